Background: an optimization exercise with open tools, aiming at small area. Do not read the settings as production practice.
The RTL was checked by simulation tests, not by an equivalence proof against the original design.
The runs stand in the order in which they began. Some may have run side by side, so a run need not build on the results above it, and the first need not be the original design.
Some runs may be left out. An edit can pass the tests and still lose a function that they never use.

[design/flow/config.mk]
export PLATFORM = sky130hd
export DESIGN_NAME = life
export DESIGN_NICKNAME = life
export VERILOG_FILES = /design/flow/design.v
export SDC_FILE = /design/flow/constraint.sdc
export NUM_CORES = 4
export LEC_CHECK = 0
export CAP_MARGIN = 20
export CORE_MARGIN = 2
export CORE_UTILIZATION = 40
export SLEW_MARGIN = 20
[design/flow/constraint.sdc]
create_clock -name core_clock -period 6.0 [get_ports {clk}]
set_input_delay 1.2000 -clock core_clock [delete_from_list [all_inputs] [get_ports {clk}]]
set_output_delay 1.2000 -clock core_clock [all_outputs]
set_load 0.01 [all_outputs]
[design/flow/design.v]
`timescale 1ns / 1ps
 module life(input logic clk,
             input logic reset,
             input logic [9:0][9:0] init,
             output logic [9:0][9:0] out);
    logic [9:0][9:0] state;
    logic [9:0][9:0] nextstate;
    always_ff @(posedge clk) 
        if(reset) state <= init;
        else state <= nextstate;
    generate
        genvar i,j;
        for (i = 0; i <= 9; i = i + 1) begin
            for (j = 0; j <= 9; j = j + 1) begin
                logic [3:0] sum;
                neighsum n(i,j, state, sum);
                calc c(sum, state[i][j],nextstate[i][j]);
            end
        end
    endgenerate
    assign out = nextstate;
 endmodule
module neighsum(input logic[3:0] i,j,
                input logic [9:0][9:0] state,
                output logic [3:0] sum);
    logic [3:0] l,r,u,d;
    assign l = i == 4'd0 ? 4'd9 : i - 1;
    assign r = i == 4'd9 ? 4'd0 : i + 1;
    assign u = j == 4'd0 ? 4'd9 : j - 1;
    assign d = j == 4'd9 ? 4'd0 : j + 1;
    assign sum = state[l][d] + 
                 state[l][j] + 
                 state[l][u] + 
                 state[i][d] + 
                 state[i][u] + 
                 state[r][d] + 
                 state[r][j] + 
                 state[r][u];    
endmodule
module calc(input logic [3:0] sum,
             input logic state,
             output logic nextstate);
    assign nextstate = ((sum == 2 & state) | sum == 3) ? 1:0;             
endmodule
module copy(input logic in,
            output logic out);
    assign out = in;
endmodule
[design/flow/run.sh]
#!/bin/bash
# synth_recipe.tcl (not shown) runs the flow's synth.tcl, then flattens the netlist and writes it again
# the make line also repeats each setting of config.mk as NAME=value (left out here)
make -C /OpenROAD-flow-scripts/flow DESIGN_CONFIG=/design/flow/config.mk WORK_HOME=/design/flow/orfs CLKGATE_MAP_FILE= SYNTH_SCRIPT=/design/flow/synth_recipe.tcl finish
==> results of run 1 <==
worst paths after layout:
check        slack (ns)       from   endpoint  depth (start not counted)
min                0.62  state[29]  state[29]                          2
max                0.27  state[14]    out[25]                         11
min reg2reg        0.62  state[29]  state[29]                          2
max reg2reg        2.35  state[77]  state[76]                         10
metal layers:
| layer | wire length, um | global-route usage (%) | up-vias |
|---|---|---|---|
| met1 | 25700 | 28.3 | 7966 |
| met2 | 29100 | 38.3 | 309 |
| met3 | 2250 | 3.12 | 85 |
| met5 | 0 | 0 | - |
| li1 | - | - | 7405 |
| met4 | 1890 | 7.38 | 0 |
worst max-delay path, stage by stage (launching register included):
cell and delay, ns:
dfxtp_1 0.51, inv_1 0.24, fa_1 0.60, fa_1 0.41, inv_1 0.07, fa_1 0.18, inv_1 0.06, fa_1 0.41
a211oi_1 0.35, mux2i_1 0.17, nor3_1 0.46, clkdlybuf4s50_1 0.66
cells in the final DEF (no fill, tap or decap), types with 9 or more instances in the layout:
master and count:
a211oi_1 33, a21oi_1 66, a31oi_1 29, buf_4 22
clkbuf_16 9, clkdlybuf4s50_1 200, dfxtp_1 100, fa_1 400
ha_1 300, inv_1 705, mux2i_1 33, nand2_1 124
nor2_1 118, nor2b_1 89, nor3_1 95, o41ai_1 40
o41ai_2 55
kinds of logic (layout without fill, tap and decap cells):
logic type,count (synthesis),count (layout)
fa+ha+maj,700,700
mux,38,38
buf+inv,827,945
simple gates,426,426
compound gates,244,244
flops,100,100
stage by stage:
stage | hold WS [ns] | worst slack (ns) | std cells | area, um^2 | util, %
final | 0.616 | 0.269 | 3149 | 24300 | 45.0
after global routing | 0.666 | 0.138 | 3149 | 24300 | 45.0
after CTS | 0.613 | 0.281 | 3149 | 24300 | 45.0
after detailed placement | 0.604 | 0.759 | 3133 | 24000 | 44.5
after global placement | 0.600 | 0.757 | 3133 | 24000 | 44.5
after floorplan | 0.544 | 1.57 | 2335 | 21800 | -
layout make-up:
type	instances	area, um^2
fillers	5162	29700
clock buffers	14	254
repair buffers	224	2200
well taps	696	871
multi-input cells	1408	16300
clock inverters	2	10.0
inverters	705	2650
flip-flops and latches	100	2000
==> impl_results.md, run 1 <==
- Width of the die: 238 um
- Synth Area in Compound Gates: 10.0%
- Clock buffer depth: 2
- Max-capacitance violation count: 0
- Share of synthesized flip-flops with an asynchronous set or reset: 0%
- Initial DRC count: 655
- Core area: 53,900 um^2
- Setup crit end kind: output pin
- Core Rows: 85
- Final setup skew: 0.0144 ns
- Hold Buf Count CTS: 0
- Min cycle time layout: 5.73 ns
- Mapped cell area: 21,800 um^2
- Worst skew pair latency: 0.41 ns
- CTS Buf Count: 9
- Synth Area in Adders: 53.9%
- Final Setup Violations: 0
- Remaining global-route overflow: 0
- Worst-margin pin slew: 0.751 ns
- Multiplexer share of the synthesized area: 1.77%
- Sequential area share after synthesis: 9.17%
- Vias in the first global route: 17,400
- Worst hold path class: register to register
- Tcrit/Tclk final: 95.5%
- Top reg by flops: state
- First-pass DRT Iterations: 5
- Initial antenna violation count: 0
- DP HPWL: 51.2 mm
- Yosys cell types: 25
- Final WL: 59.0 mm
- CP Data Required Time: 4.80 ns
- Critical path startpoint category: register
- Syn nets: 3,137
- Largest net degree at the start of global routing: 85
- Synthesized instance count: 2,335
- Gpl congestion: 0.898
- Synth top area share: 36.7%
- Share of layout cells above drive strength 1: 4.04%
- CTS tree: yes
- Post_cts resized: 0
- Post-synth top cells: inv_1 (705), fa_1 (400), ha_1 (300)
- Max-Slew Margin vs Limit: 49.9%
- Vias per inst: 5.01
- Area growth, synth to finish: 11.1%
- Simple-gate portion of the synthesized area: 8.89%
- H-Tree Depth: 3
- IO buf count: 201
- Post-synth EDFFs: 0
- # diodes: 0
- Critical Path AT: 4.53 ns
- Max Slew Vio Count: 0
- Final hold violations: 0
- First-pass GRT wire length: 94.7 mm
- Initial core utilization: 40.5%
- F_max: 174 MHz
- Die H: 238 um
- Via count: 15,800
- Most frequent cell after synthesis: inv_1
- Top_reg_cell synth: dfxtp_1
- Critical-path maximum fanout: 6
- Overall Global Routing Usage: 22.1%
- Drt wl/cell: 18.7 um
- Setup TNS: 0 ns
- YS warnings: 201
- Outcome: finished clean
- Biggest regs: state x100
- Largest family of logic cells by synthesized area: adder cells
- Yosys top cell by area: fa_1
- RSZ-0062 raised after global routing: false
- Ranking of synthesized cells by area: fa_1 (37%), ha_1 (17%), inv_1 (12%), dfxtp_1 (9.2%), o41ai_2 (4.1%)
- Root Buffer: clkbuf_16
- Largest register FFs: 100
- Clk sinks: 100
- Post-CTS setup buffer count: 0
- Setup CP Type: register to output pin
- Post-route DRC: 0
- Nets@finish: 3,250
- I/O Pins: 202
- Worst-path clk slew: 0.09 ns
- Post-Synth XOR/XNOR Area: 0%
- Antenna-violating nets left: 0
- Post-Syn Area per Cell: 9.35 um^2
- Die area: 56,500 um^2
- Post-synthesis register bit count: 100
Power of run 1 is left out: the tool's default activity adds up to more than one toggle a clock period on the data nets, which glitch-free logic cannot reach.
==> run 2: changes to the inputs <==
==> design/flow/design.v (replaced) <==
module life(input logic clk,
            input logic reset,
            input logic [9:0][9:0] init,
            output logic [9:0][9:0] out);
    logic [9:0][9:0] state;
    logic [9:0][9:0] nextstate;
    logic [9:0][9:0] d;
    always_ff @(posedge clk)
        state <= d;
    logic [1:0] v [10][10];
    logic [2:0] t [10][5];
    genvar r, c;
    generate
        for (r = 0; r < 10; r = r + 1) begin : g_row
            for (c = 0; c < 10; c = c + 1) begin : g_col
                life_fa u_col(.a(state[(r + 9) % 10][c]),
                              .b(state[r][c]),
                              .c(state[(r + 1) % 10][c]),
                              .s(v[r][c][0]),
                              .co(v[r][c][1]));
            end
            for (c = 0; c < 10; c = c + 2) begin : g_pair
                life_pair u_pair(.va(v[r][c]), .vb(v[r][c + 1]), .t(t[r][c / 2]));
            end
            for (c = 0; c < 10; c = c + 1) begin : g_cell
                life_rule u_rule(.t(t[r][c / 2]),
                                 .w(c % 2 == 0 ? v[r][(c + 9) % 10] : v[r][(c + 1) % 10]),
                                 .x(state[r][c]),
                                 .reset(reset),
                                 .init(init[r][c]),
                                 .y(nextstate[r][c]),
                                 .d(d[r][c]));
            end
        end
    endgenerate
    assign out = nextstate;
endmodule
module life_fa(input logic a, b, c,
               output logic s, co);
    assign s = a ^ b ^ c;
    assign co = (a & b) | (a & c) | (b & c);
endmodule
module life_ha(input logic a, b,
               output logic s, co);
    assign s = a ^ b;
    assign co = a & b;
endmodule
module life_pair(input logic [1:0] va, vb,
                 output logic [2:0] t);
    logic k;
    life_ha u_lo(.a(va[0]), .b(vb[0]), .s(t[0]), .co(k));
    life_fa u_hi(.a(va[1]), .b(vb[1]), .c(k), .s(t[1]), .co(t[2]));
endmodule
module life_rule(input logic [2:0] t,
                 input logic [1:0] w,
                 input logic x, reset, init,
                 output logic y, d);
    logic [3:0] s;
    assign s = {1'b0, t} + {2'b0, w};
    assign y = (s == 4'd3) | (x & (s == 4'd4));
    assign d = reset ? init : y;
endmodule
==> design/flow/flow/run.sh (new file) <==
#!/bin/bash
# Own layout flow: the standard ORFS flow, with two changes.
#  1. Synthesis is the standard script (flow/synth.tcl is synth_recipe.tcl
#     plus two wrappers): ABC maps with flow/abc.script, an area-oriented
#     script, instead of ORFS's delay-driven one, and Yosys's full-adder
#     extraction only runs on the adder modules (life_fa, life_ha).
#  2. Ports are buffered with buf_1 instead of the cell buffer_ports picks.
# Every tool's output goes to a log file in the work folder.
set -euo pipefail
W=$(pwd)
export MY_ABC_SCRIPT=$W/flow/abc.script
export MY_FA_SEL="life_fa life_ha"
bash standard.sh SYNTH_SCRIPT=$W/flow/synth.tcl synth > $W/synth.log 2>&1
bash standard.sh "BUFFER_PORTS_ARGS=-buffer_cell sky130_fd_sc_hd__buf_1" finish > $W/layout.log 2>&1
test -f out/final.def
==> design/flow/flow/abc.script (new file) <==
strash; &get -n; &deepsyn -T 10; &put; dch -f; map -a; topo
==> design/flow/flow/synth.tcl (new file) <==
proc synth {args} { yosys synth -nofsm -noshare {*}$args }
proc abc {args} {
  if {[info exists ::env(MY_ABC_SCRIPT)]} {
    set i [lsearch -exact $args -script]
    if {$i >= 0} { set args [lreplace $args [expr {$i+1}] [expr {$i+1}] $::env(MY_ABC_SCRIPT)] }
    set i [lsearch -exact $args -D]
    if {$i >= 0} { set args [lreplace $args $i [expr {$i+1}]] }
  }
  yosys abc {*}$args
}
proc extract_fa {args} {
  if {[info exists ::env(MY_FA_SEL)]} {
    yosys extract_fa {*}$args {*}$::env(MY_FA_SEL)
  } else {
    yosys extract_fa {*}$args
  }
}
source $::env(SCRIPTS_DIR)/synth.tcl
# left out here: clear keep_hierarchy, flatten, clean up, hide names made inside functions, write 1_2_yosys.v
==> design/flow/standard.sh (new file) <==
#!/bin/bash
# synth_recipe.tcl (not shown) runs the flow's synth.tcl, then flattens the netlist and writes it again
# the make line also repeats each setting of config.mk as NAME=value (left out here)
make -C /OpenROAD-flow-scripts/flow DESIGN_CONFIG=/design/flow/config.mk WORK_HOME=/design/flow/orfs CLKGATE_MAP_FILE= SYNTH_SCRIPT=/design/flow/synth_recipe.tcl "${@:-finish}"
--- a/design/flow/config.mk
+++ b/design/flow/config.mk
@@ -9,3 +9,4 @@
 export CORE_MARGIN = 2
 export CORE_UTILIZATION = 40
 export SLEW_MARGIN = 20
+export SYNTH_HIERARCHICAL = 1
removed: design/flow/run.sh
==> impl_results.md, run 2 <==
- Final WL: 33.1 mm
- FF-to-FF Start: state[60]
- Nets@finish: 1,715
- Antenna-violating nets left: 0
- Worst skew pair latency: 0.36 ns
- Root Buffer: clkbuf_16
- Final setup skew: 0.0109 ns
- Critical-path maximum fanout: 6
- Largest register FFs: 100
- Die H: 171 um
- H-Tree Depth: 3
- Most frequent cell after synthesis: nor2_1
- Final hold violations: 0
- Clk sinks: 100
- Syn nets: 1,502
- Post-synth top cells: nor2_1 (300), fa_1 (150)
- Hold Buf Count CTS: 0
- R2r setup slk: 2.77 ns
- Worst R2R Path Depth: 6
- Largest family of logic cells by synthesized area: adder cells
- Critical path startpoint category: register
- Vias per inst: 5.77
- Sequential area share after synthesis: 18.0%
- Core Rows: 61
- First-pass GRT wire length: 52.2 mm
- Die area: 29,200 um^2
- Simple-gate portion of the synthesized area: 19.1%
- RSZ-0062 raised after global routing: false
- Post-Synth XOR/XNOR Area: 0%
- Yosys top cell by area: fa_1
- CP Capture Point: out[51]
- Clock buffer depth: 2
- Drt wl/cell: 18.4 um
- Reg2Reg Capture Point: state[51]
- CTS Buf Count: 9
- Max-capacitance violation count: 0
- Largest net degree at the start of global routing: 52
- Outcome: finished clean
- Post-route DRC: 0
- # diodes: 0
- Initial DRC count: 786
- Vias in the first global route: 9,680
- Post-Syn Area per Cell: 9.28 um^2
- Most common cell after layout, fill and taps aside: nor2_1
- Setup CP Type: register to output pin
- Synth Area in Adders: 32.6%
- DP HPWL: 28.3 mm
- Ranking of synthesized cells by area: fa_1 (27%), dfxtp_1 (18%), mux2_2 (10%), nor2_1 (10%), a21o_2 (7.9%)
- Worst-margin pin slew: 0.854 ns
- Top_reg_cell synth: dfxtp_1
- Top reg by flops: state
- Synth Area in Compound Gates: 20.2%
- Share of layout cells above drive strength 1: 15.4%
- First-pass DRT Iterations: 6
- Worst-path clk slew: 0.08 ns
- Multiplexer share of the synthesized area: 10.1%
- Overall Global Routing Usage: 23.1%
- Critical Path AT: 3.39 ns
- Post-synth EDFFs: 0
- Remaining global-route overflow: 0
- Width of the die: 171 um
- I/O Pins: 202
- Max-Slew Margin vs Limit: 42.3%
- Max Slew Vio Count: 0
- Core area: 27,600 um^2
- Post_cts resized: 0
- Final Setup Violations: 0
- YS warnings: 9
- Post-CTS setup buffer count: 0
- Initial core utilization: 40.3%
- Yosys cell types: 10
- Share of synthesized flip-flops with an asynchronous set or reset: 0%
- Via count: 10,400
- CP Data Required Time: 4.80 ns
- Commonest cells after routing, fill and taps aside: nor2_1 (300), buf_1 (200), fa_1 (150)
- Min cycle time layout: 4.59 ns
- Initial antenna violation count: 0
- Area growth, synth to finish: 14.5%
- Critical path launch point: state[60]
- Worst hold path class: register to register
- Tcrit/Tclk final: 76.4%
- Synthesized instance count: 1,200
- # fillers: 2,729
- Post-synthesis register bit count: 100
- F_max: 218 MHz
- Gpl congestion: 0.875
- Mapped cell area: 11,100 um^2
- Biggest regs: state x100
- IO buf count: 201
- Setup crit end kind: output pin
- Setup TNS: 0 ns
- Synth top area share: 27.0%
- CTS tree: yes
==> run 2: changes by cell type after synthesis, moves of 182 or more <==
cell	change
ha_1	-250
inv_1	-705
nor2_1	+182
fa_1	-250
==> run 2: cells by family after synthesis <==
family                     count (synthesis)
and+or+nand+nor                          500
muxes                                    100
DFF                                      100
adders and majority gates                200
AOI/OAI and AO/OA                        300
==> run 2: critical path: stages, from the launching register on <==
cell and delay (ns):
dfxtp_1 0.57, fa_1 0.54, ha_1 0.24, fa_1 0.52, a21o_2 0.23, o41ai_1 0.71
buf_1 0.21
==> run 2: metal layers <==
layer / vias to the layer above / wire length, um / GRT usage (%)
met3: 37 / 1890 / 3.01
met2: 360 / 15300 / 37.5
met1: 5010 / 15200 / 32.7
li1: 4958 / - / -
met4: 0 / 663 / 5.75
met5: - / 0 / 0
==> run 2: how the worst min path moves through the flow <==
stage | from | to | slack [ns] | cells past startpoint
CTS | state[65] | state[65] | 0.90 | 3
detailed placement | state[65] | state[65] | 0.88 | 3
global placement | state[65] | state[65] | 0.88 | 3
finish | state[71] | state[71] | 0.89 | 3
floorplan | state[0] | state[0] | 0.84 | 3
global route | state[36] | state[36] | 0.97 | 3
==> run 2: layout make-up <==
type | count | area, um^2 | share of cell area (%)
timing repair buffer | 202 | 766 | 6.01
clock inverter | 6 | 134 | 1.05
clock buffer | 10 | 239 | 1.87
multi-input combinational | 1100 | 9130 | 71.7
tap | 378 | 473 | 3.71
sequential | 100 | 2000 | 15.7
==> run 2: metrics by stage <==
stage          cell area, um^2  util (%)  hold WS (ns)  setup slack [ns]  std cells
3_5_place_dp             12400      44.8         0.880              1.82       1780
3_3_place_gp             12400      44.8         0.880              1.85       1780
6_report                 12700      46.1         0.890              1.41       1796
2_1_floorplan            11100         -         0.840              2.41       1200
4_1_cts                  12700      46.1         0.900              1.41       1796
5_1_grt                  12700      46.1         0.965              1.28       1796
==> run 2: modules after synthesis, one instance, submodules excluded, excerpt <==
module     cells  flops+latches  times used
life         100            100           1
life_fa        1              0         150
life_ha        1              0          50
life_rule      9              0         100
Power of run 2 is left out for the same reason.
==> run 3: changes to the inputs <==
==> design/flow/design.v (replaced) <==
module life(input logic clk,
            input logic reset,
            input logic [9:0][9:0] init,
            output logic [9:0][9:0] out);
    logic [9:0][9:0] state_n;
    logic [9:0][9:0] nextstate;
    logic [9:0][9:0] d_n;
    logic reset_n;
    always_ff @(posedge clk)
        state_n <= d_n;
    assign reset_n = ~reset;
    logic [1:0] vn [10][10];
    logic [2:0] tn [10][5];
    genvar r, c;
    generate
        for (r = 0; r < 10; r = r + 1) begin : g_row
            for (c = 0; c < 10; c = c + 1) begin : g_col
                life_fa u_col(.a(state_n[(r + 9) % 10][c]),
                              .b(state_n[r][c]),
                              .c(state_n[(r + 1) % 10][c]),
                              .s(vn[r][c][0]),
                              .co(vn[r][c][1]));
            end
            for (c = 0; c < 10; c = c + 2) begin : g_pair
                life_pair u_pair(.va(vn[r][c]), .vb(vn[r][c + 1]), .t(tn[r][c / 2]));
            end
            for (c = 0; c < 10; c = c + 1) begin : g_cell
                life_rule u_rule(.tn(tn[r][c / 2]),
                                 .wn(c % 2 == 0 ? vn[r][(c + 9) % 10] : vn[r][(c + 1) % 10]),
                                 .xn(state_n[r][c]),
                                 .y(nextstate[r][c]));
                life_load u_load(.reset(reset),
                                 .reset_n(reset_n),
                                 .init(init[r][c]),
                                 .y(nextstate[r][c]),
                                 .d_n(d_n[r][c]));
            end
        end
    endgenerate
    assign out = nextstate;
endmodule
module life_fa(input logic a, b, c,
               output logic s, co);
    assign s = a ^ b ^ c;
    assign co = (a & b) | (a & c) | (b & c);
endmodule
module life_ha(input logic a, b,
               output logic s, co);
    assign s = a ^ b;
    assign co = a & b;
endmodule
module life_pair(input logic [1:0] va, vb,
                 output logic [2:0] t);
    logic k;
    life_ha u_lo(.a(va[0]), .b(vb[0]), .s(t[0]), .co(k));
    life_fa u_hi(.a(va[1]), .b(vb[1]), .c(k), .s(t[1]), .co(t[2]));
endmodule
module life_rule(input logic [2:0] tn,
                 input logic [1:0] wn,
                 input logic xn,
                 output logic y);
    logic [3:0] s;
    assign s = 4'd9 - {1'b0, tn} - {2'b0, wn};
    assign y = (s == 4'd3) | (~xn & (s == 4'd4));
endmodule
module life_load(input logic reset, reset_n, init, y,
                 output logic d_n);
    assign d_n = ~((reset & init) | (reset_n & y));
endmodule
==> design/flow/flow/abc.script (replaced) <==
strash; &get -n; &deepsyn -T 10; &put; dch -f; amap; topo
==> impl_results.md, run 3 <==
- Synth top area share: 28.9%
- Worst hold path class: register to register
- Gpl congestion: 0.885
- Final Setup Violations: 0
- Post-synth EDFFs: 0
- Util after Layout: 46.8%
- CP max stage delay: 0.55 ns
- Critical-path maximum fanout: 4
- CP Data Required Time: 4.80 ns
- Core area: 25,300 um^2
- CTS Buf Count: 9
- Core Rows: 58
- Outcome: finished clean
- Top routing layer in use: met4
- IO buf count: 201
- R2r setup slk: 3.07 ns
- Hold Crit Depth: 3
- Area growth, synth to finish: 14.2%
- Mapped cell area: 10,400 um^2
- Final WL: 32.2 mm
- Reg2Reg Capture Point: state_n[62]
- Routed wl met3: 1.95 mm
- Most frequent cell after synthesis: fa_1
- Setup TNS: 0 ns
- Tcrit/Tclk final: 73.4%
- Post-Syn Area per Cell: 9.44 um^2
- CP max-delay cell: fa_1
- Worst-path clk slew: 0.08 ns
- Remaining global-route overflow: 0
- Syn nets: 1,403
- Synthesized instance count: 1,101
- Post_cts resized: 0
- Hold Buf Count CTS: 0
- Met1 wire length: 14.6 mm
- First-pass DRT Iterations: 5
- RSZ-0062 raised after global routing: false
- Largest net degree at the start of global routing: 57
- YS warnings: 9
- Share of synthesized flip-flops with an asynchronous set or reset: 0%
- Top reg by flops: state_n
- Vias in the first global route: 9,351
- Worst-margin pin slew: 0.831 ns
- Root Buffer: clkbuf_16
- Antenna-violating nets left: 0
- Nets@finish: 1,617
- Clock buffer depth: 2
- Cell Chain, Critical Path: fa_1 -> ha_1 -> fa_1 -> and2_0 -> nor3_1 -> o22ai_1 -> a31oi_1 -> buf_1
- Cell mode on critical path: fa_1
- Final hold violations: 0
- Largest register FFs: 100
- Worst R2R Path Depth: 8
- Die area: 27,300 um^2
- FF-to-FF Start: state_n[73]
- H-Tree Depth: 3
- Final setup skew: 0.00956 ns
- Max-capacitance violation count: 0
- Die H: 165 um
- Worst Min Path Start: state_n[95]
- Top_reg_cell synth: dfxtp_1
- Commonest cells after routing, fill and taps aside: buf_1 (200), fa_1 (150)
- Post-CTS setup buffer count: 0
- Ranking of synthesized cells by area: fa_1 (29%), dfxtp_1 (19%), a22oi_1 (7.2%), o21bai_1 (7.2%), a31oi_1 (6.0%)
- Via count: 10,000
- Post-route DRC: 0
- Overall Global Routing Usage: 23.9%
- I/O Pins: 202
- Yosys top cell by area: fa_1
- Worst skew pair latency: 0.36 ns
- Initial DRC count: 635
- Initial antenna violation count: 0
- Most common cell after layout, fill and taps aside: buf_1
- Setup CP Type: register to output pin
- Max-Slew Margin vs Limit: 44.6%
- Initial core utilization: 41.0%
- CTS tree: yes
- Biggest regs: state_n x100
- F_max: 227 MHz
- Setup crit end kind: output pin
- Max Slew Vio Count: 0
- Critical path startpoint category: register
- Post-synthesis register bit count: 100
- DP HPWL: 27.1 mm
- Yosys cell types: 12
- Vias per inst: 6.07
- Min cycle time layout: 4.40 ns
- Hold Path Sink: state_n[95]
- # diodes: 0
- Sequential area share after synthesis: 19.3%
- Critical Path AT: 3.20 ns
- # fillers: 2,491
- Metal2 WL: 14.9 mm
- Clk sinks: 100
- Width of the die: 165 um
- First-pass GRT wire length: 49.5 mm
- Drt wl/cell: 19.5 um
- Share of layout cells above drive strength 1: 1.29%
[run 3: modules after synthesis, one instance, submodules excluded, a selection]
module	cells	cell area, um^2	copies in the design	flops+latches
life	101	2010	1	100
life_rule	7	40.0	100	0
life_fa	1	20.0	150	0
life_ha	1	12.5	50	0
life_load	1	7.51	100	0
[run 3: per-stage QoR]
| stage | setup slack (ns) | area [um^2] | std cells | hold WS, ns |
|---|---|---|---|---|
| after floorplan | 2.57 | 10400 | 1101 | 0.843 |
| after global placement | 2.10 | 11600 | 1634 | 0.903 |
| after detailed placement | 2.05 | 11600 | 1634 | 0.910 |
| after CTS | 1.64 | 11900 | 1650 | 0.930 |
| after global routing | 1.45 | 11900 | 1650 | 0.982 |
| final | 1.60 | 11900 | 1650 | 0.931 |
[run 3: cell type report]
type | instances | area (um^2) | share of cell area [%]
Inverter | 1 | 5.00 | 0.0422
Timing Repair Buffer | 203 | 773 | 6.52
Tap cell | 330 | 413 | 3.48
Clock buffer | 12 | 236 | 1.99
Clock inverter | 4 | 50.0 | 0.422
Sequential cell | 100 | 2000 | 16.9
Multi-Input combinational cell | 1000 | 8380 | 70.7
[run 3: cells by family after synthesis]
kind of cell               Yosys count  share of synthesized area (%)
buffers and inverters                1                         0.0361
DFF                                100                           19.3
adders and majority gates          200                           34.9
AOI/OAI and AO/OA                  500                           31.3
and+or+nand+nor                    300                           14.5
[run 3: worst max-delay path: cells and delay by family, from the launching register on]
| kind | cells | cell delay (ns) |
|---|---|---|
| AOI/OAI and AO/OA | 2 | 0.46 |
| adders and majority gates | 3 | 1.27 |
| buffers and inverters | 1 | 0.20 |
| DFF | 1 | 0.53 |
| and+or+nand+nor | 2 | 0.37 |
[run 3: worst max-delay path by stage]
stage | end | depth (start not counted) | start | slack (ns)
after floorplan | out[0] | 7 | state_n[0] | 2.57
after global placement | out[51] | 8 | state_n[50] | 2.10
after global routing | out[17] | 8 | state_n[17] | 1.45
final | out[51] | 8 | state_n[50] | 1.60
after CTS | out[51] | 8 | state_n[50] | 1.64
after detailed placement | out[51] | 8 | state_n[50] | 2.05
[run 3: per-layer routing]
layer,global-route usage (%),up-vias
met3,2.67,41
met4,7.08,0
li1,-,4773
met5,0,-
met2,39.4,359
met1,33.0,4845
Power of run 3 is left out for the same reason.
==> run 4: changes to the inputs <==
--- a/design/flow/config.mk
+++ b/design/flow/config.mk
@@ -8,5 +8,7 @@
 export CAP_MARGIN = 20
 export CORE_MARGIN = 2
 export CORE_UTILIZATION = 40
+export CTS_BUF_LIST = sky130_fd_sc_hd__clkbuf_8
+export CTS_CLUSTER_SIZE = 20
 export SLEW_MARGIN = 20
 export SYNTH_HIERARCHICAL = 1
==> impl_results.md, run 4 <==
- Outcome: finished clean
- DP HPWL: 27.1 mm
- Width of the die: 165 um
- Clock buffer depth: 2
- Max-Slew Margin vs Limit: 44.7%
- Syn nets: 1,403
- YS warnings: 9
- Critical path startpoint category: register
- First-pass DRT Iterations: 5
- Cell mode on critical path: fa_1
- Setup TNS: 0 ns
- Gpl congestion: 0.885
- Via count: 10,100
- Worst-margin pin slew: 0.829 ns
- Post-Syn Area per Cell: 9.44 um^2
- Post-synthesis register bit count: 100
- Area growth, synth to finish: 13.2%
- Final hold violations: 0
- Tcrit/Tclk final: 74.3%
- Worst skew pair latency: 0.40 ns
- Clk sinks: 100
- Largest register FFs: 100
- Core area: 25,300 um^2
- Die area: 27,300 um^2
- Antenna-violating nets left: 0
- Post-synth EDFFs: 0
- Ranking of synthesized cells by area: fa_1 (29%), dfxtp_1 (19%), a22oi_1 (7.2%), o21bai_1 (7.2%), a31oi_1 (6.0%)
- Yosys cell types: 12
- Final WL: 32.2 mm
- Biggest regs: state_n x100
- Max-capacitance violation count: 0
- Vias in the first global route: 9,303
- # diodes: 0
- Most common cell after layout, fill and taps aside: buf_1
- Most frequent cell after synthesis: fa_1
- Nets@finish: 1,617
- Yosys top cell by area: fa_1
- CTS tree: yes
- Core Rows: 58
- Cells after DPL: 1,634
- Final setup skew: 0.0103 ns
- Vias per inst: 6.10
- Root Buffer: clkbuf_8
- Largest net degree at the start of global routing: 57
- FF-to-FF Start: state_n[73]
- F_max: 224 MHz
- Cell Chain, Critical Path: fa_1 -> ha_1 -> fa_1 -> and2_0 -> nor3_1 -> o22ai_1 -> a31oi_1 -> buf_1
- Initial antenna violation count: 0
- Initial core utilization: 41.0%
- Worst Min Path Start: state_n[95]
- Top_reg_cell synth: dfxtp_1
- CP max stage delay: 0.55 ns
- Setup crit end kind: output pin
- Setup CP Type: register to output pin
- Post-CTS setup buffer count: 0
- H-Tree Depth: 3
- Worst hold path class: register to register
- Commonest cells after routing, fill and taps aside: buf_1 (200), fa_1 (150)
- CTS Buf Count: 9
- Initial DRC count: 715
- Critical Path AT: 3.26 ns
- RSZ-0062 raised after global routing: false
- CP max-delay cell: dfxtp_1
- Drt wl/cell: 19.5 um
- Worst-path clk slew: 0.11 ns
- Max Slew Vio Count: 0
- Mapped cell area: 10,400 um^2
- Post-route DRC: 0
- # fillers: 2,507
- Share of layout cells above drive strength 1: 1.29%
- Hold Crit Depth: 3
- Sequential area share after synthesis: 19.3%
- Min cycle time layout: 4.46 ns
- Post_cts resized: 0
- IO buf count: 201
- CP Data Required Time: 4.80 ns
- Die H: 165 um
- Synthesized instance count: 1,101
- Top reg by flops: state_n
- Worst R2R Path Depth: 8
- Overall Global Routing Usage: 23.8%
- I/O Pins: 202
- Share of synthesized flip-flops with an asynchronous set or reset: 0%
- First-pass GRT wire length: 49.4 mm
- Critical path launch point: state_n[45]
- Synth top area share: 28.9%
- Critical-path maximum fanout: 4
- Final Setup Violations: 0
- Non-Filler Instances: 1,650
- Remaining global-route overflow: 0
- Hold Buf Count CTS: 0
-- run 4: critical path, delay by kind of cell, from the launching register on --
family | cells | cell delay [ns]
DFF | 1 | 0.55
adders and majority gates | 3 | 1.24
buffers and inverters | 1 | 0.20
AOI/OAI and AO/OA | 2 | 0.48
and+or+nand+nor | 2 | 0.36
-- run 4: stage by stage --
| stage | area (um^2) | setup WS (ns) | hold WS (ns) | utilization (%) |
|---|---|---|---|---|
| floorplan | 10400 | 2.57 | 0.843 | - |
| global placement | 11600 | 2.10 | 0.903 | 45.7 |
| detailed placement | 11600 | 2.05 | 0.910 | 45.7 |
| CTS | 11800 | 1.59 | 0.942 | 46.4 |
| global route | 11800 | 1.39 | 0.950 | 46.4 |
| finish | 11800 | 1.54 | 0.923 | 46.4 |
-- run 4: modules after synthesis, one instance, submodules excluded, excerpt --
module	times used	flops+latches	area (um^2)	cells inside
life_ha	50	0	12.5	1
life_load	100	0	7.51	1
life_rule	100	0	40.0	7
life	1	100	2010	101
life_fa	150	0	20.0	1
-- run 4: cell families after synthesis --
family / after synthesis / share of synthesized area [%]
AOI/OAI and AO/OA: 500 / 31.3
and+or+nand+nor: 300 / 14.5
adders and majority gates: 200 / 34.9
DFF: 100 / 19.3
buffers and inverters: 1 / 0.0361
-- run 4: worst paths after layout --
path | to | slack (ns)
worst max-delay path | out[35] | 1.54
worst min-delay path | state_n[95] | 0.92
worst max register to register | state_n[62] | 3.05
worst min register to register | state_n[95] | 0.92
-- run 4: final cells by class --
| cell class | count | area [um^2] | area share, % |
|---|---|---|---|
| Multi-Input combinational cell | 1000 | 8380 | 71.3 |
| Timing Repair Buffer | 203 | 773 | 6.57 |
| Tap cell | 330 | 413 | 3.51 |
| Clock buffer | 9 | 124 | 1.05 |
| Clock inverter | 7 | 61.3 | 0.521 |
| Sequential cell | 100 | 2000 | 17.0 |
| Inverter | 1 | 5.00 | 0.0426 |
-- run 4: layer usage --
metal	vias to the layer above	routed length, um	track usage, %
met2	367	15000	39.3
met4	0	705	6.80
met3	41	1920	3.17
met1	4873	14600	32.9
met5	-	0	0
li1	4777	-	-
Power of run 4 is left out for the same reason.
==> run 5: changes to the inputs <==
--- a/design/flow/design.v
+++ b/design/flow/design.v
@@ -24,11 +24,16 @@
             for (c = 0; c < 10; c = c + 2) begin : g_pair
                 life_pair u_pair(.va(vn[r][c]), .vb(vn[r][c + 1]), .t(tn[r][c / 2]));
             end
-            for (c = 0; c < 10; c = c + 1) begin : g_cell
-                life_rule u_rule(.tn(tn[r][c / 2]),
-                                 .wn(c % 2 == 0 ? vn[r][(c + 9) % 10] : vn[r][(c + 1) % 10]),
-                                 .xn(state_n[r][c]),
-                                 .y(nextstate[r][c]));
+            for (c = 0; c < 10; c = c + 2) begin : g_cell
+                life_rule2 u_rule(.tn(tn[r][c / 2]),
+                                  .wln(vn[r][(c + 9) % 10]),
+                                  .wrn(vn[r][(c + 2) % 10]),
+                                  .xan(state_n[r][c]),
+                                  .xbn(state_n[r][c + 1]),
+                                  .ya(nextstate[r][c]),
+                                  .yb(nextstate[r][c + 1]));
+            end
+            for (c = 0; c < 10; c = c + 1) begin : g_load
                 life_load u_load(.reset(reset),
                                  .reset_n(reset_n),
                                  .init(init[r][c]),
@@ -55,15 +60,17 @@
     life_ha u_lo(.a(va[0]), .b(vb[0]), .s(t[0]), .co(k));
     life_fa u_hi(.a(va[1]), .b(vb[1]), .c(k), .s(t[1]), .co(t[2]));
 endmodule
-module life_rule(input logic [2:0] tn,
-                 input logic [1:0] wn,
-                 input logic xn,
-                 output logic y);
-    logic [3:0] s;
-    assign s = 4'd9 - {1'b0, tn} - {2'b0, wn};
-    assign y = (s == 4'd3) | (~xn & (s == 4'd4));
+module life_rule2(input logic [2:0] tn,
+                  input logic [1:0] wln, wrn,
+                  input logic xan, xbn,
+                  output logic ya, yb);
+    logic [3:0] sa, sb;
+    assign sa = 4'd9 - {1'b0, tn} - {2'b0, wln};
+    assign sb = 4'd9 - {1'b0, tn} - {2'b0, wrn};
+    assign ya = (sa == 4'd3) | (~xan & (sa == 4'd4));
+    assign yb = (sb == 4'd3) | (~xbn & (sb == 4'd4));
 endmodule
 module life_load(input logic reset, reset_n, init, y,
                  output logic d_n);
-    assign d_n = ~((reset & init) | (reset_n & y));
+    assign d_n = ~((reset | y) & (reset_n | init));
 endmodule
==> design/flow/flow/abc.script (replaced) <==
strash; &get -n; &deepsyn -T 30; &put; dch -f; amap; topo
==> impl_results.md, run 5 <==
- Outcome: finished clean
- First-pass GRT wire length: 49.4 mm
- Width of the die: 163 um
- Ranking of synthesized cells by area: fa_1 (30%), dfxtp_1 (20%), nor2_1 (9.3%), a21oi_1 (7.5%), ha_1 (6.2%)
- Critical path startpoint category: register
- H-Tree Depth: 3
- FF-to-FF Start: state_n[24]
- Worst-margin pin slew: 0.794 ns
- Root Buffer: clkbuf_8
- RSZ-0062 raised after global routing: false
- Syn nets: 1,453
- Synthesized instance count: 1,151
- Post-synth EDFFs: 0
- Area growth, synth to finish: 13.9%
- F_max: 215 MHz
- Largest register FFs: 100
- CP Capture Point: out[35]
- Yosys cell types: 13
- Min cycle time layout: 4.66 ns
- CP Data Required Time: 4.80 ns
- Critical-path maximum fanout: 6
- Hold Buf Count CTS: 0
- Largest family of logic cells by synthesized area: adder cells
- Vias per inst: 5.71
- Util after Layout: 46.0%
- Post-route cell area: 11,500 um^2
- Core Rows: 58
- Critical path launch point: state_n[24]
- Initial DRC count: 650
- Setup TNS: 0 ns
- Commonest cells after routing, fill and taps aside: nor2_1 (250), buf_1 (200), a21oi_1 (150), fa_1 (150)
- Post-CTS setup buffer count: 0
- Multiplexer share of the synthesized area: 0%
- First-pass DRT Iterations: 6
- Clk sinks: 100
- Final WL: 31.9 mm
- Final setup skew: 0.0128 ns
- Final hold violations: 0
- CTS Buf Count: 9
- Post_cts resized: 0
- Yosys top cell by area: fa_1
- Overall Global Routing Usage: 24.3%
- CTS tree: yes
- Largest net degree at the start of global routing: 55
- Drt wl/cell: 18.8 um
- Die H: 163 um
- Post-Synth XOR/XNOR Area: 0%
- Top reg by flops: state_n
- Simple-gate portion of the synthesized area: 16.1%
- Vias in the first global route: 8,869
- Post-route DRC: 0
- YS warnings: 9
- IO buf count: 201
- Post-synth top cells: nor2_1 (250), a21oi_1 (150), fa_1 (150)
- I/O Pins: 202
- Synth Area in Adders: 36.0%
- Max Slew Vio Count: 0
- Max-Slew Margin vs Limit: 46.4%
- Die area: 26,500 um^2
- Hold WS: 0.946 ns
- Top_reg_cell synth: dfxtp_1
- Worst R2R Path Depth: 6
- Setup crit end kind: output pin
- Final Setup Violations: 0
- Share of synthesized flip-flops with an asynchronous set or reset: 0%
- Post-synthesis register bit count: 100
- Synth top area share: 29.8%
- Mapped cell area: 10,100 um^2
- Placed Area: 11,300 um^2
- Worst-path clk slew: 0.11 ns
- Tcrit/Tclk final: 77.6%
- Gpl congestion: 0.894
- Core area: 25,000 um^2
- Initial antenna violation count: 1
- Reg2Reg Capture Point: state_n[35]
- R2r setup slk: 2.70 ns
- Post-Syn Area per Cell: 8.75 um^2
- Worst skew pair latency: 0.39 ns
- # fillers: 2,525
- Sequential Area: 2000 um^2
- Biggest regs: state_n x100
- Clock buffer depth: 2
- Nets@finish: 1,667
- Footprint of the multi-input gates: 8070 um^2
- Sequential area share after synthesis: 19.9%
- Antenna-violating nets left: 0
- Share of layout cells above drive strength 1: 1.32%
- Via count: 9,697
- Critical Path AT: 3.46 ns
- DP HPWL: 27.2 mm
- Initial core utilization: 40.4%
- Remaining global-route overflow: 0
- # diodes: 0
- Most frequent cell after synthesis: nor2_1
- Most common cell after layout, fill and taps aside: nor2_1
- Max-capacitance violation count: 0
- Synth Area in Compound Gates: 27.9%
- Setup CP Type: register to output pin
- Worst hold path class: register to register
==> run 5: changes by cell type in the layout (fill, tap and decap cells not counted), sizes merged, moves of 100 or more <==
cell / previous run / this run
nor3: 100 / 0
nand3: 0 / 100
a22oi: 100 / 0
nor2: 0 / 250
o21bai: 100 / 0
a21oi: 0 / 150
a31oi: 100 / 0
and2: 100 / 0
==> run 5: critical path: stages (launching register included) <==
cell	delay, ns
dfxtp_1	0.58
fa_1	0.53
ha_1	0.24
fa_1	0.59
o21ai_0	0.16
o41ai_1	0.75
buf_1	0.21
==> run 5: area by class of cell <==
class | instances | share of cell area, %
Clock buffer | 13 | 1.56
Clock inverter | 1 | 0.262
Inverter | 1 | 0.0436
Multi-Input combinational cell | 1050 | 70.3
Sequential cell | 100 | 17.5
Tap cell | 330 | 3.60
Timing Repair Buffer | 203 | 6.74
==> run 5: how the worst min path moves through the flow <==
stage | startpoint | end | slack [ns] | cells after the start
final | state_n[8] | state_n[8] | 0.95 | 4
after global routing | init[19] | state_n[19] | 0.98 | 2
after CTS | state_n[40] | state_n[40] | 0.94 | 4
after detailed placement | state_n[40] | state_n[40] | 0.91 | 4
after global placement | state_n[72] | state_n[72] | 0.92 | 4
after floorplan | state_n[0] | state_n[0] | 0.86 | 4
==> run 5: kinds of logic (layout without fill, tap and decap cells) <==
family | Yosys count | after routing
buffers and inverters | 1 | 218
DFF | 100 | 100
and+or+nand+nor | 400 | 400
adders and majority gates | 200 | 200
AOI/OAI and AO/OA | 450 | 450
==> run 5: layer usage <==
layer	track usage, %	part of all wire (%)	vias to the layer above
met5	0	0	-
met4	6.64	2.1	0
met3	2.90	5.1	36
met2	40.2	47	307
met1	33.9	46	4536
li1	-	-	4818
==> run 5: Yosys stat by module (local to each module, per instance), excerpt <==
module,area [um^2],flops+latches,copies in the design,cells
life_ha,12.5,0,50,1
life_load,6.26,0,100,1
life,2010,100,1,101
life_rule2,76.3,0,50,15
life_fa,20.0,0,150,1
==> run 5: metrics by stage <==
step                setup WS (ns)  instances
finish                       1.34       1698
global route                 1.19       1698
CTS                          1.34       1698
detailed placement           1.79       1684
global placement             1.81       1684
floorplan                    2.39       1151
Power of run 5 is left out for the same reason.
==> run 6: changes to the inputs <==
--- a/design/flow/config.mk
+++ b/design/flow/config.mk
@@ -7,7 +7,7 @@
 export LEC_CHECK = 0
 export CAP_MARGIN = 20
 export CORE_MARGIN = 2
-export CORE_UTILIZATION = 40
+export CORE_UTILIZATION = 60
 export CTS_BUF_LIST = sky130_fd_sc_hd__clkbuf_8
 export CTS_CLUSTER_SIZE = 20
 export SLEW_MARGIN = 20
==> impl_results.md, run 6 <==
- Clk sinks: 100
- Top reg by flops: state_n
- Die area: 17,800 um^2
- Top_reg_cell synth: dfxtp_1
- CP max-delay cell: o41ai_1
- Synth top area share: 29.8%
- I/O Pins: 202
- RSZ-0062 raised after global routing: false
- CP Data Required Time: 4.80 ns
- Largest register FFs: 100
- Antenna-violating nets left: 0
- Syn nets: 1,453
- Cell mode on critical path: fa_1
- Share of synthesized flip-flops with an asynchronous set or reset: 0%
- Post-Syn Area per Cell: 8.75 um^2
- Max-capacitance violation count: 0
- Final setup skew: 0.00935 ns
- Post_cts resized: 0
- Outcome: finished clean
- Yosys top cell by area: fa_1
- Post-synth EDFFs: 0
- IO buf count: 201
- Critical-path maximum fanout: 6
- Tcrit/Tclk final: 78.0%
- Hold Buf Count CTS: 0
- Final hold violations: 0
- Final Setup Violations: 0
- Post-synth top cells: nor2_1 (250), a21oi_1 (150), fa_1 (150)
- Worst-path clk slew: 0.11 ns
- Ranking of synthesized cells by area: fa_1 (30%), dfxtp_1 (20%), nor2_1 (9.3%), a21oi_1 (7.5%), ha_1 (6.2%)
- Worst-margin pin slew: 0.812 ns
- Share of layout cells above drive strength 1: 1.46%
- Initial core utilization: 61.0%
- Core Rows: 47
- Sequential area share after synthesis: 19.9%
- Overall Global Routing Usage: 34.7%
- Setup CP Type: register to output pin
- Yosys cell types: 13
- Min cycle time layout: 4.68 ns
- Most common cell after layout, fill and taps aside: nor2_1
- Width of the die: 134 um
- Initial antenna violation count: 0
- CTS tree: yes
- Biggest regs: state_n x100
- Largest net degree at the start of global routing: 61
- Setup TNS: 0 ns
- Gpl congestion: 0.937
- First-pass DRT Iterations: 5
- # diodes: 0
- Critical path startpoint category: register
- Post-route DRC: 0
- Most frequent cell after synthesis: nor2_1
- F_max: 214 MHz
- Clock buffer depth: 2
- Worst skew pair latency: 0.41 ns
- Worst hold path class: register to register
- Final WL: 29.8 mm
- Cell Chain, Critical Path: fa_1 -> ha_1 -> fa_1 -> o21ai_0 -> o41ai_1 -> buf_1
- Vias in the first global route: 9,299
- Root Buffer: clkbuf_8
- Post-synthesis register bit count: 100
- CP Buf/Inv Count: 1
- First-pass GRT wire length: 48.2 mm
- Synthesized instance count: 1,151
- Initial DRC count: 826
- CP max stage delay: 0.80 ns
- DP HPWL: 24.9 mm
- Remaining global-route overflow: 0
- YS warnings: 9
- Mapped cell area: 10,100 um^2
- Max Slew Vio Count: 0
- Vias per inst: 6.26
- Max-Slew Margin vs Limit: 45.2%
- Nets@finish: 1,667
- Critical Path AT: 3.48 ns
- CTS Buf Count: 9
- Drt wl/cell: 18.7 um
- Core area: 16,500 um^2
- Setup crit end kind: output pin
- Post-CTS setup buffer count: 0
- CP delay by family, top: adder cells
- Area growth, synth to finish: 12.4%
- Commonest cells after routing, fill and taps aside: nor2_1 (250), buf_1 (200), a21oi_1 (150), fa_1 (150)
- H-Tree Depth: 3
- Die H: 134 um
- Via count: 9,958
## run 6: cell types whose count changed in the layout (fill, tap and decap cells not counted), sizes merged
cell | previous run | this run
clkbuf | 14 | 10
clkinvlp | 0 | 1
clkinv | 1 | 3
inv | 0 | 3
## run 6: stage by stage
stage | hold slack (ns) | area (um^2) | utilization [%] | setup WS (ns) | cells
final | 0.934 | 11300 | 68.5 | 1.32 | 1590
after global routing | 0.957 | 11300 | 68.5 | 1.19 | 1590
after CTS | 0.945 | 11300 | 68.5 | 1.37 | 1590
after detailed placement | 0.912 | 11100 | 67.3 | 1.83 | 1574
after global placement | 0.899 | 11100 | 67.3 | 1.87 | 1574
after floorplan | 0.857 | 10100 | - | 2.39 | 1151
## run 6: layer usage
metal  wire [um]  vias to the layer above  GRT usage [%]
met2       13800                      448           56.8
li1            -                     4822              -
met4         807                        0           10.8
met1       13000                     4626           48.2
met5           0                        -              0
met3        2160                       62           4.76
## run 6: cell type report
class / count / area (um^2)
inverter: 1 / 5.00
timing repair buffer: 203 / 773
tap: 220 / 275
sequential: 100 / 2000
fill: 1387 / 5200
clock buffer: 9 / 124
multi-input combinational: 1050 / 8070
clock inverter: 7 / 73.8
## run 6: path summary, 6_finish.rpt
check | from | endpoint | slack, ns | cells after the start
setup reg to reg | state_n[72] | state_n[63] | 2.83 | 6
hold reg to reg | state_n[96] | state_n[96] | 0.93 | 4
hold / removal | state_n[96] | state_n[96] | 0.93 | 4
setup / recovery | state_n[72] | out[63] | 1.32 | 6
## run 6: Yosys stat by module, one instance, submodules excluded, excerpt
module	times used	flip-flops and latches	cell area [um^2]
life	1	100	2010
life_load	100	0	6.26
life_fa	150	0	20.0
life_rule2	50	0	76.3
life_ha	50	0	12.5
## run 6: tightest hold or removal path, delay by kind of cell, from the launching register on
| kind | cells | cell delay, ns |
|---|---|---|
| flip-flops | 1 | 0.50 |
| AO/OA/AOI/OAI | 3 | 0.31 |
| AND/OR/NAND/NOR | 1 | 0.08 |
## run 6: logic make-up after synthesis
group / after synthesis / synth area share (%)
buffers and inverters: 1 / 0.0372
AOI/OAI and AO/OA: 450 / 27.9
DFF: 100 / 19.9
adders and majority gates: 200 / 36.0
and+or+nand+nor: 400 / 16.1
Power of run 6 is left out for the same reason.
==> run 7: changes to the inputs <==
--- a/design/flow/design.v
+++ b/design/flow/design.v
@@ -64,11 +64,24 @@
                   input logic [1:0] wln, wrn,
                   input logic xan, xbn,
                   output logic ya, yb);
-    logic [3:0] sa, sb;
-    assign sa = 4'd9 - {1'b0, tn} - {2'b0, wln};
-    assign sb = 4'd9 - {1'b0, tn} - {2'b0, wrn};
-    assign ya = (sa == 4'd3) | (~xan & (sa == 4'd4));
-    assign yb = (sb == 4'd3) | (~xbn & (sb == 4'd4));
+    logic n_t02, n_t2t1;
+    assign n_t02 = ~(tn[0] & tn[2]);
+    assign n_t2t1 = ~(tn[2] & ~tn[1]);
+    life_rule1 u_a(.tn(tn), .wn(wln), .xn(xan), .n_t02(n_t02), .n_t2t1(n_t2t1), .y(ya));
+    life_rule1 u_b(.tn(tn), .wn(wrn), .xn(xbn), .n_t02(n_t02), .n_t2t1(n_t2t1), .y(yb));
+endmodule
+module life_rule1(input logic [2:0] tn,
+                  input logic [1:0] wn,
+                  input logic xn, n_t02, n_t2t1,
+                  output logic y);
+    logic lo_none, lo_x, lo, hi_nb, hi, big_n;
+    assign lo_none = ~(wn[0] | tn[0]);
+    assign lo_x = ~(xn | lo_none);
+    assign lo = ~((wn[0] & tn[0]) | lo_x);
+    assign hi_nb = ~(wn[1] | n_t2t1);
+    assign hi = ~((tn[1] & n_t02 & wn[1]) | hi_nb);
+    assign big_n = ~(tn[2] & lo_none & hi);
+    assign y = ~((lo | hi) & big_n);
 endmodule
 module life_load(input logic reset, reset_n, init, y,
                  output logic d_n);
--- a/design/flow/config.mk
+++ b/design/flow/config.mk
@@ -7,7 +7,7 @@
 export LEC_CHECK = 0
 export CAP_MARGIN = 20
 export CORE_MARGIN = 2
-export CORE_UTILIZATION = 60
+export CORE_UTILIZATION = 40
 export CTS_BUF_LIST = sky130_fd_sc_hd__clkbuf_8
 export CTS_CLUSTER_SIZE = 20
 export SLEW_MARGIN = 20
==> impl_results.md, run 7 <==
- Outcome: finished clean
- Synth Area in Adders: 36.2%
- IO buf count: 201
- Root Buffer: clkbuf_8
- Critical-path maximum fanout: 4
- Max-capacitance violation count: 0
- Largest family of logic cells by synthesized area: adder cells
- Biggest regs: state_n x100
- Gpl congestion: 0.936
- Ranking of synthesized cells by area: fa_1 (30%), dfxtp_1 (20%), nor2_1 (11%), a31oi_1 (6.2%), ha_1 (6.2%)
- Synth top area share: 30.0%
- Vias in the first global route: 9,493
- CP delay by family, top: adder cells
- CTS Buf Count: 9
- Simple-gate portion of the synthesized area: 21.2%
- Hold Buf Count CTS: 0
- Placed Area: 11,200 um^2
- Vias per inst: 5.70
- # fillers: 2,399
- Share of layout cells above drive strength 1: 1.20%
- Post-Synth XOR/XNOR Area: 0%
- Cell Chain, Critical Path: fa_1 -> ha_1 -> fa_1 -> nand2b_1 -> nor2_1 -> a31oi_1 -> o21ai_0 -> buf_1
- RSZ-0062 raised after global routing: false
- Initial core utilization: 40.9%
- Final Setup Violations: 0
- Synthesized instance count: 1,201
- Post-synth EDFFs: 0
- Tcrit/Tclk final: 72.4%
- Most frequent cell after synthesis: nor2_1
- Share of synthesized flip-flops with an asynchronous set or reset: 0%
- CP max-delay cell: dfxtp_1
- Multiplexer share of the synthesized area: 0%
- CP Buf/Inv Count: 1
- CP max stage delay: 0.58 ns
- Antenna-violating nets left: 0
- Post-route DRC: 0
- Setup WS post-layout: 1.66 ns
- Synth Area in Compound Gates: 22.5%
- Setup crit end kind: output pin
- Pre-CTS WS: 2.07 ns
- Final setup skew: 0.0128 ns
- Critical Path AT: 3.14 ns
- Die H: 162 um
- Nets@finish: 1,717
- Syn nets: 1,503
- CTS tree: yes
- I/O Pins: 202
- Area growth, synth to finish: 13.5%
- Width of the die: 162 um
- Worst skew pair latency: 0.38 ns
- Top reg by flops: state_n
- Remaining global-route overflow: 0
- Clk sinks: 100
- Final WL: 31.4 mm
- Setup CP Type: register to output pin
- Worst-margin pin slew: 0.737 ns
- Initial DRC count: 770
- Post-synthesis register bit count: 100
- First-pass GRT wire length: 50.1 mm
- Critical path startpoint category: register
- Post-route cell area: 11,400 um^2
- Initial antenna violation count: 0
- Max Slew Vio Count: 0
- Sequential Area: 2000 um^2
- F_max: 230 MHz
- Most common cell after layout, fill and taps aside: nor2_1
- Mapped cell area: 10,000 um^2
- Final hold violations: 0
- Util after Layout: 46.4%
- Sequential area share after synthesis: 20.0%
- DP HPWL: 26.9 mm
- Setup TNS: 0 ns
- Via count: 9,931
- Footprint of the multi-input gates: 8010 um^2
- Min cycle time layout: 4.34 ns
- Max-Slew Margin vs Limit: 50.8%
- Post-synth top cells: nor2_1 (300), fa_1 (150)
- Core area: 24,500 um^2
- Largest register FFs: 100
- H-Tree Depth: 3
- Top_reg_cell synth: dfxtp_1
- Die area: 26,300 um^2
- Commonest cells after routing, fill and taps aside: nor2_1 (300), buf_1 (200), fa_1 (150)
- Core Rows: 57
- First-pass DRT Iterations: 6
- # diodes: 0
- Worst-path clk slew: 0.10 ns
- Post_cts resized: 0
- Post-Syn Area per Cell: 8.34 um^2
- Post-CTS setup buffer count: 0
- Largest net degree at the start of global routing: 54
- Yosys top cell by area: fa_1
- Drt wl/cell: 18.0 um
- Cell mode on critical path: fa_1
- Overall Global Routing Usage: 24.5%
- Clock buffer depth: 2
- YS warnings: 9
- Yosys cell types: 12
- Worst hold path class: register to register
- CP Data Required Time: 4.80 ns
==> run 7: layer usage <==
metal	track usage [%]	wire length (um)	vias to the layer above	share of wire, %
met3	2.58	1550	31	4.9
li1	-	-	4871	-
met5	0	0	-	0
met4	5.83	541	0	1.7
met2	41.3	15000	312	48
met1	34.0	14400	4717	46
==> run 7: worst min-delay path: cells and delay by family, from the launching register on <==
kind	cells	cell delay, ns
AO/OA/AOI/OAI	3	0.34
AND/OR/NAND/NOR	1	0.13
flip-flops	1	0.41
==> run 7: cell families (layout without fill, tap and decap cells) <==
logic type                 count (synthesis)  count (layout)
and+or+nand+nor                          500             500
AOI/OAI and AO/OA                        400             400
adders and majority gates                200             200
DFF                                      100             100
buffers and inverters                      1             219
==> run 7: area by class of cell <==
cell class | count | area share (%)
Tap cell | 324 | 3.57
Multi-Input combinational cell | 1100 | 70.5
Clock buffer | 11 | 1.33
Timing Repair Buffer | 203 | 6.81
Sequential cell | 100 | 17.6
Inverter | 1 | 0.0440
Clock inverter | 4 | 0.154
==> run 7: modules after synthesis (local to each module, per instance), excerpt <==
module | cells inside | cell area, um^2 | flops+latches | copies in the design
life_rule2 | 2 | 10.0 | 0 | 50
life_load | 1 | 6.26 | 0 | 100
life_fa | 1 | 20.0 | 0 | 150
life_rule1 | 7 | 32.5 | 0 | 100
life_ha | 1 | 12.5 | 0 | 50
life | 101 | 2010 | 100 | 1
==> run 7: stage by stage <==
stage / cells / hold slack (ns)
2_1_floorplan: 1201 / 0.921
3_3_place_gp: 1728 / 0.920
3_5_place_dp: 1728 / 0.928
4_1_cts: 1743 / 0.952
5_1_grt: 1743 / 0.989
6_report: 1743 / 0.926
==> run 7: final timing paths <==
check / start / end / slack (ns) / cells past startpoint
setup / recovery: state_n[38] / out[39] / 1.66 / 8
hold / removal: state_n[50] / state_n[50] / 0.93 / 4
hold reg to reg: state_n[50] / state_n[50] / 0.93 / 4
setup reg to reg: state_n[83] / state_n[82] / 3.09 / 8
Power of run 7 is left out for the same reason.
==> run 8: changes to the inputs <==
--- a/design/flow/config.mk
+++ b/design/flow/config.mk
@@ -9,6 +9,7 @@
 export CORE_MARGIN = 2
 export CORE_UTILIZATION = 40
 export CTS_BUF_LIST = sky130_fd_sc_hd__clkbuf_8
-export CTS_CLUSTER_SIZE = 20
+export CTS_CLUSTER_DIAMETER = 100
+export CTS_CLUSTER_SIZE = 30
 export SLEW_MARGIN = 20
 export SYNTH_HIERARCHICAL = 1
==> impl_results.md, run 8 <==
- Clock buffer depth: 2
- Post-CTS setup buffer count: 0
- Cell Chain, Critical Path: fa_1 -> ha_1 -> fa_1 -> nand2b_1 -> nor2_1 -> a31oi_1 -> o21ai_0 -> buf_1
- Synthesized instance count: 1,201
- Post_cts resized: 0
- Max-Slew Margin vs Limit: 50.8%
- Post-route cell area: 11,400 um^2
- First-pass DRT Iterations: 6
- Max Slew Vio Count: 0
- Via count: 9,931
- Placed Area: 11,200 um^2
- Syn nets: 1,503
- Final WL: 31.4 mm
- Worst-path clk slew: 0.10 ns
- Sequential area share after synthesis: 20.0%
- Gpl congestion: 0.936
- Sequential Area: 2000 um^2
- Hold Buf Count CTS: 0
- F_max: 230 MHz
- CTS Buf Count: 9
- Root Buffer: clkbuf_8
- Largest net degree at the start of global routing: 54
- Setup TNS: 0 ns
- Commonest cells after routing, fill and taps aside: nor2_1 (300), buf_1 (200), fa_1 (150)
- Remaining global-route overflow: 0
- Tcrit/Tclk final: 72.4%
- First-pass GRT wire length: 50.1 mm
- Core area: 24,500 um^2
- RSZ-0062 raised after global routing: false
- Worst-margin pin slew: 0.737 ns
- Cells after DPL: 1,728
- Top reg by flops: state_n
- Setup CP Type: register to output pin
- Yosys cell types: 12
- Critical path startpoint category: register
- Initial antenna violation count: 0
- Non-Filler Instances: 1,743
- Area growth, synth to finish: 13.5%
- Post-Syn Area per Cell: 8.34 um^2
- Critical Path AT: 3.14 ns
- Drt wl/cell: 18.0 um
- Die area: 26,300 um^2
- I/O Pins: 202
- Final hold violations: 0
- Post-synth top cells: nor2_1 (300), fa_1 (150)
- Initial DRC count: 770
- Nets@finish: 1,717
- Yosys top cell by area: fa_1
- H-Tree Depth: 3
- Share of synthesized flip-flops with an asynchronous set or reset: 0%
- CP Data Required Time: 4.80 ns
- CTS tree: yes
- Worst skew pair latency: 0.38 ns
- Biggest regs: state_n x100
- Synth top area share: 30.0%
- Most frequent cell after synthesis: nor2_1
- # fillers: 2,399
- Mapped cell area: 10,000 um^2
- IO buf count: 201
- Cell mode on critical path: fa_1
- DP HPWL: 26.9 mm
- Post-route DRC: 0
- Setup crit end kind: output pin
- Clk sinks: 100
- Min cycle time layout: 4.34 ns
- Most common cell after layout, fill and taps aside: nor2_1
- Vias in the first global route: 9,493
- Final setup skew: 0.0128 ns
- Overall Global Routing Usage: 24.5%
- Core Rows: 57
- Width of the die: 162 um
- YS warnings: 9
- Footprint of the multi-input gates: 8010 um^2
- Antenna-violating nets left: 0
- Largest register FFs: 100
- Pre-CTS WS: 2.07 ns
- Critical-path maximum fanout: 4
- Worst hold path class: register to register
- CP max stage delay: 0.58 ns
- Die H: 162 um
- Ranking of synthesized cells by area: fa_1 (30%), dfxtp_1 (20%), nor2_1 (11%), a31oi_1 (6.2%), ha_1 (6.2%)
- CP max-delay cell: dfxtp_1
- Post-synthesis register bit count: 100
- Top_reg_cell synth: dfxtp_1
- Post-synth EDFFs: 0
- R2r setup slk: 3.09 ns
- Vias per inst: 5.70
- Final Setup Violations: 0
- Setup WS post-layout: 1.66 ns
- Outcome: finished clean
- Share of layout cells above drive strength 1: 1.20%
- # diodes: 0
- Initial core utilization: 40.9%
- Max-capacitance violation count: 0
==> run 8: cells by family after synthesis <==
family,after synthesis,synth area share (%)
fa+ha+maj,200,36.2
simple gates,500,21.2
compound gates,400,22.5
flops,100,20.0
buf+inv,1,0.0374
==> run 8: critical path, delay by kind of cell, from the launching register on <==
family          cells  cell delay, ns
compound gates      2            0.45
fa+ha+maj           3            1.24
buf+inv             1            0.20
flops               1            0.58
simple gates        2            0.29
==> run 8: stage by stage <==
stage	hold WS (ns)	utilization, %
after detailed placement	0.928	45.8
after global routing	0.989	46.4
final	0.926	46.4
after global placement	0.920	45.8
after floorplan	0.921	-
after CTS	0.952	46.4
==> run 8: worst paths after layout <==
| kind | startpoint | to | depth (start not counted) |
|---|---|---|---|
| min | state_n[50] | state_n[50] | 4 |
| min reg2reg | state_n[50] | state_n[50] | 4 |
| max reg2reg | state_n[83] | state_n[82] | 8 |
| max | state_n[38] | out[39] | 8 |
==> run 8: area by class of cell <==
cell class / count / share of cell area (%)
multi-input cells: 1100 / 70.5
flip-flops and latches: 100 / 17.6
repair buffers: 203 / 6.81
well taps: 324 / 3.57
clock buffers: 11 / 1.33
clock inverters: 4 / 0.154
inverters: 1 / 0.0440
==> run 8: routing by layer <==
metal / wire length, um / vias up / track usage (%)
li1: - / 4871 / -
met1: 14400 / 4717 / 34.0
met5: 0 / - / 0
met4: 541 / 0 / 5.83
met2: 15000 / 312 / 41.3
met3: 1550 / 31 / 2.58
==> run 8: per-module statistics from Yosys (local to each module, per instance), excerpt <==
module | area (um^2) | copies in the design | flops+latches
life_rule1 | 32.5 | 100 | 0
life_rule2 | 10.0 | 50 | 0
life_fa | 20.0 | 150 | 0
life | 2010 | 1 | 100
life_ha | 12.5 | 50 | 0
life_load | 6.26 | 100 | 0
Power of run 8 is left out for the same reason.
==> run 9: changes to the inputs <==
--- a/design/flow/config.mk
+++ b/design/flow/config.mk
@@ -8,8 +8,8 @@
 export CAP_MARGIN = 20
 export CORE_MARGIN = 2
 export CORE_UTILIZATION = 40
-export CTS_BUF_LIST = sky130_fd_sc_hd__clkbuf_8
-export CTS_CLUSTER_DIAMETER = 100
-export CTS_CLUSTER_SIZE = 30
+export CTS_BUF_LIST = sky130_fd_sc_hd__clkbuf_16
+export CTS_CLUSTER_DIAMETER = 150
+export CTS_CLUSTER_SIZE = 40
 export SLEW_MARGIN = 20
 export SYNTH_HIERARCHICAL = 1
==> impl_results.md, run 9 <==
- Outcome: finished clean
- Core area: 24,500 um^2
- Yosys cell types: 12
- Footprint of the multi-input gates: 8010 um^2
- Post-synthesis register bit count: 100
- Share of synthesized flip-flops with an asynchronous set or reset: 0%
- Mapped cell area: 10,000 um^2
- Post-synth EDFFs: 0
- IO buf count: 201
- Final hold violations: 0
- Final WL: 31.4 mm
- Area growth, synth to finish: 14.3%
- Post-CTS setup buffer count: 0
- # fillers: 2,404
- CTS tree: yes
- Setup TNS: 0 ns
- Core Rows: 57
- Largest register FFs: 100
- Gpl congestion: 0.936
- Min cycle time layout: 4.31 ns
- Initial antenna violation count: 0
- Largest net degree at the start of global routing: 54
- Final setup skew: 0.0110 ns
- CP delay by family, top: adder cells
- CTS Buf Count: 9
- CP Data Required Time: 4.80 ns
- Initial core utilization: 40.9%
- Post_cts resized: 0
- YS warnings: 9
- Max-capacitance violation count: 0
- Final Setup Violations: 0
- Synthesized instance count: 1,201
- Via count: 9,950
- Initial DRC count: 670
- Max-Slew Margin vs Limit: 51.5%
- # diodes: 0
- Die area: 26,300 um^2
- Sequential area share after synthesis: 20.0%
- Critical-path maximum fanout: 4
- Ranking of synthesized cells by area: fa_1 (30%), dfxtp_1 (20%), nor2_1 (11%), a31oi_1 (6.2%), ha_1 (6.2%)
- Worst hold path class: register to register
- Cell Chain, Critical Path: fa_1 -> ha_1 -> fa_1 -> nand2b_1 -> nor2_1 -> a31oi_1 -> o21ai_0 -> buf_1
- Nets@finish: 1,717
- Drt wl/cell: 18.0 um
- Antenna-violating nets left: 0
- Worst skew pair latency: 0.35 ns
- Post-route DRC: 0
- Post-synth top cells: nor2_1 (300), fa_1 (150)
- Synth top area share: 30.0%
- DP HPWL: 26.9 mm
- Commonest cells after routing, fill and taps aside: nor2_1 (300), buf_1 (200), fa_1 (150)
- Clk sinks: 100
- RSZ-0062 raised after global routing: false
- Vias in the first global route: 9,507
- Critical Path AT: 3.11 ns
- Die H: 162 um
- Share of layout cells above drive strength 1: 1.06%
- F_max: 232 MHz
- CP max stage delay: 0.56 ns
- I/O Pins: 202
- Yosys top cell by area: fa_1
- First-pass DRT Iterations: 5
- Biggest regs: state_n x100
- H-Tree Depth: 3
- Syn nets: 1,503
- Top_reg_cell synth: dfxtp_1
- Top reg by flops: state_n
- Max Slew Vio Count: 0
- Overall Global Routing Usage: 24.5%
- Worst-margin pin slew: 0.726 ns
- Setup CP Type: register to output pin
- Critical path startpoint category: register
- Clock buffer depth: 2
- Root Buffer: clkbuf_16
- First-pass GRT wire length: 50.1 mm
- Remaining global-route overflow: 0
- Tcrit/Tclk final: 71.9%
- Vias per inst: 5.71
- Cell mode on critical path: fa_1
- CP max-delay cell: dfxtp_1
- Most frequent cell after synthesis: nor2_1
- Worst-path clk slew: 0.07 ns
- Sequential Area: 2000 um^2
- Most common cell after layout, fill and taps aside: nor2_1
- Width of the die: 162 um
- CP Buf/Inv Count: 1
- Hold Buf Count CTS: 0
- Post-Syn Area per Cell: 8.34 um^2
- Setup crit end kind: output pin
## run 9: layout make-up
type                       count  area share, %
clock buffer                   9           1.97
clock inverter                 6          0.219
inverter                       1         0.0437
multi-input combinational   1100           70.0
sequential                   100           17.5
tap                          324           3.54
timing repair buffer         203           6.76
## run 9: worst paths after layout
kind                                   from          end  slack, ns  cells after the start
worst max register to register  state_n[73]  state_n[62]       3.09                      8
worst max-delay path            state_n[38]      out[38]       1.69                      8
worst min register to register  state_n[50]  state_n[50]       0.92                      4
worst min-delay path            state_n[50]  state_n[50]       0.92                      4
## run 9: logic make-up (layout without fill, tap and decap cells)
logic type | Yosys count | count (layout) | share of synthesized area [%]
compound gates | 400 | 400 | 22.5
fa+ha+maj | 200 | 200 | 36.2
buf+inv | 1 | 219 | 0.0374
flops | 100 | 100 | 20.0
simple gates | 500 | 500 | 21.2
## run 9: tightest hold or removal path, stage by stage (launching register included)
cell     delay, ns
dfxtp_1       0.39
nor2_1        0.13
a21oi_1       0.04
o21ai_0       0.21
o22ai_1       0.09
## run 9: Yosys stat by module (local to each module, per instance), excerpt
module / cells inside / times used / area, um^2 / flip-flops and latches
life_fa: 1 / 150 / 20.0 / 0
life_rule1: 7 / 100 / 32.5 / 0
life_ha: 1 / 50 / 12.5 / 0
life_rule2: 2 / 50 / 10.0 / 0
life_load: 1 / 100 / 6.26 / 0
life: 101 / 1 / 2010 / 100
## run 9: through the flow
step,setup WS (ns),instance area (um^2),util (%),hold WS [ns],std cells
after detailed placement,2.07,11200,45.8,0.928,1728
final,1.69,11400,46.8,0.922,1743
after floorplan,2.59,10000,-,0.921,1201
after CTS,1.67,11400,46.8,0.947,1743
after global routing,1.47,11400,46.8,0.997,1743
after global placement,2.09,11200,45.8,0.920,1728
## run 9: routing by layer
metal | GRT usage [%] | vias to the layer above | share of wire (%)
li1 | - | 4880 | -
met1 | 33.9 | 4718 | 46
met2 | 41.5 | 317 | 47
met3 | 2.73 | 35 | 5.0
met4 | 5.59 | 0 | 1.8
met5 | 0 | - | 0
Power of run 9 is left out for the same reason.
==> run 10: changes to the inputs <==
--- a/design/flow/flow/run.sh
+++ b/design/flow/flow/run.sh
@@ -5,11 +5,13 @@
 #     script, instead of ORFS's delay-driven one, and Yosys's full-adder
 #     extraction only runs on the adder modules (life_fa, life_ha).
 #  2. Ports are buffered with buf_1 instead of the cell buffer_ports picks.
+#  3. Clock tree synthesis uses clkbuf_8 and no dummy loads.
 # Every tool's output goes to a log file in the work folder.
 set -euo pipefail
 W=$(pwd)
 export MY_ABC_SCRIPT=$W/flow/abc.script
 export MY_FA_SEL="life_fa life_ha"
 bash standard.sh SYNTH_SCRIPT=$W/flow/synth.tcl synth > $W/synth.log 2>&1
-bash standard.sh "BUFFER_PORTS_ARGS=-buffer_cell sky130_fd_sc_hd__buf_1" finish > $W/layout.log 2>&1
+bash standard.sh "BUFFER_PORTS_ARGS=-buffer_cell sky130_fd_sc_hd__buf_1" \
+  "CTS_ARGS=-sink_clustering_enable -repair_clock_nets -dont_use_dummy_load -buf_list sky130_fd_sc_hd__clkbuf_8" finish > $W/layout.log 2>&1
 test -f out/final.def
--- a/design/flow/config.mk
+++ b/design/flow/config.mk
@@ -8,8 +8,5 @@
 export CAP_MARGIN = 20
 export CORE_MARGIN = 2
 export CORE_UTILIZATION = 40
-export CTS_BUF_LIST = sky130_fd_sc_hd__clkbuf_16
-export CTS_CLUSTER_DIAMETER = 150
-export CTS_CLUSTER_SIZE = 40
 export SLEW_MARGIN = 20
 export SYNTH_HIERARCHICAL = 1
==> impl_results.md, run 10 <==
- Critical-path maximum fanout: 4
- Post-route DRC: 0
- Critical Path AT: 3.15 ns
- Post-synth EDFFs: 0
- CP max-delay cell: dfxtp_1
- Worst Min Path Start: state_n[50]
- Nets@finish: 1,717
- CP max stage delay: 0.57 ns
- Tcrit/Tclk final: 72.5%
- Outcome: finished clean
- Setup WS post-layout: 1.65 ns
- I/O Pins: 202
- Setup CP Type: register to output pin
- R2r setup slk: 3.08 ns
- Most frequent cell after synthesis: nor2_1
- Synthesized instance count: 1,201
- Core Rows: 57
- Clk sinks: 100
- Clock buffer depth: 2
- Critical path launch point: state_n[38]
- Min cycle time layout: 4.35 ns
- Max Slew Vio Count: 0
- Area growth, synth to finish: 13.0%
- Die area: 26,300 um^2
- First-pass GRT wire length: 50.1 mm
- Width of the die: 162 um
- Multiplexer share of the synthesized area: 0%
- Final setup skew: 0.0194 ns
- F_max: 230 MHz
- Share of synthesized flip-flops with an asynchronous set or reset: 0%
- Yosys cell types: 12
- Synth top area share: 30.0%
- Yosys top cell by area: fa_1
- Max-Slew Margin vs Limit: 51.0%
- Post-Syn Area per Cell: 8.34 um^2
- Vias in the first global route: 9,504
- Drt wl/cell: 18.1 um
- Initial core utilization: 40.9%
- Die H: 162 um
- # fillers: 2,407
- Cell mode on critical path: fa_1
- Overall Global Routing Usage: 24.5%
- H-Tree Depth: 3
- Post-synthesis register bit count: 100
- CTS Buf Count: 9
- Mapped cell area: 10,000 um^2
- Setup TNS: 0 ns
- Cell Chain, Critical Path: fa_1 -> ha_1 -> fa_1 -> nand2b_1 -> nor2_1 -> a31oi_1 -> o21ai_0 -> buf_1
- # diodes: 0
- Simple-gate portion of the synthesized area: 21.2%
- Antenna-violating nets left: 0
- Initial DRC count: 735
- CTS tree: yes
- Via count: 9,884
- RSZ-0062 raised after global routing: false
- Final hold violations: 0
- Root Buffer: clkbuf_8
- Post-Synth XOR/XNOR Area: 0%
- Largest family of logic cells by synthesized area: adder cells
- Vias per inst: 5.69
- FF-to-FF Start: state_n[73]
- Critical path startpoint category: register
- Commonest cells after routing, fill and taps aside: nor2_1 (300), buf_1 (200), fa_1 (150)
- Top reg by flops: state_n
- Initial antenna violation count: 0
- Post-route cell area: 11,300 um^2
- Worst skew pair latency: 0.38 ns
- Largest register FFs: 100
- Remaining global-route overflow: 0
- Worst hold path class: register to register
- Biggest regs: state_n x100
- Pre-CTS WS: 2.07 ns
- CP Data Required Time: 4.80 ns
- Placed Area: 11,200 um^2
- IO buf count: 201
- Final WL: 31.5 mm
- Syn nets: 1,503
- Core area: 24,500 um^2
- Synth Area in Compound Gates: 22.5%
- Worst-margin pin slew: 0.734 ns
- Worst-path clk slew: 0.10 ns
- Sequential Area: 2000 um^2
- Final Setup Violations: 0
- YS warnings: 9
- Post_cts resized: 0
- Sequential area share after synthesis: 20.0%
- Footprint of the multi-input gates: 8010 um^2
- Post-CTS setup buffer count: 0
- First-pass DRT Iterations: 6
- Share of layout cells above drive strength 1: 0.920%
- Largest net degree at the start of global routing: 54
- Ranking of synthesized cells by area: fa_1 (30%), dfxtp_1 (20%), nor2_1 (11%), a31oi_1 (6.2%), ha_1 (6.2%)
- Gpl congestion: 0.936
- Top_reg_cell synth: dfxtp_1
- Setup crit end kind: output pin
- Synth Area in Adders: 36.2%
- Post-synth top cells: nor2_1 (300), fa_1 (150)
- DP HPWL: 26.9 mm
- Hold Buf Count CTS: 0
- Max-capacitance violation count: 0
- Most common cell after layout, fill and taps aside: nor2_1
## run 10: cell counts after synthesis
Identical to the previous run, type by type.
## run 10: critical path: cells and delay by family (launching register included)
family	cells	cell delay [ns]
buffers and inverters	1	0.21
adder cells (fa/ha/maj)	3	1.24
flip-flops	1	0.57
AND/OR/NAND/NOR	2	0.28
AO/OA/AOI/OAI	2	0.46
## run 10: per-stage QoR
stage	hold slack [ns]	std cells	util [%]
CTS	0.952	1737	46.3
floorplan	0.921	1201	-
global route	0.980	1737	46.3
detailed placement	0.928	1728	45.8
global placement	0.920	1728	45.8
finish	0.928	1737	46.3
## run 10: area by class of cell
cell class / count / share of cell area (%)
clock buffers: 9 / 1.09
inverters: 1 / 0.0442
multi-input cells: 1100 / 70.8
flip-flops and latches: 100 / 17.7
well taps: 324 / 3.58
repair buffers: 203 / 6.83
## run 10: kinds of logic (layout without fill, tap and decap cells)
kind of cell    count (synthesis)  in the layout
simple gates                  500            500
compound gates                400            400
fa+ha+maj                     200            200
flops                         100            100
buf+inv                         1            213
## run 10: layer usage
metal  vias to the layer above  routed length, um  track usage (%)
met2                       309              14900             41.4
li1                       4868                  -                -
met5                         -                  0                0
met4                         0                564             5.83
met3                        36               1720             2.86
met1                      4671              14300             33.8
## run 10: worst paths after layout
kind                      end  cells past startpoint
setup / recovery      out[39]                      8
hold / removal    state_n[50]                      4
setup reg to reg  state_n[62]                      8
hold reg to reg   state_n[50]                      4
## run 10: per-module statistics from Yosys, one instance, submodules excluded, a selection
module      times used  flip-flops and latches  cells
life_rule2          50                       0      2
life_ha             50                       0      1
life                 1                     100    101
life_load          100                       0      1
life_fa            150                       0      1
life_rule1         100                       0      7
Power of run 10 is left out for the same reason.

-- separate check: timing with driven ports --
The results above use ideal ports. As a check the final layouts listed here were re-extracted and re-timed, cells and wires unchanged.
Step 1, drivers: a clkbuf_16 drives clk and a buf_2 each remaining input, both assumed.
Step 2 adds t to the input delays and takes it off the output delays; t is the mean of the earliest and latest rising clock arrival at the registers after step 1. Input paths then give back, and output paths get back, about the clock's delay inside the block.
Three values: no drivers, after step 1, after step 2; two values: the first two.
| run | t, ns | setup WS [ns] | worst setup path at the end | worst data-port slew with drivers (ns) | pins driven straight from the clock port |
|---|---|---|---|---|---|
| run 1 | 0.463 | 0.269 / 0.211 / 0.674 | register to output | 0.05 | 1 |
| run 2 | 0.401 | 1.414 / 1.366 / 1.767 | register to output | 0.04 | 1 |
| run 3 | 0.404 | 1.599 / 1.552 / 1.956 | register to output | 0.04 | 1 |
| run 4 | 0.436 | 1.543 / 1.503 / 1.939 | register to output | 0.04 | 1 |
| run 5 | 0.426 | 1.341 / 1.301 / 1.727 | register to output | 0.04 | 1 |
| run 6 | 0.448 | 1.320 / 1.277 / 1.725 | register to output | 0.04 | 1 |
| run 7 | 0.417 | 1.655 / 1.611 / 2.029 | register to output | 0.04 | 1 |
| run 8 | 0.417 | 1.655 / 1.611 / 2.029 | register to output | 0.04 | 1 |
| run 9 | 0.396 | 1.688 / 1.638 / 2.034 | register to output | 0.04 | 1 |
| run 10 | 0.418 | 1.650 / 1.606 / 2.024 | register to output | 0.04 | 1 |
After both steps every run listed still meets setup and hold.
